Context: an optimization exercise on an open-source flow, tuned for small area, a short achievable clock period and few clock cycles per item. The choices shown serve that exercise and are no tape-out recipe. Function was checked by simulation only, so behaviour that the tests miss may differ from the original. Order is by start time. A run may have started before the one above it ended, and the first run may already hold edits. The series may have gaps, and a smaller design here may also do less where the tests do not look. The clock input has no modelled driver; a real chip could not lean on it and would need a root buffer or a full tree. Power figures rest on the tool's default switching activity, not on a simulated workload.

==> flow/design.v <==
module Mux2to1
#(
	parameter WORD_LENGTH = 32
)
(
	input selector,
	input [WORD_LENGTH-1:0]Data_0,
	input [WORD_LENGTH-1:0]Data_1,	
	output [WORD_LENGTH-1:0] Mux_Output
);
assign Mux_Output=selector ? Data_1:Data_0;
endmodule
module Mux4to1
#(
	parameter WORD_LENGTH = 32
)
(
	input [1:0]selector,
	input [WORD_LENGTH-1:0]Data_0,
	input [WORD_LENGTH-1:0]Data_1,
	input [WORD_LENGTH-1:0]Data_2,
	input [WORD_LENGTH-1:0]Data_3,
	output [WORD_LENGTH-1:0] Mux_Output
);
wire [WORD_LENGTH-1:0] wire_muxa;
wire [WORD_LENGTH-1:0] wire_muxb;
Mux2to1
#(
	.WORD_LENGTH(WORD_LENGTH)
)
Mux_A
(
	.selector(selector[0]),
	.Data_0(Data_0),
	.Data_1(Data_1),
	.Mux_Output(wire_muxa)
);
Mux2to1
#(
	.WORD_LENGTH(WORD_LENGTH)
)
Mux_B
(
	.selector(selector[0]),
	.Data_0(Data_2),
	.Data_1(Data_3),
	.Mux_Output(wire_muxb)
);
Mux2to1
#(
	.WORD_LENGTH(WORD_LENGTH)
)
Mux_C
(
	.selector(selector[1]),
	.Data_0(wire_muxa),
	.Data_1(wire_muxb),
	.Mux_Output(Mux_Output)
);
endmodule
 module Register
#(
	parameter WORD_LENGTH = 32
)
(
	input clk,
	input reset,
	input enable,
	input [WORD_LENGTH-1 : 0] Data_Input,
	output [WORD_LENGTH-1 : 0] Data_Output
);
reg  [WORD_LENGTH-1 : 0] Data_reg;
always@(posedge clk) begin
	if(~reset) Data_reg <= 0;
	else begin
			if (enable)	Data_reg <= Data_Input;
			else Data_reg <= Data_reg;
		end
end
assign Data_Output = Data_reg;
endmodule
 module Register_pc
#(
	parameter WORD_LENGTH = 32, parameter DATA_BASE_ADDRESS = 'h40_0000
)
(
	input clk,
	input reset,
	input enable,
	input [WORD_LENGTH-1 : 0] Data_Input,
	output [WORD_LENGTH-1 : 0] Data_Output
);
reg  [WORD_LENGTH-1 : 0] Data_reg;
always@(posedge clk) begin
	if(~reset) Data_reg <= ({WORD_LENGTH{1'b0}}) | DATA_BASE_ADDRESS;
	else begin
			if (enable)	Data_reg <= Data_Input;
			else Data_reg <= Data_reg;
		end
end
assign Data_Output = Data_reg;
endmodule
module sign_extend(
	input [15:0] Data_in,
	output [31:0] Data_out
);
assign Data_out = (Data_in[15])?{{16{1'b1}},Data_in}:{{16{1'b0}},Data_in};
endmodule
module ALU
#(
	parameter WORD_LENGTH = 32
)
(
	input signed [WORD_LENGTH-1:0] A,
	input signed [WORD_LENGTH-1:0] B,
	input [4:0] Shamt,
	input [2:0] Control,
	output signed [WORD_LENGTH-1:0] C
); 
reg signed[WORD_LENGTH-1: 0] reg_C;
always@* begin
		case(Control[2:0])
				3'd0:	reg_C = A + B;								 
				3'd1: reg_C = B << Shamt;							 
				3'd2: reg_C = A | {16'b0, B[15:0]};								 
				3'd3: reg_C = A & B;								 
				3'd4: reg_C = A - B;								 
				3'd5: reg_C = {B[15:0],16'b0};				 
				default: reg_C = 'h40_0000;
			endcase
end
assign C = reg_C;
endmodule
module RegisterFile 
#(
	parameter WORD_LENGTH = 32,
	parameter NUM_REGISTERS = 32,
	parameter READ_REGISTER_LENGTH = CeilLog(NUM_REGISTERS),
	parameter CONTROL_WORD_LENGTH = CeilLog(WORD_LENGTH)
)
(
	input [READ_REGISTER_LENGTH-1:0]read_register_1,
	input [READ_REGISTER_LENGTH-1:0]read_register_2,
	input [CONTROL_WORD_LENGTH-1:0]write_register,
	input [WORD_LENGTH-1:0] write_data,
	input write, clk, reset,
	output [WORD_LENGTH-1:0] read_data_1,
	output [WORD_LENGTH-1:0] read_data_2
);
reg [NUM_REGISTERS-1:0] write_select_reg;
wire [WORD_LENGTH-1:0] output_reg [NUM_REGISTERS-1:0];
reg [WORD_LENGTH-1:0] reg_read_data_1;
reg [WORD_LENGTH-1:0] reg_read_data_2;
Register
#(
	.WORD_LENGTH(WORD_LENGTH)
)
RegisterUnit
(
	.clk(clk),
	.reset(reset),
	.Data_Input({WORD_LENGTH{1'b0}}),
	.enable(1'b1),
	.Data_Output(output_reg[0])
	);
integer j;
genvar i;
generate
	for (i = 1; i < NUM_REGISTERS; i = i+1) begin: register_inst 
	Register
	#(
		.WORD_LENGTH(WORD_LENGTH)
	)
	RegisterUnit
	(
		.clk(clk),
		.reset(reset),
		.Data_Input(write_data),
		.enable(write_select_reg[i]),
		.Data_Output(output_reg[i])
	);
	end
endgenerate
always @(*) begin
	case(read_register_1)
		0: reg_read_data_1 = output_reg[0];
		1: reg_read_data_1 = output_reg[1];
		2: reg_read_data_1 = output_reg[2] ;
		3: reg_read_data_1 = output_reg[3] ;
		4: reg_read_data_1 = output_reg[4] ;
		5: reg_read_data_1 = output_reg[5] ;
		6: reg_read_data_1 = output_reg[6] ;
		7: reg_read_data_1 = output_reg[7] ;
		8: reg_read_data_1 = output_reg[8] ;
		9: reg_read_data_1 = output_reg[9] ;
		10: reg_read_data_1 = output_reg[10] ;
		11: reg_read_data_1 = output_reg[11] ;
		12: reg_read_data_1 = output_reg[12] ;
		13: reg_read_data_1 = output_reg[13] ;
		14: reg_read_data_1 = output_reg[14] ;
		15: reg_read_data_1 = output_reg[15] ;
		16: reg_read_data_1 = output_reg[16] ;
		17: reg_read_data_1 = output_reg[17] ;
		18: reg_read_data_1 = output_reg[18] ;
		19: reg_read_data_1 = output_reg[19] ;
		20: reg_read_data_1 = output_reg[20] ;
		21: reg_read_data_1 = output_reg[21] ;
		22: reg_read_data_1 = output_reg[22] ;
		23: reg_read_data_1 = output_reg[23] ;
		24: reg_read_data_1 = output_reg[24] ;
		25: reg_read_data_1 = output_reg[25] ;
		26: reg_read_data_1 = output_reg[26] ;
		27: reg_read_data_1 = output_reg[27] ;
		28: reg_read_data_1 = output_reg[28] ;
		29: reg_read_data_1 = output_reg[29] ;
		30: reg_read_data_1 = output_reg[30] ;
		31: reg_read_data_1 = output_reg[31] ;	
	endcase
end
always @(*) begin
	case(read_register_2)
		0: reg_read_data_2= output_reg[0];
		1: reg_read_data_2= output_reg[1];
		2: reg_read_data_2= output_reg[2] ;
		3: reg_read_data_2= output_reg[3] ;
		4: reg_read_data_2= output_reg[4] ;
		5: reg_read_data_2= output_reg[5] ;
		6: reg_read_data_2= output_reg[6] ;
		7: reg_read_data_2= output_reg[7] ;
		8: reg_read_data_2= output_reg[8] ;
		9: reg_read_data_2= output_reg[9] ;
		10: reg_read_data_2= output_reg[10] ;
		11: reg_read_data_2= output_reg[11] ;
		12: reg_read_data_2= output_reg[12] ;
		13: reg_read_data_2= output_reg[13] ;
		14: reg_read_data_2= output_reg[14] ;
		15: reg_read_data_2= output_reg[15] ;
		16: reg_read_data_2= output_reg[16] ;
		17: reg_read_data_2= output_reg[17] ;
		18: reg_read_data_2= output_reg[18] ;
		19: reg_read_data_2= output_reg[19] ;
		20: reg_read_data_2= output_reg[20] ;
		21: reg_read_data_2= output_reg[21] ;
		22: reg_read_data_2= output_reg[22] ;
		23: reg_read_data_2= output_reg[23] ;
		24: reg_read_data_2= output_reg[24] ;
		25: reg_read_data_2= output_reg[25] ;
		26: reg_read_data_2= output_reg[26] ;
		27: reg_read_data_2= output_reg[27] ;
		28: reg_read_data_2= output_reg[28] ;
		29: reg_read_data_2= output_reg[29] ;
		30: reg_read_data_2= output_reg[30] ;
		31: reg_read_data_2= output_reg[31] ;		
	endcase
end
always @(write_register, write) begin
			for (j=0; j<NUM_REGISTERS;j=j+1)
				if ((j == write_register) & (write)) write_select_reg[j] = 1'b1;
				else write_select_reg [j] = 1'b0;			
end 
assign read_data_1 = reg_read_data_1;
assign read_data_2 = reg_read_data_2;
     function integer CeilLog;
       input integer data;
       integer i,result;
       begin
          for(i=0; 2**i < data; i=i+1)
             result = i + 1;
          CeilLog = result;
       end
    endfunction
endmodule
module Control (clk, reset, Op, Funct, IorD, ALUControl, ALUSrcB, MemWrite, IRWrite, PCWrite, Branch, PCSrc,ALUSrcA,RegWrite, RegDst, MemtoReg);
input [5:0] Op, Funct;
input clk, reset;
output reg [2:0] ALUControl;
output reg [1:0] ALUSrcB;
output reg IorD,MemWrite, IRWrite, PCWrite, Branch, PCSrc,ALUSrcA,RegWrite, RegDst, MemtoReg;
localparam IDLE = 0;
localparam FETCH = 1;
localparam DECODE = 2;
localparam EXECUTE = 3;
localparam MEMORY = 4;
localparam WRITE_BACK = 5;
localparam ADD = 'h20;
localparam SLL = 'h00;
localparam SUB = 'h22;
localparam LUI = 'hf;
localparam ORI = 'hd;
localparam ADDI = 'h8;
reg [2:0] State;
reg reg_ALUSrcA,reg_IorD,reg_RegWrite,reg_RegDst,reg_MemtoReg,reg_MemWrite;
reg [1:0] reg_ALUSrcB; 
reg [2:0] reg_ALUControl;
reg [127:0] STATE_DEBUG;
always@(posedge clk) begin
	if (reset==0)
		State <= IDLE;
	else begin
		case (State)
		IDLE: State <= FETCH;
		FETCH: State <= DECODE;
		DECODE: State <= EXECUTE;
		EXECUTE: State <= MEMORY;
		MEMORY: State <= WRITE_BACK;
		WRITE_BACK: State <= FETCH;
		endcase
	end
end
always@(State,reg_ALUControl,reg_ALUSrcB,reg_ALUSrcA,reg_IorD,reg_RegWrite,reg_RegDst,reg_MemtoReg,reg_MemWrite)begin
	case (State)
		IDLE: 		{IorD, MemWrite, IRWrite, PCWrite, Branch, PCSrc, ALUControl, ALUSrcB, ALUSrcA, RegWrite, RegDst, MemtoReg,STATE_DEBUG} = {15'b0,({128{1'b0}}|"IDLE")};
		FETCH: 		{IorD, MemWrite, IRWrite, PCWrite, Branch, PCSrc, ALUControl, ALUSrcB, ALUSrcA, RegWrite, RegDst, MemtoReg,STATE_DEBUG} = {15'b0_0_1_1_0_0_000_01_0_0_0_0,({128{1'b0}}|"FETCH")};
		DECODE:		{IorD, MemWrite, IRWrite, PCWrite, Branch, PCSrc, ALUControl, ALUSrcB, ALUSrcA, RegWrite, RegDst, MemtoReg,STATE_DEBUG} = {15'b0,({128{1'b0}}|"DECODE")};
		EXECUTE: 	{IorD, MemWrite, IRWrite, PCWrite, Branch, PCSrc, ALUControl, ALUSrcB, ALUSrcA, RegWrite, RegDst, MemtoReg,STATE_DEBUG} = {6'b0_0_0_0_0_0,reg_ALUControl,reg_ALUSrcB,reg_ALUSrcA,3'b0,({128{1'b0}}|"EXECUTE")};
		MEMORY: 		{IorD, MemWrite, IRWrite, PCWrite, Branch, PCSrc, ALUControl, ALUSrcB, ALUSrcA, RegWrite, RegDst, MemtoReg,STATE_DEBUG} = {reg_IorD,8'b0,3'b1_10,reg_RegWrite,reg_RegDst,reg_MemtoReg,({128{1'b0}}|"MEMORY")};
		WRITE_BACK:	{IorD, MemWrite, IRWrite, PCWrite, Branch, PCSrc, ALUControl, ALUSrcB, ALUSrcA, RegWrite, RegDst, MemtoReg,STATE_DEBUG} = {reg_IorD, reg_MemWrite,13'b0,({128{1'b0}}|"WRITE_BACK")};	
		default:		{IorD, MemWrite, IRWrite, PCWrite, Branch, PCSrc, ALUControl, ALUSrcB, ALUSrcA, RegWrite, RegDst, MemtoReg,STATE_DEBUG} = {15'b0,({128{1'b0}}|"DEFAULT")};
	endcase
end
always @(Op, Funct) begin
	if (Op == 0) begin  
		{reg_ALUSrcB, reg_ALUSrcA,reg_IorD,reg_RegWrite,reg_RegDst,reg_MemtoReg,reg_MemWrite} <= 8'b00_1_0_1_1_0_0;
		case(Funct)
			ADD: 		reg_ALUControl <= 3'b000;
			SLL: 		reg_ALUControl <= 3'b001;
			SUB: 		reg_ALUControl <= 3'b100;
			default: reg_ALUControl <= 3'b000;
		endcase
	end else begin
		{reg_ALUSrcB,reg_ALUSrcA,reg_IorD,reg_RegWrite,reg_RegDst,reg_MemtoReg,reg_MemWrite} <= 'b10_1_0_1_0_0_0;
		case (Op)
			LUI: 		reg_ALUControl <= 3'b101;
			ORI: 		reg_ALUControl <= 3'b010;
			ADDI:    reg_ALUControl <= 3'b000;
			default: reg_ALUControl <= 3'b101;
		endcase
	end
end
endmodule
module MIPS(clk, reset, imem_addr, imem_rdata, rf_we, rf_waddr, rf_wdata);
parameter DATA_WIDTH='d32; 
parameter ADDR_WIDTH='d32;
parameter ADDR_SIZE='d8;
parameter DATA_BASE_ADDRESS='h40_0000;
input clk, reset;
output [ADDR_WIDTH-1:0] imem_addr;
input [DATA_WIDTH-1:0] imem_rdata;
output rf_we;
output [4:0] rf_waddr;
output [DATA_WIDTH-1:0] rf_wdata;
wire [5:0] Op, Funct;
wire [2:0] ALUControl;
wire [1:0] ALUSrcB;
wire IorD, MemWrite, IRWrite, PCWrite, Branch, PCSrc,ALUSrcA,RegWrite, RegDst, MemtoReg, PCEn;
wire [DATA_WIDTH-1:0] PC_PRIMO, PC, Adr, ALUOut, WD, RD, Instr, Data, WD3, RD1, RD2, A, SignImm, SrcA, SrcB, ALUResult;
wire [4:0] A3;
Register_pc #(.WORD_LENGTH(DATA_WIDTH), .DATA_BASE_ADDRESS(DATA_BASE_ADDRESS)) PCEnable (.clk(clk), .reset(reset), .enable(PCEn), .Data_Input(PC_PRIMO), .Data_Output(PC));
Mux2to1 #(.WORD_LENGTH(DATA_WIDTH)) MuxIorD (.selector(IorD), .Data_0({12'b0,PC[21:2]}), .Data_1(ALUOut), .Mux_Output(Adr));
assign RD = imem_rdata;
Register #(.WORD_LENGTH(DATA_WIDTH)) InstructionRegister (.clk(clk), .reset(reset), .enable(IRWrite), .Data_Input(RD), .Data_Output(Instr));
Register #(.WORD_LENGTH(DATA_WIDTH)) DataRegister (.clk(clk), .reset(reset), .enable(1'b1), .Data_Input(RD), .Data_Output(Data));
Mux2to1 #(.WORD_LENGTH(5)) RegDstMux (.selector(RegDst), .Data_0(Instr[20:16]), .Data_1(Instr[15:11]), .Mux_Output(A3));
Mux2to1 #(.WORD_LENGTH(DATA_WIDTH)) MemtoRegMux (.selector(MemtoReg), .Data_0(ALUOut), .Data_1(Data), .Mux_Output(WD3));
RegisterFile #(.WORD_LENGTH(DATA_WIDTH)) RegisterFileMips (.read_register_1(Instr[25:21]),.read_register_2(Instr[20:16]), .write_register(A3), .write_data(WD3), .write(RegWrite), .clk(clk), .reset(reset), .read_data_1(RD1), .read_data_2(RD2));
Register #(.WORD_LENGTH(DATA_WIDTH)) DataRegister_A (.clk(clk), .reset(reset), .enable(1'b1), .Data_Input(RD1), .Data_Output(A));
Register #(.WORD_LENGTH(DATA_WIDTH)) DataRegister_B (.clk(clk), .reset(reset), .enable(1'b1), .Data_Input(RD2), .Data_Output(WD));
sign_extend datosigno (.Data_in(Instr[15:0]), .Data_out(SignImm));
Mux2to1 #(.WORD_LENGTH(DATA_WIDTH)) ALUSrcAMux (.selector(ALUSrcA), .Data_0(PC), .Data_1(A), .Mux_Output(SrcA));
Mux4to1 #(.WORD_LENGTH(DATA_WIDTH)) ALUSrcBMux (.selector (ALUSrcB), .Data_0(WD), .Data_1(32'd4), .Data_2(SignImm), .Data_3({SignImm[DATA_WIDTH-1:2],2'b0}), .Mux_Output(SrcB));
ALU #(.WORD_LENGTH(DATA_WIDTH)) ALUMIPS (.A(SrcA), .B(SrcB), .Shamt(Instr[10:6]), .Control(ALUControl), .C(ALUResult));
Register #(.WORD_LENGTH(DATA_WIDTH)) RegALUResult (.clk(clk), .reset(reset), .enable(1'b1), .Data_Input(ALUResult), .Data_Output(ALUOut));
Mux2to1 #(.WORD_LENGTH(DATA_WIDTH)) ALUOutMux (.selector(PCSrc), .Data_0(ALUResult), .Data_1(ALUOut), .Mux_Output(PC_PRIMO));
Control uControl (clk, reset, Instr[31:26], Instr[5:0], IorD, ALUControl, ALUSrcB, MemWrite, IRWrite, PCWrite, Branch, PCSrc,ALUSrcA,RegWrite, RegDst, MemtoReg);
assign PCEn = PCWrite | Branch;
assign imem_addr = Adr;
assign rf_we = RegWrite;
assign rf_waddr = A3;
assign rf_wdata = WD3;
endmodule
==> flow/run.sh <==
#!/bin/bash
# synth_recipe.tcl (not shown) runs the flow's synth.tcl, then flattens the netlist and writes it again
# the make line also repeats each setting of config.mk as NAME=value (left out here)
make -C /OpenROAD-flow-scripts/flow DESIGN_CONFIG=/design/flow/config.mk WORK_HOME=/design/flow/orfs CLKGATE_MAP_FILE= SYNTH_SCRIPT=/design/flow/synth_recipe.tcl finish
==> flow/config.mk <==
export PLATFORM = sky130hd
export DESIGN_NAME = MIPS
export DESIGN_NICKNAME = MIPS
export VERILOG_FILES = /design/flow/design.v
export SDC_FILE = /design/flow/constraint.sdc
export NUM_CORES = 4
export LEC_CHECK = 0
export CAP_MARGIN = 20
export CORE_MARGIN = 2
export CORE_UTILIZATION = 30
export PLACE_DENSITY = 0.5
export SLEW_MARGIN = 20
==> flow/constraint.sdc <==
create_clock -name core_clock -period 10.0 [get_ports {clk}]
set_input_delay 2.0000 -clock core_clock [delete_from_list [all_inputs] [get_ports {clk}]]
set_output_delay 2.0000 -clock core_clock [all_outputs]
set_load 0.01 [all_outputs]
==> results of run 1 <==
## worst min-delay path, delay by kind of cell, from the launching register on
family           cells  cell delay, ps
flip-flops           1             310
AO/OA/AOI/OAI        1              50
AND/OR/NAND/NOR      1              50
## final timing paths
| check | slack [ps] | end |
|---|---|---|
| worst max-delay path | 3050 | RegALUResult.Data_reg[30] |
| worst min register to register | 450 | PCEnable.Data_reg[30] |
| worst min-delay path | 450 | PCEnable.Data_reg[30] |
| worst max register to register | 3050 | RegALUResult.Data_reg[30] |
## power breakdown
part | switching, mW | internal [mW] | leakage [nW] | total [mW]
Sequential | 0.0948 | 4.69 | 9.32 | 4.79
Clock | 2.19 | 2.87 | 2.12 | 5.06
Combinational | 1.68 | 0.630 | 9.05 | 2.32
## Yosys cell counts (30+ instances only)
cell type	n
nand3_1	160
a221oi_1	326
a222oi_1	70
a22o_1	319
o21ai_0	61
ha_1	30
inv_1	34
and2_1	31
buf_4	43
a21oi_1	1081
nand4_1	70
a22oi_1	275
mux2i_1	77
xnor2_1	38
nor3_1	87
mux2_2	30
nor2_1	309
clkbuf_1	623
dfxtp_1	1155
nand2_1	2112
## area by class of cell
cell class / count / share of cell area
timing repair buffer: 345 / 0.0449
multi-input combinational: 5393 / 0.477
sequential: 1155 / 0.360
tap: 2480 / 0.0483
clock inverter: 41 / 0.00754
antenna: 27 / 0.00105
clock buffer: 188 / 0.0594
inverter: 36 / 0.00222
## cells by family (layout without fill, tap and decap cells)
kind of cell,count (synthesis),count (layout),share of synthesized area
adder cells (fa/ha/maj),38,38,0.00832
multiplexers,124,124,0.0267
AO/OA/AOI/OAI,2305,2305,0.281
other,1,39,0.0000671
AND/OR/NAND/NOR,2856,2856,0.207
XOR/XNOR,58,58,0.00922
buffers and inverters,756,610,0.0546
flip-flops,1155,1155,0.414
## layer usage
metal | vias up | track usage | wire [microns]
met3 | 2063 | 0.171 | 59700
met4 | 46 | 0.257 | 33300
met1 | 30923 | 0.453 | 133000
met5 | - | 0.0179 | 715
li1 | 25617 | - | -
met2 | 6319 | 0.517 | 145000
## metrics by stage
stage | util | cell area, sq um | power [mW] | hold WS [ps] | worst slack (ps)
floorplan | - | 56000 | 6.16 | 430 | 5140
global placement | 0.323 | 59800 | 7.13 | 446 | 3110
detailed placement | 0.323 | 59800 | 7.11 | 448 | 3190
CTS | 0.346 | 64100 | 12.1 | 455 | 3150
global route | 0.346 | 64200 | 12.4 | 476 | 2620
finish | 0.347 | 64200 | 12.2 | 455 | 3050
==> impl_results.rst, run 1 <==
.. list-table::
   :header-rows: 1

   * - Metric
     - Value
   * - Status
     - complete, no violations
   * - Maximum net fanout on the critical path
     - 36
   * - Final count of pins violating max slew
     - 0
   * - CTS Root Buffer Type
     - clkbuf_16
   * - Number of global-route vias before repair
     - 57511
   * - Combined area of all synthesized cells
     - 55900 sq um
   * - Element type at the critical path start
     - flip-flop
   * - Hold Buf Count CTS
     - 0
   * - Horizontal die dimension
     - 436 microns
   * - Biggest cell delay along the critical path
     - 820 ps
   * - Number of synthesized flops with an enable pin
     - 0
   * - Dominant cell type by area after synthesis
     - dfxtp_1
   * - Highest Clock Rate
     - 0.144 GHz
   * - Final setup vio count
     - 0
   * - Kind of capture point of the worst setup path
     - flip-flop
   * - TritonCTS clock tree
     - done
   * - Sink count of the clock tree
     - 1155
   * - CP top delay family
     - compound AO/OA/AOI/OAI gates
   * - Critical path startpoint
     - uControl.State[2]
   * - Most common cell after layout, fill and taps aside
     - nand2_1
   * - Commonest cells after routing, fill and taps aside
     - nand2_1 (2082), dfxtp_1 (1152), a21oi_1 (1081)
   * - Final wirelength
     - between 300 and 400 mm
   * - Pin count of the biggest net entering global routing
     - between 200 and 250
   * - Drt first-iter violations
     - 13107
   * - Non-filler instance count after layout
     - 9665
   * - Cell count after synthesis
     - 7293
   * - CTS clk-pin slew, worst paths
     - ~60 ps
   * - Critical path data arrival time
     - 7680 ps
   * - Clock latency on the worst-skew pair
     - 840 ps
   * - Syn. warnings
     - 5
   * - Power per cell area
     - 189 nW/um^2
   * - Number of buffers created by CTS
     - 132
   * - Detailed Routing Iterations Pass 1
     - 13
   * - Global routing usage summed across all routing layers
     - 0.373
   * - Leak pwr
     - 20.5 nW
   * - CP required
     - 10730 ps
   * - Proportion of synthesized chip area in sequential cells
     - 0.414
   * - Sequential cell area
     - roughly 23000 sq um
   * - Die Ht
     - 436 microns
   * - Area share of the leading cell type in the synthesized netlist
     - 0.414
   * - Endpoints failing hold
     - 0
   * - Vias/cell
     - between 6 and 7
   * - Number of distinct library cell variants in the gate-level netlist after synthesis
     - 89
   * - Antenna violations before repair
     - 35
   * - Unrepaired setup endpoints after global routing
     - no
   * - Aggregate negative setup slack
     - 0 ps
   * - Net count reported at finish
     - roughly 7100
   * - Count of cells along the worst register-to-register path
     - 19
   * - Average wire length per cell after detail routing
     - 38.5 microns
   * - Max-cap violations
     - 0
   * - Worst r2r src
     - uControl.State[2]
   * - Share of the clock period used by the worst path after layout
     - 0.695
   * - Ports placed on the boundary
     - 104
   * - Via Count
     - between 60000 and 70000
   * - Multi-input gate area
     - 30600 sq um
   * - Cell count after placement
     - between 9000 and 10000
   * - Critical path depth in cells
     - 19
   * - Layout Area Growth over Synthesis
     - 14.9%
   * - Overflow left after global routing
     - 0
   * - Async SR Flop Fraction
     - 0
   * - Number of buffers inserted by port buffering
     - 91
   * - Worst hold path stage count
     - 2
   * - Startpoint-to-endpoint class of the critical path
     - reg2reg
   * - Worst ir drop on vdd
     - 0.000178 V
   * - Crit-path cells
     - nand3b_1 -> buf_4 -> a31o_2 -> a21o_1 -> nand2_1 -> or3_1 -> nand2_1 -> xnor2_1 -> ha_1 -> nor2b_1 -> o2111ai_1 -> a21oi_1 -> o2111ai_1 -> a31oi_1 -> a21oi_1 -> o21ai_0 -> xor2_1 -> nand2_1 -> a41oi_1
   * - Cell repeated most along the worst path
     - nand2_1
   * - Startpoint of the tightest hold check path
     - PCEnable.Data_reg[30]
   * - Final weighted congestion of routability-driven global placement
     - 0.992
   * - Antenna violation net count after detailed routing
     - 0
   * - Normalized max-slew margin
     - 0.0997
   * - CP Buf/Inv Count
     - 1
   * - Flip-flop and latch count after synthesis
     - 1155
   * - Average cell area after synthesis
     - 7.67 sq um
   * - HPWL after detailed placement
     - 215 mm
   * - First-pass GRT wire length
     - 496 mm
   * - Number of flip-flops under the largest register name
     - around 1000
   * - Gates resized, CTS repair
     - 0
   * - Leading register cell type out of synthesis
     - dfxtp_1
   * - Slowest stage cell on the critical path
     - or3_1
   * - Most area-consuming cells after synthesis
     - dfxtp_1 (41%), nand2_1 (14%), a21oi_1 (9.7%)
   * - Post-CTS Setup Repair Bufs
     - 0
   * - DRC violations left
     - 0
   * - Filler cells
     - 19345
   * - H-Tree Depth
     - 4
   * - Shortest clock period the worst path allows after layout
     - 6950 ps
   * - Worst hold path type
     - reg2reg
   * - Total core area
     - 185000 sq um
   * - Number of placement rows
     - 158
   * - Buffer depth of the longest clock path
     - 3
   * - Worst clock skew
     - 53.2 ps
   * - Floorplan die area
     - 190000 sq um
   * - Fraction of layout instances using a drive strength above 1
     - 0.0964
   * - Initial core utilization
     - 0.302
   * - Tightest Pin Transition
     - ~1300 ps
Testbench counts, summed over its fixed seeds: cycles 16,000, instrs 3,200.
==> run 2: changes to the inputs <==
--- a/flow/design.v
+++ b/flow/design.v
@@ -341,40 +341,95 @@
 module MIPS(clk, reset, imem_addr, imem_rdata, rf_we, rf_waddr, rf_wdata);
-parameter DATA_WIDTH='d32; 
-parameter ADDR_WIDTH='d32;
-parameter ADDR_SIZE='d8;
-parameter DATA_BASE_ADDRESS='h40_0000;
 input clk, reset;
-output [ADDR_WIDTH-1:0] imem_addr;
-input [DATA_WIDTH-1:0] imem_rdata;
+output [31:0] imem_addr;
+input [31:0] imem_rdata;
 output rf_we;
 output [4:0] rf_waddr;
-output [DATA_WIDTH-1:0] rf_wdata;
-wire [5:0] Op, Funct;
-wire [2:0] ALUControl;
-wire [1:0] ALUSrcB;
-wire IorD, MemWrite, IRWrite, PCWrite, Branch, PCSrc,ALUSrcA,RegWrite, RegDst, MemtoReg, PCEn;
-wire [DATA_WIDTH-1:0] PC_PRIMO, PC, Adr, ALUOut, WD, RD, Instr, Data, WD3, RD1, RD2, A, SignImm, SrcA, SrcB, ALUResult;
-wire [4:0] A3;
-Register_pc #(.WORD_LENGTH(DATA_WIDTH), .DATA_BASE_ADDRESS(DATA_BASE_ADDRESS)) PCEnable (.clk(clk), .reset(reset), .enable(PCEn), .Data_Input(PC_PRIMO), .Data_Output(PC));
-Mux2to1 #(.WORD_LENGTH(DATA_WIDTH)) MuxIorD (.selector(IorD), .Data_0({12'b0,PC[21:2]}), .Data_1(ALUOut), .Mux_Output(Adr));
-assign RD = imem_rdata;
-Register #(.WORD_LENGTH(DATA_WIDTH)) InstructionRegister (.clk(clk), .reset(reset), .enable(IRWrite), .Data_Input(RD), .Data_Output(Instr));
-Register #(.WORD_LENGTH(DATA_WIDTH)) DataRegister (.clk(clk), .reset(reset), .enable(1'b1), .Data_Input(RD), .Data_Output(Data));
-Mux2to1 #(.WORD_LENGTH(5)) RegDstMux (.selector(RegDst), .Data_0(Instr[20:16]), .Data_1(Instr[15:11]), .Mux_Output(A3));
-Mux2to1 #(.WORD_LENGTH(DATA_WIDTH)) MemtoRegMux (.selector(MemtoReg), .Data_0(ALUOut), .Data_1(Data), .Mux_Output(WD3));
-RegisterFile #(.WORD_LENGTH(DATA_WIDTH)) RegisterFileMips (.read_register_1(Instr[25:21]),.read_register_2(Instr[20:16]), .write_register(A3), .write_data(WD3), .write(RegWrite), .clk(clk), .reset(reset), .read_data_1(RD1), .read_data_2(RD2));
-Register #(.WORD_LENGTH(DATA_WIDTH)) DataRegister_A (.clk(clk), .reset(reset), .enable(1'b1), .Data_Input(RD1), .Data_Output(A));
-Register #(.WORD_LENGTH(DATA_WIDTH)) DataRegister_B (.clk(clk), .reset(reset), .enable(1'b1), .Data_Input(RD2), .Data_Output(WD));
-sign_extend datosigno (.Data_in(Instr[15:0]), .Data_out(SignImm));
-Mux2to1 #(.WORD_LENGTH(DATA_WIDTH)) ALUSrcAMux (.selector(ALUSrcA), .Data_0(PC), .Data_1(A), .Mux_Output(SrcA));
-Mux4to1 #(.WORD_LENGTH(DATA_WIDTH)) ALUSrcBMux (.selector (ALUSrcB), .Data_0(WD), .Data_1(32'd4), .Data_2(SignImm), .Data_3({SignImm[DATA_WIDTH-1:2],2'b0}), .Mux_Output(SrcB));
-ALU #(.WORD_LENGTH(DATA_WIDTH)) ALUMIPS (.A(SrcA), .B(SrcB), .Shamt(Instr[10:6]), .Control(ALUControl), .C(ALUResult));
-Register #(.WORD_LENGTH(DATA_WIDTH)) RegALUResult (.clk(clk), .reset(reset), .enable(1'b1), .Data_Input(ALUResult), .Data_Output(ALUOut));
-Mux2to1 #(.WORD_LENGTH(DATA_WIDTH)) ALUOutMux (.selector(PCSrc), .Data_0(ALUResult), .Data_1(ALUOut), .Mux_Output(PC_PRIMO));
-Control uControl (clk, reset, Instr[31:26], Instr[5:0], IorD, ALUControl, ALUSrcB, MemWrite, IRWrite, PCWrite, Branch, PCSrc,ALUSrcA,RegWrite, RegDst, MemtoReg);
-assign PCEn = PCWrite | Branch;
-assign imem_addr = Adr;
-assign rf_we = RegWrite;
-assign rf_waddr = A3;
-assign rf_wdata = WD3;
+output [31:0] rf_wdata;
+reg [19:0] pc;
+reg rst_q;                  
+always @(posedge clk) begin
+	rst_q <= reset;
+	if (~reset) pc <= 20'd0;
+	else pc <= pc + 20'd1;
+end
+assign imem_addr = {12'd0, pc};
+reg [31:0] ir;
+reg v_d, v_e, v_w;
+always @(posedge clk) ir <= imem_rdata;
+wire [5:0] op    = ir[31:26];
+wire [4:0] rs    = ir[25:21];
+wire [4:0] rt    = ir[20:16];
+wire [4:0] rd    = ir[15:11];
+wire [4:0] shamt = ir[10:6];
+wire [15:0] imm  = ir[15:0];
+wire [5:0] funct = ir[5:0];
+wire rtype  = ~op[3];               
+wire is_sll = rtype & ~funct[5];
+wire is_sub = rtype & funct[1];
+wire is_lui = ~rtype & op[1];
+wire is_ori = ~rtype & op[0] & ~op[1];
+wire use_a  = ~is_sll & ~is_lui;    
+wire use_b  = rtype;                
+wire [4:0] dest = rtype ? rd : rt;
+reg [31:0] a_e, b_e;
+reg fwd_a, fwd_b;
+reg [4:0] sh_e;
+reg sub_e, or_e, sll_e;
+reg [4:0] dest_e;
+reg [31:0] res_w;
+reg [4:0] dest_w;
+reg [32*32-1:0] rf;
+wire clr = ~rst_q;
+wire [31:0] wdata = res_w & {32{~clr}};
+genvar gi;
+generate
+	for (gi = 1; gi < 32; gi = gi + 1) begin : g_rf
+		wire we = clr | (v_w & (dest_w == gi));
+		always @(posedge clk)
+			if (we) rf[gi*32 +: 32] <= wdata;
+	end
+endgenerate
+wire byp_a = v_w & (dest_w == rs) & (rs != 5'd0);
+wire byp_b = v_w & (dest_w == rt) & (rt != 5'd0);
+reg [31:0] rd_a, rd_b;
+integer k;
+always @(*) begin
+	rd_a = res_w & {32{byp_a & use_a}};
+	rd_b = res_w & {32{byp_b & use_b}};
+	for (k = 1; k < 32; k = k + 1) begin
+		rd_a = rd_a | (rf[k*32 +: 32] & {32{(rs == k) & ~byp_a & use_a}});
+		rd_b = rd_b | (rf[k*32 +: 32] & {32{(rt == k) & ~byp_b & use_b}});
+	end
+end
+wire [31:0] imm_v = is_lui ? {imm, 16'd0} : is_ori ? {16'd0, imm} : {{16{imm[15]}}, imm};
+always @(posedge clk) begin
+	a_e    <= rd_a;
+	b_e    <= use_b ? rd_b : imm_v;
+	fwd_a  <= use_a & v_e & (dest_e == rs) & (rs != 5'd0);
+	fwd_b  <= use_b & v_e & (dest_e == rt) & (rt != 5'd0);
+	sh_e   <= shamt;
+	sub_e  <= is_sub;
+	or_e   <= is_ori;
+	sll_e  <= is_sll;
+	dest_e <= dest;
+end
+wire [31:0] opa = fwd_a ? res_w : a_e;
+wire [31:0] opb = fwd_b ? res_w : b_e;
+wire [31:0] bx  = opb ^ {32{sub_e}};
+wire [32:0] sum33 = {opa, 1'b1} + {bx, sub_e};
+wire [31:0] sum = sum33[32:1];
+wire [31:0] shl = opb << sh_e;
+wire [31:0] res = or_e ? (opa | opb) : sll_e ? shl : sum;
+always @(posedge clk) begin
+	res_w  <= res;
+	dest_w <= dest_e;
+end
+always @(posedge clk) begin
+	v_d <= reset & rst_q;
+	v_e <= reset & v_d;
+	v_w <= reset & v_e;
+end
+assign rf_we    = v_w;
+assign rf_waddr = dest_w;
+assign rf_wdata = res_w;
 endmodule
==> impl_results.rst, run 2 <==
.. list-table::
   :header-rows: 1

   * - Metric
     - Value
   * - Status
     - complete, no violations
   * - Area after DPL
     - 55200 sq um (-7.7%)
   * - Leading register cell type out of synthesis
     - edfxtp_1
   * - Most common cell after layout, fill and taps aside
     - edfxtp_1
   * - Post-route cell area
     - 59400 sq um (-7.6%)
   * - Leading post-synthesis cells by instance count
     - edfxtp_1 (992), a22oi_1 (827), nand4_1 (177), dfxtp_1 (169), clkbuf_1 (129)
   * - Non-filler instance count after layout
     - 6101 (-37%)
   * - Antenna violation net count after detailed routing
     - 0 (unchanged)
   * - Worst clock skew
     - 59.4 ps (+6.20 ps)
   * - Normalized max-slew margin
     - 0.168 (+0.0684)
   * - Main combinational cell family by area after synthesis
     - compound AO/OA/AOI/OAI gates
   * - Unrepaired setup endpoints after global routing
     - no
   * - Sink count of the clock tree
     - 1161 (+0.52%)
   * - Power per cell area
     - 226 nW/um^2 (+19%)
   * - Overflow left after global routing
     - 0 (unchanged)
   * - Number of global-route vias before repair
     - 39668 (-31%)
   * - Worst hold path stage count
     - 0 (-2)
   * - Most area-consuming cells after synthesis
     - edfxtp_1 (58%), a22oi_1 (12%), dfxtp_1 (6.6%)
   * - Number of flip-flops under the largest register name
     - 992 (unchanged)
   * - First-pass GRT wire length
     - 351 mm (-29%)
   * - Tightest Pin Transition
     - 1250 ps (-94.0 ps)
   * - Highest Clock Rate
     - 0.217 GHz (+51%)
   * - Worst ir drop on vdd
     - 0.000186 V (+4.5%)
   * - Clock latency on the worst-skew pair
     - 800 ps (-40 ps)
   * - Aggregate negative setup slack
     - 0 ps (unchanged)
   * - Gates resized, CTS repair
     - 0 (unchanged)
   * - Layout Area Growth over Synthesis
     - 15.9%
   * - Share of the clock period used by the worst path after layout
     - 0.461 (-0.233)
   * - Ports placed on the boundary
     - 104 (unchanged)
   * - Cell count after synthesis
     - 3721 (-49%)
   * - Reg2Reg Capture Point
     - res_w[31]
   * - Mux contribution to synthesized area
     - 0.0336 (+0.00689)
   * - Maximum net fanout on the critical path
     - 48 (+33%)
   * - Vias/cell
     - 6.95 (+3.5%)
   * - Horizontal die dimension
     - 417 microns (-4.2%)
   * - Fraction of layout instances using a drive strength above 1
     - 0.125 (+0.0290)
   * - Proportion of synthesized chip area in sequential cells
     - 0.647 (+0.234)
   * - Number of placement rows
     - 151 (-4.4%)
   * - Flip-flop and latch count after synthesis
     - 1161 (+0.52%)
   * - Antenna violations before repair
     - 22 (-37%)
   * - Fraction of the mapped netlist area in compound gates
     - 0.188 (-0.0929)
   * - Total core area
     - 169000 sq um (-8.5%)
   * - TritonCTS clock tree
     - done
   * - Via Count
     - 42428 (-35%)
   * - Most common cell in the netlist
     - edfxtp_1
   * - Average cell area after synthesis
     - 13.8 sq um (+80%)
   * - Hold Buf Count CTS
     - 0 (unchanged)
   * - Critical path data arrival time
     - 5270 ps (-2410 ps)
   * - HPWL after detailed placement
     - 133 mm (-38%)
   * - Floorplan die area
     - 174000 sq um (-8.3%)
   * - Average wire length per cell after detail routing
     - 43.7 microns (+14%)
   * - Async SR Flop Fraction
     - 0 (unchanged)
   * - Xor/xnor cell area share of the yosys netlist
     - 0.0159 (+0.00667)
   * - Final weighted congestion of routability-driven global placement
     - 0.909 (-8.4%)
   * - Drt first-iter violations
     - 10253 (-22%)
   * - Endpoint, Worst Hold
     - dest_w[2]
   * - R2R setup slack
     - 5390 ps (+2330 ps)
   * - Startpoint of the tightest hold check path
     - dest_e[2]
   * - Count of cells along the worst register-to-register path
     - 12 (-7)
   * - Final wirelength
     - 267 mm (-28%)
   * - Initial core utilization
     - 0.302 (+0.000590)
   * - Detailed Routing Iterations Pass 1
     - 8 (-5)
   * - Kind of capture point of the worst setup path
     - flip-flop
   * - Final setup vio count
     - 0 (unchanged)
   * - Combined area of all synthesized cells
     - 51300 sq um (-8.3%)
   * - Endpoints failing hold
     - 0 (unchanged)
   * - Global routing usage summed across all routing layers
     - 0.295 (-0.0777)
   * - Pin count of the biggest net entering global routing
     - 53 (-75%)
   * - Dominant cell type by area after synthesis
     - edfxtp_1
   * - Area share of and/or/nand/nor cells after synthesis
     - 0.0785 (-0.129)
   * - CTS clk-pin slew, worst paths
     - 60 ps (about the same)
   * - H-Tree Depth
     - 3 (-1)
   * - Worst hold path type
     - reg2reg
   * - Number of buffers inserted by port buffering
     - 88 (-3.3%)
   * - Syn. warnings
     - 1 (-4)
   * - Final count of pins violating max slew
     - 0 (unchanged)
   * - Net count reported at finish
     - 3837 (-46%)
   * - Cell count after placement
     - 5868 (-38%)
   * - Filler cells
     - 16237 (-16%)
   * - CTS Root Buffer Type
     - clkbuf_16
   * - Element type at the critical path start
     - flip-flop
   * - DRC violations left
     - 0 (unchanged)
   * - Commonest cells after routing, fill and taps aside
     - edfxtp_1 (992), a22oi_1 (827), nand4_1 (177)
   * - Number of synthesized flops with an enable pin
     - 992 (+992)
   * - Worst r2r src
     - fwd_b
   * - Number of buffers created by CTS
     - 119 (-9.8%)
   * - Area share of the leading cell type in the synthesized netlist
     - 0.581 (+0.168)
   * - Die Ht
     - 417 microns (-4.2%)
   * - CP required
     - 10660 ps (-70 ps)
   * - Post-CTS Setup Repair Bufs
     - 0 (unchanged)
   * - Buffer depth of the longest clock path
     - 3 (unchanged)
   * - Max-cap violations
     - 0 (unchanged)
   * - Adder and majority gate portion of the synthesized area
     - 0.00781 (-0.000513)
   * - Leak pwr
     - 19.9 nW (-2.8%)
   * - Startpoint-to-endpoint class of the critical path
     - reg2reg
   * - Number of distinct library cell variants in the gate-level netlist after synthesis
     - 78 (-12%)
   * - Shortest clock period the worst path allows after layout
     - 4610 ps (-2330 ps)
==> run 2: cell count changes after synthesis, moves of 494 or more <==
| cell | before | now |
|---|---|---|
| a21oi_1 | 1081 | 59 |
| a22oi_1 | 275 | 827 |
| clkbuf_1 | 623 | 129 |
| dfxtp_1 | 1155 | 169 |
| edfxtp_1 | 0 | 992 |
| nand2_1 | 2112 | 82 |
==> run 2: power by group <==
part           internal (mW)  total [mW]  leakage (nW)  switching [mW]
Clock                   2.70        4.77          1.99            2.07
Sequential              6.29        7.08          11.5           0.794
Combinational          0.505        1.58          6.38            1.07
Total                   9.49        13.4          19.9            3.94
==> run 2: worst max-delay path by stage <==
stage / startpoint / end / slack, ps / cells past startpoint
after floorplan: fwd_b / res_w[24] / 5750 / 17
after global placement: fwd_b / res_w[31] / 5460 / 12
after detailed placement: fwd_b / res_w[31] / 5430 / 12
after CTS: fwd_b / res_w[31] / 5400 / 12
after global routing: fwd_b / res_w[31] / 4980 / 12
final: fwd_b / res_w[31] / 5390 / 12
==> run 2: cells by family after synthesis <==
family	count (synthesis)
compound gates	1281
flops	1161
simple gates	697
buf+inv	318
mux	138
xor+xnor	93
fa+ha+maj	32
other cells	1
==> run 2: area by class of cell <==
cell class | instances | area (sq um) | area share
Antenna cell | 6 | 15.0 | 0.000253
Clock buffer | 150 | 3240 | 0.0545
Clock inverter | 77 | 898 | 0.0151
Inverter | 35 | 131 | 0.00221
Multi-Input combinational cell | 2253 | 17400 | 0.293
Sequential cell | 1161 | 33200 | 0.559
Tap cell | 2218 | 2780 | 0.0467
Timing Repair Buffer | 201 | 1730 | 0.0291
==> run 2: stage by stage <==
step / setup slack [ps] / total power [mW] / hold slack [ps] / util
finish: 5390 / 13.4 / 406 / 0.350
floorplan: 5750 / 7.57 / 350 / -
global route: 4980 / 13.7 / 411 / 0.350
detailed placement: 5430 / 8.61 / 392 / 0.326
CTS: 5400 / 13.3 / 406 / 0.350
global placement: 5460 / 8.61 / 393 / 0.326
==> run 2: worst max-delay path: stages (launching register included) <==
cell and delay, ps:
dfxtp_4 440, buf_4 610, mux2i_1 590, xnor2_1 130
ha_1 320, nand3_1 110, nor4_2 560, o2111ai_1 410
a21oi_1 370, o2111a_1 290, o211ai_1 120, a2111oi_0 380
nor3_1 90
==> run 2: routing by layer <==
layer / wire [microns] / GRT usage / vias to the layer above
li1: - / - / 15592
met1: 94700 / 0.375 / 21068
met2: 108000 / 0.418 / 4589
met3: 44600 / 0.123 / 1146
met4: 18600 / 0.172 / 33
met5: 391 / 0.00472 / -
Testbench counts for the RTL of run 2, summed over its fixed seeds: cycles 3,232, instrs 3,200.
==> run 3: changes to the inputs <==
--- a/flow/design.v
+++ b/flow/design.v
@@ -374,3 +374,2 @@
 reg [31:0] a_e, b_e;
-reg fwd_a, fwd_b;
 reg [4:0] sh_e;
@@ -380,5 +379,8 @@
 reg [4:0] dest_w;
+reg ph;
+always @(posedge clk) ph <= ~ph & rst_q;
 reg [32*32-1:0] rf;
-wire clr = ~rst_q;
-wire [31:0] wdata = res_w & {32{~clr}};
+reg [31:1] we_r, nwe_r;
+reg clr_r;
+wire [31:0] wdn = ~(res_w & {32{~clr_r}}) ^ {32{~ph & ~clr_r}};
 genvar gi;
@@ -386,25 +388,34 @@
 	for (gi = 1; gi < 32; gi = gi + 1) begin : g_rf
-		wire we = clr | (v_w & (dest_w == gi));
-		always @(posedge clk)
-			if (we) rf[gi*32 +: 32] <= wdata;
+		always @(posedge clk) begin
+			we_r[gi]  <= ~reset | (v_e & (dest_e == gi));
+			nwe_r[gi] <= ~(~reset | (v_e & (dest_e == gi)));
+			rf[gi*32 +: 32] <= ~(({32{we_r[gi]}} | rf[gi*32 +: 32]) & ({32{nwe_r[gi]}} | wdn));
+		end
 	end
 endgenerate
+always @(posedge clk) clr_r <= ~reset;
 wire byp_a = v_w & (dest_w == rs) & (rs != 5'd0);
 wire byp_b = v_w & (dest_w == rt) & (rt != 5'd0);
-reg [31:0] rd_a, rd_b;
+wire nz_a = use_a & (rs != 5'd0);
+wire nz_b = use_b & (rt != 5'd0);
+reg [31:0] sel_a, sel_b;
 integer k;
 always @(*) begin
-	rd_a = res_w & {32{byp_a & use_a}};
-	rd_b = res_w & {32{byp_b & use_b}};
+	sel_a = 32'd0;
+	sel_b = 32'd0;
 	for (k = 1; k < 32; k = k + 1) begin
-		rd_a = rd_a | (rf[k*32 +: 32] & {32{(rs == k) & ~byp_a & use_a}});
-		rd_b = rd_b | (rf[k*32 +: 32] & {32{(rt == k) & ~byp_b & use_b}});
+		sel_a = sel_a | (rf[k*32 +: 32] & {32{(rs == k) & use_a}});
+		sel_b = sel_b | (rf[k*32 +: 32] & {32{(rt == k) & use_b}});
 	end
 end
+wire [31:0] rd_a = byp_a & use_a ? res_w : sel_a ^ {32{ph & nz_a}};
+wire [31:0] rd_b = byp_b & use_b ? res_w : sel_b ^ {32{ph & nz_b}};
 wire [31:0] imm_v = is_lui ? {imm, 16'd0} : is_ori ? {16'd0, imm} : {{16{imm[15]}}, imm};
+wire [31:0] res;
+wire fwd_a_d = use_a & v_e & (dest_e == rs) & (rs != 5'd0);
+wire fwd_b_d = use_b & v_e & (dest_e == rt) & (rt != 5'd0);
+wire [31:0] b_d = use_b ? (fwd_b_d ? res : rd_b) : imm_v;
 always @(posedge clk) begin
-	a_e    <= rd_a;
-	b_e    <= use_b ? rd_b : imm_v;
-	fwd_a  <= use_a & v_e & (dest_e == rs) & (rs != 5'd0);
-	fwd_b  <= use_b & v_e & (dest_e == rt) & (rt != 5'd0);
+	a_e    <= fwd_a_d ? res : rd_a;
+	b_e    <= b_d ^ {32{is_sub}};    
 	sh_e   <= shamt;
@@ -415,9 +426,6 @@
 end
-wire [31:0] opa = fwd_a ? res_w : a_e;
-wire [31:0] opb = fwd_b ? res_w : b_e;
-wire [31:0] bx  = opb ^ {32{sub_e}};
-wire [32:0] sum33 = {opa, 1'b1} + {bx, sub_e};
+wire [32:0] sum33 = {a_e, 1'b1} + {b_e, sub_e};
 wire [31:0] sum = sum33[32:1];
-wire [31:0] shl = opb << sh_e;
-wire [31:0] res = or_e ? (opa | opb) : sll_e ? shl : sum;
+wire [31:0] shl = b_e << sh_e;
+assign res = or_e ? (a_e | b_e) : sll_e ? shl : sum;
 always @(posedge clk) begin
==> impl_results.rst, run 3 <==
.. list-table::
   :header-rows: 1

   * - Metric
     - Value
   * - Biggest cell delay along the critical path
     - 800 ps (+190 ps)
   * - Proportion of synthesized chip area in sequential cells
     - 0.458 (-0.189)
   * - Antenna violation net count after detailed routing
     - 0 (unchanged)
   * - Average cell area after synthesis
     - 9.30 sq um (-32%)
   * - Pin count of the biggest net entering global routing
     - 132 (+150%)
   * - Unrepaired setup endpoints after global routing
     - no
   * - Via Count
     - 58979 (+39%)
   * - Floorplan die area
     - 182000 sq um (+4.3%)
   * - Kind of capture point of the worst setup path
     - flip-flop
   * - Dominant cell type by area after synthesis
     - dfxtp_1
   * - Power per cell area
     - 263 nW/um^2 (+16%)
   * - Startpoint-to-endpoint class of the critical path
     - reg2reg
   * - Average wire length per cell after detail routing
     - 42.2 microns (-3.4%)
   * - Global routing usage summed across all routing layers
     - 0.354 (+0.0588)
   * - Net switching power
     - 5.86 mW (+49%)
   * - Number of placement rows
     - 154 (+2.0%)
   * - Number of global-route vias before repair
     - 53440 (+35%)
   * - Internal power consumption
     - 10.2 mW (+8.0%)
   * - Detailed Routing Iterations Pass 1
     - 9 (+1)
   * - Overflow left after global routing
     - 0 (unchanged)
   * - Shortest clock period the worst path allows after layout
     - 5510 ps (+897 ps)
   * - Post-CTS Setup Repair Bufs
     - 0 (unchanged)
   * - TritonCTS clock tree
     - done
   * - HPWL after detailed placement
     - 181 mm (+36%)
   * - Highest Clock Rate
     - 0.181 GHz (-16%)
   * - Maximum net fanout on the critical path
     - 42 (-13%)
   * - Cell count after synthesis
     - 5750 (+55%)
   * - Post-route cell area
     - 61300 sq um (+3.2%)
   * - Endpoints failing hold
     - 0 (unchanged)
   * - Normalized max-slew margin
     - 0.0905 (-0.0775)
   * - Number of distinct library cell variants in the gate-level netlist after synthesis
     - 88 (+13%)
   * - Fraction of layout instances using a drive strength above 1
     - 0.114 (-0.0117)
   * - R2R setup slack
     - 4490 ps (-900 ps)
   * - Max-cap violations
     - 0 (unchanged)
   * - CTS Root Buffer Type
     - clkbuf_16
   * - Most common cell after layout, fill and taps aside
     - dfxtp_1
   * - Net count reported at finish
     - 5599 (+46%)
   * - Reg2Reg Capture Point
     - b_e[28]
   * - Startpoint of the tightest hold check path
     - v_d
   * - CP required
     - 10710 ps (+50 ps)
   * - Most area-consuming cells after synthesis
     - dfxtp_1 (46%), o22ai_1 (12%), a22oi_1 (4.8%)
   * - Status
     - complete, no violations
   * - Horizontal die dimension
     - 426 microns (+2.1%)
   * - Initial core utilization
     - 0.303 (about the same)
   * - Worst hold path stage count
     - 1 (+1)
   * - Count of cells along the worst register-to-register path
     - 12 (unchanged)
   * - Number of buffers inserted by port buffering
     - 88 (unchanged)
   * - Syn. warnings
     - 1 (unchanged)
   * - Share of the clock period used by the worst path after layout
     - 0.551 (+0.0897)
   * - Vias/cell
     - 7.40 (+6.4%)
   * - Gates resized, CTS repair
     - 0 (unchanged)
   * - Overall power consumption
     - 16.1 mW (+20%)
   * - Cell repeated most along the worst path
     - buf_4
   * - Area after DPL
     - 56700 sq um (+2.7%)
   * - Final wirelength
     - 337 mm (+26%)
   * - Leading post-synthesis cells by instance count
     - dfxtp_1 (1223), o22ai_1 (1011), clkbuf_1 (475), nand3_1 (435), a22oi_1 (344)
   * - Buffer depth of the longest clock path
     - 3 (unchanged)
   * - Switching part of the total
     - 0.364 (+0.0703)
   * - Final count of pins violating max slew
     - 0 (unchanged)
   * - Slowest stage cell on the critical path
     - dfxtp_1
   * - Commonest cells after routing, fill and taps aside
     - dfxtp_1 (1156), o22ai_1 (1011), nand3_1 (435)
   * - Most common cell in the netlist
     - dfxtp_1
   * - Worst ir drop on vdd
     - 0.000132 V (-29%)
   * - DRC violations left
     - 0 (unchanged)
   * - Relative contribution of the clock network to total power
     - 0.319 (-0.036)
   * - Die Ht
     - 426 microns (+2.1%)
   * - Drt first-iter violations
     - 12428 (+21%)
   * - Worst r2r src
     - ir[18]
   * - Final setup vio count
     - 0 (unchanged)
   * - Leading register cell type out of synthesis
     - dfxtp_1
   * - H-Tree Depth
     - 4 (+1)
   * - Ports placed on the boundary
     - 104 (unchanged)
   * - First-pass GRT wire length
     - 450 mm (+28%)
   * - Aggregate negative setup slack
     - 0 ps (unchanged)
   * - Multi-input gate area
     - 26500 sq um (+52%)
   * - Hold Buf Count CTS
     - 0 (unchanged)
   * - Area share of the leading cell type in the synthesized netlist
     - 0.458 (-0.123)
   * - Number of flip-flops under the largest register name
     - 992 (unchanged)
   * - Endpoint, Worst Hold
     - v_e
   * - Comb power frac
     - 0.206 (+0.088)
   * - Total core area
     - 177000 sq um (+4.3%)
   * - Critical path data arrival time
     - 6220 ps (+950 ps)
   * - Number of buffers created by CTS
     - 135 (+13%)
   * - Tightest Pin Transition
     - 1360 ps (+118 ps)
   * - Combined area of all synthesized cells
     - 53500 sq um (+4.4%)
   * - Filler cells
     - 18019 (+11%)
   * - Async SR Flop Fraction
     - 0 (unchanged)
   * - Element type at the critical path start
     - flip-flop
   * - Worst hold path type
     - reg2reg
   * - Worst clock skew
     - 50.5 ps (-8.91 ps)
   * - Final weighted congestion of routability-driven global placement
     - 0.953 (+4.8%)
   * - Leak pwr
     - 22.3 nW (+12%)
   * - Sink count of the clock tree
     - 1223 (+5.3%)
   * - Clock latency on the worst-skew pair
     - 840 ps (+40 ps)
   * - CTS clk-pin slew, worst paths
     - 60 ps (about the same)
   * - Number of synthesized flops with an enable pin
     - 0 (-100%)
   * - Flip-flop and latch count after synthesis
     - 1223 (+5.3%)
   * - Part of the power in registers
     - 0.474 (-0.053)
   * - Antenna violations before repair
     - 20 (-9.1%)
   * - Crit-path cells
     - nor4b_4 -> buf_4 -> buf_4 -> and2_1 -> buf_4 -> a22oi_1 -> nand4_1 -> nor3_1 -> and3_1 -> or3_1 -> a31o_1 -> a221o_1
   * - Layout Area Growth over Synthesis
     - 14.5%
   * - Sequential cell area
     - 24700 sq um (-26%)
## run 3: cell count changes after synthesis, sizes merged, moves of 94 or more
| cell | change |
|---|---|
| a22oi | -483 |
| nand2 | +94 |
| nand3 | +337 |
| clkbuf | +346 |
| edfxtp | -992 |
| and3 | +104 |
| o22ai | +1000 |
| inv | +96 |
| dfxtp | +1054 |
## run 3: cells by family (layout without fill, tap and decap cells)
group / Yosys count / count (layout) / synth area share
muxes: 136 / 136 / 0.0341
DFF: 1223 / 1223 / 0.458
other: 1 / 38 / 0.0000701
AOI/OAI and AO/OA: 2167 / 2167 / 0.287
and+or+nand+nor: 1238 / 1238 / 0.125
buffers and inverters: 787 / 629 / 0.0593
xor gates and xnor gates: 133 / 133 / 0.0218
adders and majority gates: 65 / 65 / 0.0153
## run 3: metal layers
layer,up-vias,global-route usage,wire (microns)
li1,22193,-,-
met1,28542,0.426,119000
met2,6156,0.477,129000
met3,2060,0.185,57500
met4,28,0.251,31300
met5,-,0.00450,391
## run 3: worst max path at each step
| stage | start | end | slack, ps | depth (start not counted) |
|---|---|---|---|---|
| after detailed placement | ir[18] | b_e[28] | 4870 | 12 |
| after global routing | ir[18] | b_e[20] | 4710 | 13 |
| after floorplan | b_e[1] | b_e[30] | 7040 | 11 |
| after CTS | ir[18] | b_e[28] | 4890 | 12 |
| final | ir[18] | b_e[28] | 4490 | 12 |
| after global placement | ir[18] | b_e[28] | 4900 | 12 |
## run 3: cell type report
cell class	count	share of cell area
antenna	26	0.00106
tap	2340	0.0478
clock buffer	190	0.0633
inverter	131	0.00803
timing repair buffer	258	0.0356
clock inverter	50	0.00907
multi-input combinational	3751	0.432
sequential	1223	0.403
## run 3: through the flow
stage / std cells / worst slack [ps] / hold slack, ps / utilization
2_1_floorplan: 5761 / 7040 / 329 / -
3_3_place_gp: 7697 / 4900 / 426 / 0.320
3_5_place_dp: 7700 / 4870 / 420 / 0.321
4_1_cts: 7940 / 4890 / 452 / 0.346
5_1_grt: 7945 / 4710 / 467 / 0.346
6_report: 7969 / 4490 / 449 / 0.347
## run 3: power groups by stage
stage               clock, mW  sequential [mW]  combinational, mW
floorplan                   0             6.94               2.13
global placement            0             7.60               3.09
detailed placement          0             7.61               3.15
CTS                      5.10             7.51               3.15
global route             5.31             7.67               3.49
finish                   5.14             7.64               3.32
## run 3: critical path, delay by kind of cell (launching register included)
family                 cells  cell delay, ps
flip-flops                 1             800
AO/OA/AOI/OAI              3             750
buffers and inverters      3            1860
AND/OR/NAND/NOR            6            1830
Testbench counts for the RTL of run 3, summed over its fixed seeds: cycles 3,232, instrs 3,200.
==> run 4: changes to the inputs <==
--- a/flow/design.v
+++ b/flow/design.v
@@ -355,32 +355,51 @@
 assign imem_addr = {12'd0, pc};
-reg [31:0] ir;
-reg v_d, v_e, v_w;
-always @(posedge clk) ir <= imem_rdata;
-wire [5:0] op    = ir[31:26];
-wire [4:0] rs    = ir[25:21];
-wire [4:0] rt    = ir[20:16];
-wire [4:0] rd    = ir[15:11];
-wire [4:0] shamt = ir[10:6];
-wire [15:0] imm  = ir[15:0];
-wire [5:0] funct = ir[5:0];
-wire rtype  = ~op[3];               
-wire is_sll = rtype & ~funct[5];
-wire is_sub = rtype & funct[1];
-wire is_lui = ~rtype & op[1];
-wire is_ori = ~rtype & op[0] & ~op[1];
-wire use_a  = ~is_sll & ~is_lui;    
-wire use_b  = rtype;                
-wire [4:0] dest = rtype ? rd : rt;
-reg [31:0] a_e, b_e;
-reg [4:0] sh_e;
-reg sub_e, or_e, sll_e;
-reg [4:0] dest_e;
-reg [31:0] res_w;
-reg [4:0] dest_w;
-reg ph;
-always @(posedge clk) ph <= ~ph & rst_q;
+reg v_d, v_e, v_w;           
+reg [4:0] dest_d, dest_e;    
+reg ph;                      
+wire [31:0] in = imem_rdata;
+wire [4:0] i_rs = in[25:21];
+wire [4:0] i_rt = in[20:16];
+wire i_rtype = ~in[29];                  
+wire i_sll   = i_rtype & ~in[5];
+wire i_use_a = ~(i_rtype ? ~in[5] : in[27]);    
+wire i_use_b = i_rtype;                  
+wire [4:0] i_dest = i_rtype ? in[15:11] : in[20:16];
+wire i_nz_a = i_use_a & (i_rs != 5'd0);
+wire i_nz_b = i_use_b & (i_rt != 5'd0);
+wire i_fa = i_nz_a & v_d & (i_rs == dest_d);
+wire i_fb = i_nz_b & v_d & (i_rt == dest_d);
+wire i_ba = i_nz_a & v_e & (i_rs == dest_e);
+wire i_bb = i_nz_b & v_e & (i_rt == dest_e);
+reg [31:1] sa_d, sb_d;       
+reg fa_d, fb_d, ba_d, bb_d, nz_a_d, nz_b_d;
+reg sub_d, sll_d, or_d, lui_d, use_b_d;
+reg [15:0] imm_d;
+integer k;
+always @(posedge clk) begin
+	for (k = 1; k < 32; k = k + 1) begin
+		sa_d[k] <= i_use_a & (i_rs == k) & ~i_ba;
+		sb_d[k] <= i_use_b & (i_rt == k) & ~i_bb;
+	end
+	fa_d   <= i_fa;
+	fb_d   <= i_fb;
+	ba_d   <= i_ba;
+	bb_d   <= i_bb;
+	nz_a_d <= i_nz_a;
+	nz_b_d <= i_nz_b;
+	sub_d  <= i_rtype & in[1];
+	sll_d  <= i_sll;
+	or_d   <= ~i_rtype & in[26] & ~in[27];
+	lui_d  <= ~i_rtype & in[27];
+	use_b_d <= i_use_b;
+	imm_d  <= in[15:0];
+	dest_d <= i_dest;
+end
 reg [32*32-1:0] rf;
-reg [31:1] we_r, nwe_r;
+reg [31:1] we_r, nwe_r;      
+reg [31:0] wb_enc;           
 reg clr_r;
-wire [31:0] wdn = ~(res_w & {32{~clr_r}}) ^ {32{~ph & ~clr_r}};
+always @(posedge clk) begin
+	clr_r <= ~rst_q;
+	ph <= ~clr_r & ~ph;
+end
 genvar gi;
@@ -389,5 +408,5 @@
 		always @(posedge clk) begin
-			we_r[gi]  <= ~reset | (v_e & (dest_e == gi));
-			nwe_r[gi] <= ~(~reset | (v_e & (dest_e == gi)));
-			rf[gi*32 +: 32] <= ~(({32{we_r[gi]}} | rf[gi*32 +: 32]) & ({32{nwe_r[gi]}} | wdn));
+			we_r[gi]  <= ~rst_q | (v_e & (dest_e == gi));
+			nwe_r[gi] <= ~rst_q | ~(v_e & (dest_e == gi));
+			rf[gi*32 +: 32] <= ~(({32{we_r[gi]}} | rf[gi*32 +: 32]) & ({32{nwe_r[gi]}} | wb_enc));
 		end
@@ -395,32 +414,27 @@
 endgenerate
-always @(posedge clk) clr_r <= ~reset;
-wire byp_a = v_w & (dest_w == rs) & (rs != 5'd0);
-wire byp_b = v_w & (dest_w == rt) & (rt != 5'd0);
-wire nz_a = use_a & (rs != 5'd0);
-wire nz_b = use_b & (rt != 5'd0);
-reg [31:0] sel_a, sel_b;
-integer k;
+reg [31:0] ra, rb;
 always @(*) begin
-	sel_a = 32'd0;
-	sel_b = 32'd0;
+	ra = wb_enc & {32{ba_d}};
+	rb = wb_enc & {32{bb_d}};
 	for (k = 1; k < 32; k = k + 1) begin
-		sel_a = sel_a | (rf[k*32 +: 32] & {32{(rs == k) & use_a}});
-		sel_b = sel_b | (rf[k*32 +: 32] & {32{(rt == k) & use_b}});
+		ra = ra | (rf[k*32 +: 32] & {32{sa_d[k]}});
+		rb = rb | (rf[k*32 +: 32] & {32{sb_d[k]}});
 	end
 end
-wire [31:0] rd_a = byp_a & use_a ? res_w : sel_a ^ {32{ph & nz_a}};
-wire [31:0] rd_b = byp_b & use_b ? res_w : sel_b ^ {32{ph & nz_b}};
-wire [31:0] imm_v = is_lui ? {imm, 16'd0} : is_ori ? {16'd0, imm} : {{16{imm[15]}}, imm};
+wire [31:0] rd_a = ra ^ {32{ph & nz_a_d}};
+wire [31:0] rd_b = rb ^ {32{ph & nz_b_d}};
+wire [15:0] imm = imm_d;
+wire [31:0] imm_v = lui_d ? {imm, 16'd0} : or_d ? {16'd0, imm} : {{16{imm[15]}}, imm};
 wire [31:0] res;
-wire fwd_a_d = use_a & v_e & (dest_e == rs) & (rs != 5'd0);
-wire fwd_b_d = use_b & v_e & (dest_e == rt) & (rt != 5'd0);
-wire [31:0] b_d = use_b ? (fwd_b_d ? res : rd_b) : imm_v;
+reg [31:0] a_e, b_e;
+reg [4:0] sh_e;
+reg sub_e, or_e, sll_e;
 always @(posedge clk) begin
-	a_e    <= fwd_a_d ? res : rd_a;
-	b_e    <= b_d ^ {32{is_sub}};    
-	sh_e   <= shamt;
-	sub_e  <= is_sub;
-	or_e   <= is_ori;
-	sll_e  <= is_sll;
-	dest_e <= dest;
+	a_e    <= fa_d ? res : rd_a;
+	b_e    <= (fb_d ? res : (rd_b | (imm_v & {32{~use_b_d}}))) ^ {32{sub_d}};
+	sh_e   <= imm[10:6];
+	sub_e  <= sub_d;
+	or_e   <= or_d;
+	sll_e  <= sll_d;
+	dest_e <= dest_d;
 end
@@ -430,14 +444,17 @@
 assign res = or_e ? (a_e | b_e) : sll_e ? shl : sum;
+reg [4:0] waddr_q;
+reg [31:0] wdata_q;          
 always @(posedge clk) begin
-	res_w  <= res;
-	dest_w <= dest_e;
+	wb_enc  <= res ^ {32{~ph}};
+	wdata_q <= res;
+	waddr_q <= dest_e;
 end
 always @(posedge clk) begin
-	v_d <= reset & rst_q;
-	v_e <= reset & v_d;
-	v_w <= reset & v_e;
+	v_d <= rst_q & reset;
+	v_e <= rst_q & v_d;
+	v_w <= rst_q & v_e;
 end
 assign rf_we    = v_w;
-assign rf_waddr = dest_w;
-assign rf_wdata = res_w;
+assign rf_waddr = waddr_q;
+assign rf_wdata = wdata_q;
 endmodule
==> flow/flow/run.sh (new file) <==
#!/bin/bash
# Own layout flow: the standard synthesis unchanged, then the standard ORFS
# steps with a tighter repair target (setup margin), port buffers from buf_2
# (repair may resize them), and a clock tree with larger sink clusters and no
# dummy loads. Each step's full output goes to a log file in this folder.
set -euo pipefail
bash standard.sh synth > run_synth.log 2>&1
bash standard.sh \
  SETUP_SLACK_MARGIN=6.8 \
  "BUFFER_PORTS_ARGS=-buffer_cell sky130_fd_sc_hd__buf_2" \
  "CTS_ARGS=-sink_clustering_enable -repair_clock_nets -dont_use_dummy_load -sink_clustering_size 26 -sink_clustering_max_diameter 80" \
  finish > run_layout.log 2>&1
==> flow/standard.sh (new file) <==
#!/bin/bash
# synth_recipe.tcl (not shown) runs the flow's synth.tcl, then flattens the netlist and writes it again
# the make line also repeats each setting of config.mk as NAME=value (left out here)
make -C /OpenROAD-flow-scripts/flow DESIGN_CONFIG=/design/flow/config.mk WORK_HOME=/design/flow/orfs CLKGATE_MAP_FILE= SYNTH_SCRIPT=/design/flow/synth_recipe.tcl "${@:-finish}"
--- a/flow/config.mk
+++ b/flow/config.mk
@@ -9,4 +9,4 @@
 export CORE_MARGIN = 2
-export CORE_UTILIZATION = 30
-export PLACE_DENSITY = 0.5
+export CORE_UTILIZATION = 40
+export PLACE_DENSITY = 0.6
 export SLEW_MARGIN = 20
removed: flow/run.sh
==> impl_results.rst, run 4 <==
.. list-table::
   :header-rows: 1

   * - Metric
     - Value
   * - Relative contribution of the clock network to total power
     - 0.234 (-0.085)
   * - Global routing usage summed across all routing layers
     - 0.435 (+0.0812)
   * - Final count of pins violating max slew
     - 0 (unchanged)
   * - Dominant cell type by area after synthesis
     - dfxtp_1
   * - Final setup vio count
     - 0 (unchanged)
   * - Leading register cell type out of synthesis
     - dfxtp_1
   * - Unrepaired setup endpoints after global routing
     - yes
   * - Drt first-iter violations
     - 14439 (+16%)
   * - Initial core utilization
     - 0.403 (+0.101)
   * - Switching part of the total
     - 0.360 (-0.00318)
   * - Antenna violation net count after detailed routing
     - 0 (unchanged)
   * - Minimum setup slack after placement
     - 6020 ps (+1140 ps)
   * - Most area-consuming cells after synthesis
     - dfxtp_1 (50%), o22ai_1 (12%), a22oi_1 (7.1%)
   * - Horizontal die dimension
     - 368 microns (-14%)
   * - Number of placement rows
     - 133 (-14%)
   * - Async SR Flop Fraction
     - 0 (unchanged)
   * - Detailed Routing Iterations Pass 1
     - 13 (+4)
   * - Vias/cell
     - 8.23 (+11%)
   * - Via Count
     - 57378 (-2.7%)
   * - Aggregate negative setup slack
     - 0 ps (unchanged)
   * - Final weighted congestion of routability-driven global placement
     - 0.980 (+2.9%)
   * - Flip-flop and latch count after synthesis
     - 1320 (+7.9%)
   * - Normalized max-slew margin
     - 0.0426 (-0.0479)
   * - Die Ht
     - 368 microns (-14%)
   * - Net switching power
     - 4.42 mW (-25%)
   * - Antenna violations before repair
     - 24 (+20%)
   * - Cell count after placement
     - 6833 (-11%)
   * - Overflow left after global routing
     - 0 (unchanged)
   * - Shortest clock period the worst path allows after layout
     - 3480 ps (-2030 ps)
   * - Slowest stage cell on the critical path
     - nor3_1
   * - First-pass GRT wire length
     - 415 mm (-7.9%)
   * - Total core area
     - 131000 sq um (-26%)
   * - Area share of the leading cell type in the synthesized netlist
     - 0.498 (+0.0407)
   * - Cell count after synthesis
     - 5421 (-5.7%)
   * - Combined area of all synthesized cells
     - 53000 sq um (-0.88%)
   * - Worst setup margin
     - 6520 ps (+2030 ps)
   * - Most common cell in the netlist
     - dfxtp_1
   * - Highest Clock Rate
     - 0.287 GHz (+58%)
   * - Comb power frac
     - 0.245 (+0.039)
   * - Max-cap violations
     - 0 (unchanged)
   * - CP required
     - 10690 ps (-20 ps)
   * - Critical path data arrival time
     - 4170 ps (-2050 ps)
   * - Number of distinct library cell variants in the gate-level netlist after synthesis
     - 86 (-2.3%)
   * - HPWL after detailed placement
     - 158 mm (-13%)
   * - Commonest cells after routing, fill and taps aside
     - dfxtp_1 (1136), o22ai_1 (1001), a22oi_1 (502)
   * - DRC violations left
     - 0 (unchanged)
   * - Tightest Pin Transition
     - 1430 ps (+60.9 ps)
   * - Overall power consumption
     - 12.3 mW (-24%)
   * - Maximum net fanout on the critical path
     - 20 (-52%)
   * - Crit-path cells
     - buf_4 -> a22o_1 -> a221oi_1 -> nand4_1 -> nor3_1 -> xnor2_1 -> o21ai_1
   * - Number of flip-flops under the largest register name
     - 992 (unchanged)
   * - CTS Root Buffer Type
     - clkbuf_16
   * - Clock latency on the worst-skew pair
     - 780 ps (-60 ps)
   * - Hold Buf Count CTS
     - 0 (unchanged)
   * - Average cell area after synthesis
     - 9.78 sq um (+5.1%)
   * - Kind of capture point of the worst setup path
     - flip-flop
   * - Net count reported at finish
     - 5278 (-5.7%)
   * - Proportion of synthesized chip area in sequential cells
     - 0.498 (+0.0407)
   * - Leak pwr
     - 20.7 nW (-7.1%)
   * - H-Tree Depth
     - 2 (-2)
   * - Buffer depth of the longest clock path
     - 3 (unchanged)
   * - Most common cell after layout, fill and taps aside
     - dfxtp_1
   * - Syn. warnings
     - 1 (unchanged)
   * - Average wire length per cell after detail routing
     - 44.5 microns (+5.4%)
   * - R2R setup slack
     - 6520 ps (+2030 ps)
   * - Ports placed on the boundary
     - 104 (unchanged)
   * - Sink count of the clock tree
     - 1320 (+7.9%)
   * - Power per cell area
     - 212 nW/um^2 (-19%)
   * - Worst hold path type
     - reg2reg
   * - Status
     - complete, no violations
   * - Floorplan die area
     - 135000 sq um (-25%)
   * - Filler cells
     - 12679 (-30%)
   * - Number of synthesized flops with an enable pin
     - 0 (unchanged)
   * - Pin count of the biggest net entering global routing
     - 62 (-53%)
   * - Number of buffers inserted by port buffering
     - 88 (unchanged)
   * - TritonCTS clock tree
     - done
   * - Part of the power in registers
     - 0.521 (+0.047)
   * - Number of buffers created by CTS
     - 61 (-55%)
   * - Element type at the critical path start
     - flip-flop
   * - Final wirelength
     - 311 mm (-7.7%)
   * - Leading post-synthesis cells by instance count
     - dfxtp_1 (1320), o22ai_1 (1002), clkbuf_1 (540), a22oi_1 (502)
   * - Share of the clock period used by the worst path after layout
     - 0.348 (-0.203)
   * - CTS clk-pin slew, worst paths
     - 110 ps (+50 ps)
   * - Startpoint-to-endpoint class of the critical path
     - reg2reg
   * - Post-layout utilization of the core
     - 0.440 (+0.0929)
   * - Internal power consumption
     - 7.84 mW (-24%)
   * - Layout Area Growth over Synthesis
     - 9.01%
   * - Biggest cell delay along the critical path
     - 1090 ps (+290 ps)
   * - Endpoints failing hold
     - 0 (unchanged)
   * - Worst ir drop on vdd
     - 0.000141 V (+6.6%)
   * - Worst clock skew
     - 84.2 ps (+33.7 ps)
   * - Non-filler instance count after layout
     - 6975 (-12%)
   * - Fraction of layout instances using a drive strength above 1
     - 0.135 (+0.0209)
   * - Number of global-route vias before repair
     - 50647 (-5.2%)
## run 4: cell types whose count changed in the layout (fill, tap and decap cells not counted), sizes merged, moves of 69 or more
cell           before   now
nor2               64   133
a22o              134   261
a222oi             77     0
a22oi             344   503
dfxtp            1223  1320
buf               167   291
clkbuf            193    61
clkdlybuf4s50      88     0
and3              112    22
nand3             435    38
a221oi            128   261
## run 4: cells by family after synthesis
kind of cell,share of synthesized area
buffers and inverters,0.0522
and+or+nand+nor,0.0705
muxes,0.0208
DFF,0.498
adders and majority gates,0.0155
AOI/OAI and AO/OA,0.313
xor gates and xnor gates,0.0299
other,0.0000707
## run 4: final timing paths
check	startpoint	endpoint	cells past startpoint
worst max-delay path	sa_d[18]	a_e[15]	7
worst min-delay path	sll_d	sll_e	0
worst min register to register	sll_d	sll_e	0
worst max register to register	sa_d[18]	a_e[15]	7
## run 4: cell type report
type	count	area [sq um]	area share
Multi-Input combinational cell	3395	24600	0.426
Timing Repair Buffer	291	2200	0.0380
Clock buffer	61	1530	0.0264
Antenna cell	43	108	0.00186
Tap cell	1755	2200	0.0380
Inverter	110	414	0.00717
Sequential cell	1320	26700	0.463
## run 4: worst max-delay path: cells and delay by family, from the launching register on
family                 cells  cell delay, ps
XOR/XNOR                   1             230
flip-flops                 1             600
buffers and inverters      1             490
AO/OA/AOI/OAI              3             800
AND/OR/NAND/NOR            2            1220
## run 4: power groups by stage
stage	Clock [mW]	Combinational (mW)	Sequential (mW)
2_1_floorplan	0	1.77	6.20
3_3_place_gp	0	2.58	6.43
3_5_place_dp	0	2.59	6.43
4_1_cts	2.80	2.72	6.33
5_1_grt	2.98	3.11	6.41
6_report	2.87	3.00	6.39
## run 4: per-stage QoR
stage / hold slack (ps) / cell area [sq um]
global placement: 311 / 54900
global route: 341 / 57700
detailed placement: 314 / 54900
CTS: 337 / 57100
finish: 335 / 57800
floorplan: 310 / 53100
## run 4: repair_timing
| action | CTS | global route |
|---|---|---|
| endpoints found under the hold margin | 0 | 0 |
| pin swaps | 11 | 12 |
| setup buffers | 20 | 15 |
| resized for setup | 115 | 94 |
| endpoints found under the setup margin | 102 | 102 |
## run 4: metal layers
layer  routed length, microns  global-route usage
met5                      557              0.0385
met4                    33400               0.311
met3                    60000               0.280
met2                   109000               0.535
met1                   108000               0.531
Testbench counts for the RTL of run 4, summed over its fixed seeds: cycles 3,232, instrs 3,200.
==> run 5: changes to the inputs <==
--- a/flow/flow/run.sh
+++ b/flow/flow/run.sh
@@ -4,7 +4,10 @@
 # (repair may resize them), and a clock tree with larger sink clusters and no
-# dummy loads. Each step's full output goes to a log file in this folder.
+# dummy loads, whose root buffer is removed (post_cts.tcl) before the CTS-stage
+# timing repair. Each step's full output goes to a log file in this folder.
 set -euo pipefail
+HERE=$(pwd)
 bash standard.sh synth > run_synth.log 2>&1
-bash standard.sh \
-  SETUP_SLACK_MARGIN=6.8 \
+POST_CTS_TCL=$HERE/flow/post_cts.tcl bash standard.sh \
+  SETUP_SLACK_MARGIN=7.1 \
+  SKIP_CTS_REPAIR_TIMING=1 \
   "BUFFER_PORTS_ARGS=-buffer_cell sky130_fd_sc_hd__buf_2" \
==> flow/flow/post_cts.tcl (new file) <==
set block [ord::get_db_block]
set clkport [get_full_name [lindex [get_property [lindex [all_clocks] 0] sources] 0]]
set clknet [[$block findBTerm $clkport] getNet]
set iterms [$clknet getITerms]
if { [llength $iterms] == 1 } {
  set root [[lindex $iterms 0] getInst]
  set rootout [$root findITerm X]
  if { $rootout != "NULL" && [string match "*clkbuf*" [[$root getMaster] getName]] } {
    set onet [$rootout getNet]
    set loads {}
    foreach it [$onet getITerms] {
      if { [$it isInputSignal] } { lappend loads $it }
    }
    if { [llength $loads] <= 4 && [llength [$onet getBTerms]] == 0 } {
      foreach it $loads {
        $it disconnect
        $it connect $clknet
      }
      puts "post_cts: removed clock root buffer [$root getName]; clock port drives [llength $loads] buffers"
      odb::dbInst_destroy $root
      odb::dbNet_destroy $onet
    }
  }
}
estimate_parasitics -placement
repair_timing_helper
detailed_placement
check_placement -verbose
==> impl_results.rst, run 5 <==
.. list-table::
   :header-rows: 1

   * - Metric
     - Value
   * - Status
     - complete, no violations
   * - Via Count
     - 57974 (+1.0%)
   * - Net count reported at finish
     - 5334 (+1.1%)
   * - Number of buffers inserted by port buffering
     - 88 (unchanged)
   * - Overflow left after global routing
     - 0 (unchanged)
   * - Dominant cell type by area after synthesis
     - dfxtp_1
   * - Post-layout utilization of the core
     - 0.451 (+0.0116)
   * - Sequential cell area
     - 26800 sq um (+0.24%)
   * - Internal power consumption
     - 8.02 mW (+2.3%)
   * - Final hold slack
     - 334 ps (-1.37 ps)
   * - Number of distinct library cell variants in the gate-level netlist after synthesis
     - 86 (unchanged)
   * - Final setup vio count
     - 0 (unchanged)
   * - Fraction of layout instances using a drive strength above 1
     - 0.166 (+0.0314)
   * - Final wirelength
     - 313 mm (+0.91%)
   * - Proportion of synthesized chip area in sequential cells
     - 0.498 (unchanged)
   * - Layout Area Growth over Synthesis
     - 11.9%
   * - HPWL after detailed placement
     - 159 mm (+0.46%)
   * - Power per cell area
     - 211 nW/um^2 (-0.40%)
   * - Startpoint of the tightest hold check path
     - sll_d
   * - Maximum net fanout on the critical path
     - 18 (-10%)
   * - Pin count of the biggest net entering global routing
     - 58 (-6.5%)
   * - Most common cell in the netlist
     - dfxtp_1
   * - Highest Clock Rate
     - 0.307 GHz (+7.0%)
   * - Antenna violations before repair
     - 31 (+29%)
   * - Comb power frac
     - 0.265 (+0.020)
   * - Normalized max-slew margin
     - 0.0998 (+0.0572)
   * - CTS clk-pin slew, worst paths
     - 90 ps (-20 ps)
   * - Unrepaired setup endpoints after global routing
     - yes
   * - Multi-input gate area
     - 25300 sq um (+2.8%)
   * - CP required
     - 10360 ps (-330 ps)
   * - Cell count after synthesis
     - 5421 (unchanged)
   * - Combined area of all synthesized cells
     - 53000 sq um (unchanged)
   * - DRC violations left
     - 0 (unchanged)
   * - Vias/cell
     - 8.24 (+0.18%)
   * - Number of global-route vias before repair
     - 51497 (+1.7%)
   * - Detailed Routing Iterations Pass 1
     - 17 (+4)
   * - Drt first-iter violations
     - 13506 (-6.5%)
   * - Initial core utilization
     - 0.403 (unchanged)
   * - Syn. warnings
     - 1 (unchanged)
   * - Critical path startpoint
     - sa_d[3]
   * - Max-cap violations
     - 0 (unchanged)
   * - Most area-consuming cells after synthesis
     - dfxtp_1 (50%), o22ai_1 (12%), a22oi_1 (7.1%)
   * - Final count of pins violating max slew
     - 0 (unchanged)
   * - Aggregate negative setup slack
     - 0 ps (unchanged)
   * - Antenna violation net count after detailed routing
     - 0 (unchanged)
   * - Async SR Flop Fraction
     - 0 (unchanged)
   * - Startpoint-to-endpoint class of the critical path
     - reg2reg
   * - Total core area
     - 131000 sq um (unchanged)
   * - Worst ir drop on vdd
     - 0.000129 V (-8.6%)
   * - Post-route cell area
     - 59300 sq um (+2.6%)
   * - Most common cell after layout, fill and taps aside
     - dfxtp_1
   * - Part of the power in registers
     - 0.510 (-0.011)
   * - Endpoints failing hold
     - 0 (unchanged)
   * - Global routing usage summed across all routing layers
     - 0.439 (+0.00356)
   * - First-pass GRT wire length
     - 419 mm (+1.0%)
   * - Worst r2r src
     - sa_d[3]
   * - Area share of the leading cell type in the synthesized netlist
     - 0.498 (unchanged)
   * - Clock latency on the worst-skew pair
     - 560 ps (-220 ps)
   * - Worst clock skew
     - 88.6 ps (+4.45 ps)
   * - Switching part of the total
     - 0.360 (-0.000751)
   * - Number of placement rows
     - 133 (unchanged)
   * - Filler cells
     - 12556 (-0.97%)
   * - Horizontal die dimension
     - 368 microns (unchanged)
   * - Leading register cell type out of synthesis
     - dfxtp_1
   * - Leading post-synthesis cells by instance count
     - dfxtp_1 (1320), o22ai_1 (1002), clkbuf_1 (540), a22oi_1 (502)
   * - Share of the clock period used by the worst path after layout
     - 0.325 (-0.0227)
   * - Tightest Pin Transition
     - 1350 ps (-74.9 ps)
   * - Worst hold path type
     - reg2reg
   * - Flip-flop and latch count after synthesis
     - 1320 (unchanged)
   * - Element type at the critical path start
     - flip-flop
   * - Number of flip-flops under the largest register name
     - 992 (unchanged)
   * - Average cell area after synthesis
     - 9.78 sq um (unchanged)
   * - Number of synthesized flops with an enable pin
     - 0 (unchanged)
   * - Die Ht
     - 368 microns (unchanged)
   * - Ports placed on the boundary
     - 104 (unchanged)
   * - Average wire length per cell after detail routing
     - 44.6 microns (about the same)
   * - Floorplan die area
     - 135000 sq um (unchanged)
   * - Area after DPL
     - 54900 sq um (about the same)
   * - Final weighted congestion of routability-driven global placement
     - 1.00 (+2.0%)
   * - Kind of capture point of the worst setup path
     - flip-flop
   * - Commonest cells after routing, fill and taps aside
     - dfxtp_1 (1116), o22ai_1 (1001), a22oi_1 (502)
   * - Critical path data arrival time
     - 3610 ps (-560 ps)
   * - Net switching power
     - 4.51 mW (+2.0%)
   * - Leak pwr
     - 21.2 nW (+2.4%)
   * - Sink count of the clock tree
     - 1320 (unchanged)
   * - Shortest clock period the worst path allows after layout
     - 3250 ps (-227 ps)
   * - Relative contribution of the clock network to total power
     - 0.225 (-0.009)
-- run 5: path summary, 6_finish.rpt --
kind | endpoint | slack (ps) | cells past startpoint
setup / recovery | a_e[15] | 6750 | 7
hold / removal | sll_e | 330 | 0
setup reg to reg | a_e[15] | 6750 | 7
hold reg to reg | sll_e | 330 | 0
-- run 5: power groups by stage --
stage	Clock [mW]	Combinational, mW	Sequential (mW)
3_5_place_dp	0	2.62	6.42
6_report	2.82	3.32	6.39
5_1_grt	2.93	3.43	6.40
2_1_floorplan	0	1.77	6.20
3_3_place_gp	0	2.61	6.42
-- run 5: area by class of cell --
cell class	count	share of cell area
Inverter	110	0.00707
Multi-Input combinational cell	3395	0.427
Sequential cell	1320	0.452
Antenna cell	47	0.00198
Clock buffer	60	0.0253
Timing Repair Buffer	348	0.0500
Tap cell	1755	0.0370
-- run 5: cells by family (layout without fill, tap and decap cells) --
logic type | after synthesis | in the layout | share of synthesized area
DFF | 1320 | 1320 | 0.498
and+or+nand+nor | 740 | 740 | 0.0705
buffers and inverters | 717 | 518 | 0.0522
AOI/OAI and AO/OA | 2323 | 2323 | 0.313
adders and majority gates | 65 | 65 | 0.0155
muxes | 74 | 74 | 0.0208
other | 1 | 59 | 0.0000707
xor gates and xnor gates | 181 | 181 | 0.0299
-- run 5: worst max-delay path, cell delays in order, from the launching register on --
cell and delay [ps]:
dfxtp_2 640, buf_4 460, a22o_1 320, a221oi_1 260
nand4_1 160, nor3_1 910, xnor2_1 200, o21ai_1 70
-- run 5: per-stage QoR --
| stage | power (mW) | setup slack, ps | instances |
|---|---|---|---|
| final | 12.5 | 6750 | 7035 |
| after global routing | 12.8 | 6740 | 6991 |
| after detailed placement | 9.04 | 6090 | 6831 |
| after global placement | 9.03 | 6110 | 6831 |
| after floorplan | 7.97 | 6580 | 5432 |
-- run 5: routing by layer --
layer / GRT usage / part of all wire / vias to the layer above
li1: - / - / 20905
met1: 0.531 / 0.34 / 27452
met2: 0.532 / 0.35 / 7121
met3: 0.291 / 0.20 / 2470
met4: 0.328 / 0.11 / 26
met5: 0.0256 / 0.0014 / -
==> run 6: changes to the inputs <==
--- a/flow/design.v
+++ b/flow/design.v
@@ -426,3 +426,4 @@
 wire [15:0] imm = imm_d;
-wire [31:0] imm_v = lui_d ? {imm, 16'd0} : or_d ? {16'd0, imm} : {{16{imm[15]}}, imm};
+wire [31:0] a_d = fa_d ? res : rd_a;
+wire [31:0] imm_v = lui_d ? {imm, 16'd0} : or_d ? {16'd0, imm & ~a_d[15:0]} : {{16{imm[15]}}, imm};
 wire [31:0] res;
@@ -430,5 +431,5 @@
 reg [4:0] sh_e;
-reg sub_e, or_e, sll_e;
+reg sub_e, sll_e;
 always @(posedge clk) begin
-	a_e    <= fa_d ? res : rd_a;
+	a_e    <= a_d;
 	b_e    <= (fb_d ? res : (rd_b | (imm_v & {32{~use_b_d}}))) ^ {32{sub_d}};
@@ -436,3 +437,2 @@
 	sub_e  <= sub_d;
-	or_e   <= or_d;
 	sll_e  <= sll_d;
@@ -443,3 +443,3 @@
 wire [31:0] shl = b_e << sh_e;
-assign res = or_e ? (a_e | b_e) : sll_e ? shl : sum;
+assign res = sll_e ? shl : sum;
 reg [4:0] waddr_q;
--- a/flow/flow/run.sh
+++ b/flow/flow/run.sh
@@ -13,3 +13,3 @@
   "BUFFER_PORTS_ARGS=-buffer_cell sky130_fd_sc_hd__buf_2" \
-  "CTS_ARGS=-sink_clustering_enable -repair_clock_nets -dont_use_dummy_load -sink_clustering_size 26 -sink_clustering_max_diameter 80" \
+  "CTS_ARGS=-sink_clustering_enable -repair_clock_nets -dont_use_dummy_load -sink_clustering_size 26 -sink_clustering_max_diameter 90" \
   finish > run_layout.log 2>&1
==> impl_results.rst, run 6 <==
.. list-table::
   :header-rows: 1

   * - Metric
     - Value
   * - Sink count of the clock tree
     - 1319 (-0.076%)
   * - Layout Area Growth over Synthesis
     - 10.5%
   * - Count of cells along the worst register-to-register path
     - 11 (+4)
   * - Power per cell area
     - 213 nW/um^2 (+0.66%)
   * - Main combinational cell family by area after synthesis
     - compound AO/OA/AOI/OAI gates
   * - Net switching power
     - 4.36 mW (-3.3%)
   * - Critical path depth in cells
     - 11 (+4)
   * - Dominant cell type by area after synthesis
     - dfxtp_1
   * - Cell count after synthesis
     - 5321 (-1.8%)
   * - First-pass GRT wire length
     - 403 mm (-3.8%)
   * - Minimum setup slack after placement
     - 6030 ps (-54.1 ps)
   * - Horizontal die dimension
     - 365 microns (-0.78%)
   * - Area share of the leading cell type in the synthesized netlist
     - 0.506 (+0.00758)
   * - Worst hold path stage count
     - 0 (unchanged)
   * - Total core area
     - 129000 sq um (-1.5%)
   * - Worst clock skew
     - 129 ps (+39.9 ps)
   * - Initial core utilization
     - 0.403 (about the same)
   * - Leading register cell type out of synthesis
     - dfxtp_1
   * - Final setup vio count
     - 0 (unchanged)
   * - Via Count
     - 57171 (-1.4%)
   * - Final count of pins violating max slew
     - 0 (unchanged)
   * - Average cell area after synthesis
     - 9.81 sq um (+0.28%)
   * - Vias/cell
     - 8.34 (+1.2%)
   * - Critical path startpoint
     - a_e[0]
   * - Unrepaired setup endpoints after global routing
     - yes
   * - Most common cell after layout, fill and taps aside
     - dfxtp_1
   * - Most common cell in the netlist
     - dfxtp_1
   * - Normalized max-slew margin
     - 0.164 (+0.0643)
   * - Average wire length per cell after detail routing
     - 44.3 microns (-0.64%)
   * - Internal power consumption
     - 7.90 mW (-1.6%)
   * - Element type at the critical path start
     - flip-flop
   * - Number of synthesized flops with an enable pin
     - 0 (unchanged)
   * - Aggregate negative setup slack
     - 0 ps (unchanged)
   * - Kind of capture point of the worst setup path
     - flip-flop
   * - CP required
     - 10450 ps (+90 ps)
   * - Comb power frac
     - 0.243 (-0.022)
   * - Startpoint of the tightest hold check path
     - sll_d
   * - Combined area of all synthesized cells
     - 52200 sq um (-1.6%)
   * - Worst hold path type
     - reg2reg
   * - Drt first-iter violations
     - 12729 (-5.8%)
   * - Final weighted congestion of routability-driven global placement
     - 0.953 (-4.7%)
   * - Endpoints failing hold
     - 0 (unchanged)
   * - Relative contribution of the clock network to total power
     - 0.229 (+0.004)
   * - Commonest cells after routing, fill and taps aside
     - dfxtp_1 (1136), o22ai_1 (1013), a22oi_1 (547)
   * - Number of distinct library cell variants in the gate-level netlist after synthesis
     - 78 (-9.3%)
   * - Floorplan die area
     - 133000 sq um (-1.6%)
   * - Switching part of the total
     - 0.356 (-0.00404)
   * - Fraction of layout instances using a drive strength above 1
     - 0.147 (-0.0193)
   * - CTS clk-pin slew, worst paths
     - 100 ps (about the same)
   * - Clock latency on the worst-skew pair
     - 570 ps (about the same)
   * - Antenna violations before repair
     - 21 (-32%)
   * - Net count reported at finish
     - 5144 (-3.6%)
   * - Ports placed on the boundary
     - 104 (unchanged)
   * - Number of buffers inserted by port buffering
     - 88 (unchanged)
   * - HPWL after detailed placement
     - 140 mm (-12%)
   * - Tightest Pin Transition
     - 1250 ps (-96.5 ps)
   * - Antenna violation net count after detailed routing
     - 0 (unchanged)
   * - Critical path data arrival time
     - 3570 ps (-40 ps)
   * - Share of the clock period used by the worst path after layout
     - 0.312 (-0.0138)
   * - Status
     - complete, no violations
   * - Detailed Routing Iterations Pass 1
     - 11 (-6)
   * - CP top delay family
     - compound AO/OA/AOI/OAI gates
   * - Number of global-route vias before repair
     - 50214 (-2.5%)
   * - Proportion of synthesized chip area in sequential cells
     - 0.506 (+0.00758)
   * - Number of placement rows
     - 132 (-0.75%)
   * - Mux contribution to synthesized area
     - 0.0205 (-0.000291)
   * - DRC violations left
     - 0 (unchanged)
   * - Pin count of the biggest net entering global routing
     - 59 (+1.7%)
   * - Max-cap violations
     - 0 (unchanged)
   * - Cell repeated most along the worst path
     - a211oi_4
   * - Adder and majority gate portion of the synthesized area
     - 0.00806 (-0.00743)
   * - Fraction of the mapped netlist area in compound gates
     - 0.316 (+0.00317)
   * - Number of flip-flops under the largest register name
     - 992 (unchanged)
   * - Area share of and/or/nand/nor cells after synthesis
     - 0.0724 (+0.00194)
   * - Maximum net fanout on the critical path
     - 6 (-12)
   * - Highest Clock Rate
     - 0.321 GHz (+4.4%)
   * - Final wirelength
     - 304 mm (-3.2%)
   * - Slowest stage cell on the critical path
     - fa_2
   * - Worst ir drop on vdd
     - 0.000214 V (+66%)
   * - Shortest clock period the worst path allows after layout
     - 3120 ps (-138 ps)
   * - Leak pwr
     - 20.2 nW (-4.4%)
   * - Global routing usage summed across all routing layers
     - 0.429 (-0.00924)
   * - Async SR Flop Fraction
     - 0 (unchanged)
   * - Syn. warnings
     - 1 (unchanged)
   * - Leading post-synthesis cells by instance count
     - dfxtp_1 (1319), o22ai_1 (1018), a22oi_1 (547), clkbuf_1 (523), a221oi_1 (242)
   * - Crit-path cells
     - fa_2 -> a21o_1 -> a221o_1 -> a41o_4 -> a211oi_4 -> o22a_4 -> a21oi_2 -> a211oi_4 -> buf_6 -> buf_12 -> xor2_4
   * - Xor/xnor cell area share of the yosys netlist
     - 0.0302 (+0.000310)
   * - Worst setup margin
     - 6880 ps (+138 ps)
   * - Most area-consuming cells after synthesis
     - dfxtp_1 (51%), o22ai_1 (12%), a22oi_1 (7.9%)
   * - Overflow left after global routing
     - 0 (unchanged)
   * - R2R setup slack
     - 6880 ps (+140 ps)
   * - Die Ht
     - 365 microns (-0.78%)
   * - Startpoint-to-endpoint class of the critical path
     - reg2reg
   * - CP Buf/Inv Count
     - 2 (+1)
   * - Worst r2r src
     - a_e[0]
   * - Part of the power in registers
     - 0.527 (+0.017)
   * - Biggest cell delay along the critical path
     - 390 ps (-520 ps)
   * - Flip-flop and latch count after synthesis
     - 1319 (-0.076%)
-- run 6: changes by cell type in the layout (fill, tap and decap cells not counted), moves of 20 or more --
cell	before	now
a22oi_1	502	547
ha_1	48	21
dfxtp_2	151	118
a22o_1	261	239
o21ai_0	72	92
dfxtp_1	1116	1136
a221oi_1	260	238
buf_4	219	146
inv_1	97	23
-- run 6: worst paths after layout --
check | to
max reg2reg | wb_enc[29]
max | wb_enc[29]
min | sll_e
min reg2reg | sll_e
-- run 6: routing by layer --
metal | global-route usage | up-vias | part of all wire
li1 | - | 20502 | -
met2 | 0.539 | 6939 | 0.36
met1 | 0.506 | 27201 | 0.34
met5 | 0.0476 | - | 0.0059
met4 | 0.271 | 62 | 0.10
met3 | 0.310 | 2467 | 0.20
-- run 6: area by class of cell --
type | count | area (sq um)
fillers | 12383 | 71800
flip-flops and latches | 1319 | 26800
multi-input cells | 3380 | 24400
repair buffers | 290 | 2580
well taps | 1742 | 2180
clock buffers | 60 | 1500
inverters | 26 | 97.6
diodes | 39 | 97.6
-- run 6: logic make-up after synthesis --
kind of cell / after synthesis
compound gates: 2334
fa+ha+maj: 33
buf+inv: 633
xor+xnor: 180
simple gates: 750
flops: 1319
mux: 71
other cells: 1
-- run 6: power groups by stage --
stage	combinational (mW)	clock, mW	sequential [mW]
2_1_floorplan	1.73	0	6.19
3_3_place_gp	2.40	0	6.49
3_5_place_dp	2.42	0	6.49
5_1_grt	3.10	2.92	6.47
6_report	2.98	2.81	6.47
-- run 6: stage by stage --
stage	util	hold WS, ps	cell area (sq um)	power (mW)	cells
floorplan	-	310	52300	7.92	5332
global placement	0.415	314	53700	8.89	6670
detailed placement	0.415	319	53700	8.91	6670
global route	0.445	346	57600	12.5	6820
finish	0.445	337	57600	12.3	6856
Testbench counts for the RTL of run 6, summed over its fixed seeds: cycles 3,232, instrs 3,200.
==> run 7: changes to the inputs <==
--- a/flow/flow/run.sh
+++ b/flow/flow/run.sh
@@ -10,3 +10,3 @@
 POST_CTS_TCL=$HERE/flow/post_cts.tcl bash standard.sh \
-  SETUP_SLACK_MARGIN=7.1 \
+  SETUP_SLACK_MARGIN=7.0 \
   SKIP_CTS_REPAIR_TIMING=1 \
==> impl_results.rst, run 7 <==
.. list-table::
   :header-rows: 1

   * - Metric
     - Value
   * - Drt first-iter violations
     - 12958 (+1.8%)
   * - Number of placement rows
     - 132 (unchanged)
   * - Cell count after synthesis
     - 5321 (unchanged)
   * - Vias/cell
     - 8.29 (-0.54%)
   * - Final hold slack
     - 339 ps (+2.26 ps)
   * - Most common cell in the netlist
     - dfxtp_1
   * - Area share of the leading cell type in the synthesized netlist
     - 0.506 (unchanged)
   * - Layout Area Growth over Synthesis
     - 10.2%
   * - Commonest cells after routing, fill and taps aside
     - dfxtp_1 (1149), o22ai_1 (1013), a22oi_1 (546)
   * - Antenna violation net count after detailed routing
     - 0 (unchanged)
   * - Leading post-synthesis cells by instance count
     - dfxtp_1 (1319), o22ai_1 (1018), a22oi_1 (547), clkbuf_1 (523), a221oi_1 (242)
   * - Power per cell area
     - 214 nW/um^2 (+0.43%)
   * - Average wire length per cell after detail routing
     - 44.1 microns (-0.47%)
   * - Tightest Pin Transition
     - 1240 ps (-12.8 ps)
   * - Relative contribution of the clock network to total power
     - 0.228 (about the same)
   * - Endpoint, Worst Hold
     - sll_e
   * - DRC violations left
     - 0 (unchanged)
   * - Net count reported at finish
     - 5147 (+0.058%)
   * - Fraction of layout instances using a drive strength above 1
     - 0.142 (-0.00481)
   * - Average cell area after synthesis
     - 9.81 sq um (unchanged)
   * - HPWL after detailed placement
     - 142 mm (+2.0%)
   * - Detailed Routing Iterations Pass 1
     - 11 (unchanged)
   * - Status
     - complete, no violations
   * - Antenna violations before repair
     - 12 (-43%)
   * - Reg2Reg Capture Point
     - wb_enc[29]
   * - Part of the power in registers
     - 0.525 (-0.002)
   * - Count of cells along the worst register-to-register path
     - 11 (unchanged)
   * - Net switching power
     - 4.38 mW (+0.36%)
   * - Met3 Track Usage GR
     - 0.309 (-0.000488)
   * - Endpoints failing hold
     - 0 (unchanged)
   * - Worst hold path stage count
     - 0 (unchanged)
   * - Combined area of all synthesized cells
     - 52200 sq um (unchanged)
   * - Async SR Flop Fraction
     - 0 (unchanged)
   * - Proportion of synthesized chip area in sequential cells
     - 0.506 (unchanged)
   * - Critical path data arrival time
     - 3650 ps (+80 ps)
   * - Max-cap violations
     - 0 (unchanged)
   * - Final count of pins violating max slew
     - 0 (unchanged)
   * - R2R setup slack
     - 6790 ps (-90 ps)
   * - Number of distinct library cell variants in the gate-level netlist after synthesis
     - 78 (unchanged)
   * - Number of flip-flops under the largest register name
     - 992 (unchanged)
   * - Worst hold path type
     - reg2reg
   * - Layer with the highest usage
     - met2
   * - Number of synthesized flops with an enable pin
     - 0 (unchanged)
   * - Overflow left after global routing
     - 0 (unchanged)
   * - Sink count of the clock tree
     - 1319 (unchanged)
   * - Pin count of the biggest net entering global routing
     - 59 (unchanged)
   * - Switching part of the total
     - 0.356 (+0.000678)
   * - Leak pwr
     - 20.1 nW (-0.57%)
   * - Highest Clock Rate
     - 0.312 GHz (-2.8%)
   * - Normalized max-slew margin
     - 0.173 (+0.00855)
   * - Via Count
     - 56893 (-0.49%)
   * - Shortest clock period the worst path allows after layout
     - 3210 ps (+89.2 ps)
   * - Syn. warnings
     - 1 (unchanged)
   * - Most common cell after layout, fill and taps aside
     - dfxtp_1
   * - Total core area
     - 129000 sq um (unchanged)
   * - CP required
     - 10440 ps (about the same)
   * - Unrepaired setup endpoints after global routing
     - yes
   * - Worst r2r src
     - sub_e
   * - Die Ht
     - 365 microns (unchanged)
   * - Final wirelength
     - 302 mm (-0.41%)
   * - Startpoint of the tightest hold check path
     - sll_d
   * - Clock latency on the worst-skew pair
     - 570 ps (about the same)
   * - Internal power consumption
     - 7.90 mW (about the same)
   * - Final weighted congestion of routability-driven global placement
     - 0.951 (-0.22%)
   * - Dominant cell type by area after synthesis
     - dfxtp_1
   * - Leading register cell type out of synthesis
     - dfxtp_1
   * - First-pass GRT wire length
     - 400 mm (-0.56%)
   * - GR Layer Usage met1
     - 0.502 (-0.00393)
   * - Most area-consuming cells after synthesis
     - dfxtp_1 (51%), o22ai_1 (12%), a22oi_1 (7.9%)
   * - Met2 global-route usage
     - 0.535 (-0.00453)
   * - Share of the clock period used by the worst path after layout
     - 0.321 (+0.00892)
   * - Initial core utilization
     - 0.403 (unchanged)
   * - Element type at the critical path start
     - flip-flop
   * - Comb power frac
     - 0.247 (+0.004)
   * - Startpoint-to-endpoint class of the critical path
     - reg2reg
   * - Kind of capture point of the worst setup path
     - flip-flop
   * - CTS clk-pin slew, worst paths
     - 110 ps (about the same)
   * - Floorplan die area
     - 133000 sq um (unchanged)
   * - Worst clock skew
     - 133 ps (+4.79 ps)
   * - Flip-flop and latch count after synthesis
     - 1319 (unchanged)
   * - Maximum net fanout on the critical path
     - 6 (unchanged)
   * - Aggregate negative setup slack
     - 0 ps (unchanged)
   * - Worst ir drop on vdd
     - 0.000163 V (-24%)
   * - Number of buffers inserted by port buffering
     - 88 (unchanged)
   * - Global routing usage summed across all routing layers
     - 0.428 (-0.00121)
   * - Filler cells
     - 12474 (+0.73%)
   * - Horizontal die dimension
     - 365 microns (unchanged)
   * - Final setup vio count
     - 0 (unchanged)
   * - Number of global-route vias before repair
     - 50411 (+0.39%)
   * - Ports placed on the boundary
     - 104 (unchanged)
==> run 7: cells by family (layout without fill, tap and decap cells) <==
group                    Yosys count  in the layout  share of synthesized area
AO/OA/AOI/OAI                   2334           2334                      0.316
flip-flops                      1319           1319                      0.506
buffers and inverters            633            379                     0.0469
AND/OR/NAND/NOR                  750            750                     0.0724
multiplexers                      71             71                     0.0205
adder cells (fa/ha/maj)           33             33                    0.00806
XOR/XNOR                         180            180                     0.0302
other                              1             52                  0.0000719
==> run 7: cell type report <==
type	instances	area (sq um)	area share
flip-flops and latches	1319	26800	0.466
multi-input cells	3380	24400	0.424
repair buffers	293	2470	0.0429
well taps	1742	2180	0.0379
clock buffers	60	1500	0.0261
inverters	26	101	0.00176
diodes	40	100	0.00174
==> run 7: metal layers <==
metal / up-vias / part of all wire
met1: 26955 / 0.34
met4: 50 / 0.098
met5: - / 0.0047
met2: 6944 / 0.35
met3: 2439 / 0.21
li1: 20505 / -
==> run 7: stage by stage <==
stage,power [mW],area [sq um],setup WS [ps],utilization,instances
floorplan,7.92,52300,6590,-,5332
global placement,8.91,53700,5870,0.415,6676
detailed placement,8.92,53700,5950,0.415,6676
global route,12.5,57400,6760,0.443,6827
finish,12.3,57500,6790,0.444,6860
==> run 7: worst max-delay path: stages (launching register included) <==
cell and delay [ps]:
dfxtp_2 340, fa_2 380, a21o_1 200, a221o_1 340
a41o_4 290, a211oi_4 370, o22a_4 290, a21oi_4 80
a211oi_4 220, buf_6 140, buf_12 120, xor2_4 340
==> run 7: worst max path at each step <==
stage / from / end / slack [ps]
6_report: sub_e / wb_enc[29] / 6790
5_1_grt: sub_e / b_e[27] / 6760
3_5_place_dp: sll_e / b_e[0] / 5950
3_3_place_gp: sll_e / b_e[0] / 5870
2_1_floorplan: imem_rdata[21] / sa_d[28] / 6590
==> run 7: power by group through the flow <==
stage	clock network (mW)	registers [mW]	logic (mW)
after floorplan	0	6.19	1.73
after global placement	0	6.48	2.42
after detailed placement	0	6.48	2.44
after global routing	2.91	6.46	3.13
final	2.80	6.45	3.03
==> run 8: changes to the inputs <==
--- a/flow/flow/run.sh
+++ b/flow/flow/run.sh
@@ -10,3 +10,3 @@
 POST_CTS_TCL=$HERE/flow/post_cts.tcl bash standard.sh \
-  SETUP_SLACK_MARGIN=7.0 \
+  SETUP_SLACK_MARGIN=7.2 \
   SKIP_CTS_REPAIR_TIMING=1 \
==> impl_results.rst, run 8 <==
.. list-table::
   :header-rows: 1

   * - Metric
     - Value
   * - Worst clock skew
     - 106 ps (-27.2 ps)
   * - Power per cell area
     - 213 nW/um^2 (-0.23%)
   * - Relative contribution of the clock network to total power
     - 0.223 (-0.005)
   * - Floorplan die area
     - 133000 sq um (unchanged)
   * - Detailed Routing Iterations Pass 1
     - 17 (+6)
   * - Filler cells
     - 12327 (-1.2%)
   * - Average cell area after synthesis
     - 9.81 sq um (unchanged)
   * - Worst hold path type
     - reg2reg
   * - Critical path data arrival time
     - 3510 ps (-140 ps)
   * - Status
     - complete, no violations
   * - Leading post-synthesis cells by instance count
     - dfxtp_1 (1319), o22ai_1 (1018), a22oi_1 (547), clkbuf_1 (523), a221oi_1 (242)
   * - Final wirelength
     - 305 mm (+0.88%)
   * - Leak pwr
     - 20.5 nW (+2.1%)
   * - Horizontal die dimension
     - 365 microns (unchanged)
   * - Commonest cells after routing, fill and taps aside
     - dfxtp_1 (1129), o22ai_1 (1012), a22oi_1 (546)
   * - Final weighted congestion of routability-driven global placement
     - 0.935 (-1.7%)
   * - Total core area
     - 129000 sq um (unchanged)
   * - Die Ht
     - 365 microns (unchanged)
   * - Global routing usage summed across all routing layers
     - 0.433 (+0.00532)
   * - Number of global-route vias before repair
     - 50767 (+0.71%)
   * - Shortest clock period the worst path allows after layout
     - 3100 ps (-105 ps)
   * - Initial core utilization
     - 0.403 (unchanged)
   * - Aggregate negative setup slack
     - 0 ps (unchanged)
   * - Comb power frac
     - 0.259 (+0.012)
   * - Cell count after synthesis
     - 5321 (unchanged)
   * - Maximum net fanout on the critical path
     - 5 (-1)
   * - Via Count
     - 56799 (-0.17%)
   * - HPWL after detailed placement
     - 141 mm (-1.2%)
   * - First-pass GRT wire length
     - 405 mm (+1.2%)
   * - Most common cell after layout, fill and taps aside
     - dfxtp_1
   * - Worst ir drop on vdd
     - 0.000172 V (+5.8%)
   * - Tightest Pin Transition
     - 1330 ps (+93.8 ps)
   * - Ports placed on the boundary
     - 104 (unchanged)
   * - Kind of capture point of the worst setup path
     - flip-flop
   * - Switching part of the total
     - 0.356 (about the same)
   * - Number of buffers inserted by port buffering
     - 88 (unchanged)
   * - Number of distinct library cell variants in the gate-level netlist after synthesis
     - 78 (unchanged)
   * - Number of placement rows
     - 132 (unchanged)
   * - Normalized max-slew margin
     - 0.103 (-0.0694)
   * - Most area-consuming cells after synthesis
     - dfxtp_1 (51%), o22ai_1 (12%), a22oi_1 (7.9%)
   * - Proportion of synthesized chip area in sequential cells
     - 0.506 (unchanged)
   * - Net count reported at finish
     - 5184 (+0.72%)
   * - Unrepaired setup endpoints after global routing
     - yes
   * - DRC violations left
     - 0 (unchanged)
   * - Final count of pins violating max slew
     - 0 (unchanged)
   * - Max-cap violations
     - 0 (unchanged)
   * - Final hold slack
     - 335 ps (-4.38 ps)
   * - Clock latency on the worst-skew pair
     - 540 ps (-30 ps)
   * - Area share of the leading cell type in the synthesized netlist
     - 0.506 (unchanged)
   * - Net switching power
     - 4.45 mW (+1.7%)
   * - Overflow left after global routing
     - 0 (unchanged)
   * - Leading register cell type out of synthesis
     - dfxtp_1
   * - Vias/cell
     - 8.24 (-0.64%)
   * - Fraction of layout instances using a drive strength above 1
     - 0.165 (+0.0226)
   * - Flip-flop and latch count after synthesis
     - 1319 (unchanged)
   * - Syn. warnings
     - 1 (unchanged)
   * - Most common cell in the netlist
     - dfxtp_1
   * - Sink count of the clock tree
     - 1319 (unchanged)
   * - CTS clk-pin slew, worst paths
     - 110 ps (about the same)
   * - Number of flip-flops under the largest register name
     - 992 (unchanged)
   * - Share of the clock period used by the worst path after layout
     - 0.310 (-0.0105)
   * - Combined area of all synthesized cells
     - 52200 sq um (unchanged)
   * - Endpoints failing hold
     - 0 (unchanged)
   * - Highest Clock Rate
     - 0.323 GHz (+3.4%)
   * - Average wire length per cell after detail routing
     - 44.2 microns (+0.40%)
   * - Final setup vio count
     - 0 (unchanged)
   * - Drt first-iter violations
     - 12883 (-0.58%)
   * - Antenna violation net count after detailed routing
     - 0 (unchanged)
   * - Multi-input gate area
     - 24800 sq um (+2.0%)
   * - CP required
     - 10410 ps (-30 ps)
   * - Async SR Flop Fraction
     - 0 (unchanged)
   * - Part of the power in registers
     - 0.518 (-0.007)
   * - Dominant cell type by area after synthesis
     - dfxtp_1
   * - Element type at the critical path start
     - flip-flop
   * - Antenna violations before repair
     - 18 (+6)
   * - Startpoint-to-endpoint class of the critical path
     - reg2reg
   * - Pin count of the biggest net entering global routing
     - 59 (unchanged)
   * - Sequential cell area
     - 26800 sq um (about the same)
   * - Internal power consumption
     - 8.04 mW (+1.8%)
   * - Number of synthesized flops with an enable pin
     - 0 (unchanged)
   * - Layout Area Growth over Synthesis
     - 12.3%
==> run 8: cell counts after synthesis <==
Identical to the previous run, type by type.
==> run 8: power by group through the flow <==
stage	Combinational, mW	Sequential, mW	Clock, mW
global placement	2.42	6.48	0
finish	3.24	6.47	2.79
global route	3.34	6.48	2.89
detailed placement	2.43	6.48	0
floorplan	1.73	6.19	0
==> run 8: cells by family after synthesis <==
kind of cell / Yosys count / share of synthesized area
adder cells (fa/ha/maj): 33 / 0.00806
multiplexers: 71 / 0.0205
buffers and inverters: 633 / 0.0469
other: 1 / 0.0000719
AND/OR/NAND/NOR: 750 / 0.0724
AO/OA/AOI/OAI: 2334 / 0.316
XOR/XNOR: 180 / 0.0302
flip-flops: 1319 / 0.506
==> run 8: layout make-up <==
cell class	instances	share of cell area
timing repair buffer	331	0.0533
inverter	26	0.00166
sequential	1319	0.457
clock buffer	59	0.0252
tap	1742	0.0372
antenna	36	0.00154
multi-input combinational	3380	0.424
==> run 8: path summary, 6_finish.rpt <==
path	start	endpoint	depth (start not counted)	slack, ps
worst max-delay path	sub_e	wb_enc[27]	10	6900
worst max register to register	sub_e	wb_enc[27]	10	6900
worst min register to register	sll_d	sll_e	0	330
worst min-delay path	sll_d	sll_e	0	330
==> run 8: routing by layer <==
layer	GRT usage	wire length [microns]
met5	0.0363	1260
met4	0.280	30500
met3	0.312	62800
met2	0.546	108000
met1	0.509	102000
==> run 8: metrics by stage <==
stage	power [mW]	instances	worst slack (ps)	utilization	instance area (sq um)
2_1_floorplan	7.92	5332	6590	-	52300
3_3_place_gp	8.90	6676	6090	0.415	53700
3_5_place_dp	8.91	6676	6060	0.415	53700
5_1_grt	12.7	6869	6910	0.452	58600
6_report	12.5	6893	6900	0.453	58600
==> run 8: worst max-delay path, cell delays in order, from the launching register on <==
cell      delay [ps]
dfxtp_2          350
fa_2             380
a21o_1           180
a221o_1          350
a41o_4           290
a211oi_4         330
o22a_4           280
mux2i_4          270
a211oi_4          60
buf_6            160
xor2_4           350

[afterwards: timing with drivers on the ports]
In the flow no input, the clock included, has a driving cell. The finished layouts below were timed again as built, in two steps. Step 1 sets driving cells, clkbuf_16 on the clock port and buf_2 on the other inputs (assumed; they add their load-dependent delay and slew). Step 2 adds t to the input delays and takes it off the output delays; t is the mean of the earliest and latest rising clock arrival at the registers after step 1. Input paths then give back, and output paths get back, about the clock's delay inside the block. Three values: ideal ports, drivers, drivers and shift; two values: the first two.
run	shift t [ns]	slack for setup (ns)	worst setup path after step 2
run 1	0.901	3.054 / 3.054 / 3.054	register to register
run 2	0.860	5.386 / 5.386 / 5.386	register to register
run 3	0.895	4.489 / 4.489 / 4.489	register to register
run 4	0.823	6.519 / 6.519 / 6.270	input to register
run 5	0.682	6.746 / 6.745 / 6.428	input to register
run 6	0.670	6.884 / 6.770 / 6.558	input to register
run 7	0.680	6.795 / 6.787 / 6.483	input to register
run 8	0.662	6.900 / 6.819 / 6.591	input to register
After both steps setup and hold are still met in every run listed. The setup slack of run 6, which loses most, moves by -0.114 ns with the drivers and by -0.326 ns with both steps.
